Context: an optimization exercise on an open-source flow, tuned for small area. The choices shown serve that exercise and are no tape-out recipe.
In this exercise RTL edits were held to simulation tests only and were not proved equivalent to the original.
The runs stand in the order in which they began. Some may have run side by side, so a run need not build on the results above it, and the first need not be the original design.
The series may have gaps, and a smaller design here may also do less where the tests do not look.
In runs 7 to 9 the design's own scripts or RTL, not TritonCTS, make the clock network.
The clock port is modelled as an ideal driver, which makes a skipped or thinned clock tree look cheaper than it is; a real chip needs a root buffer or a tree.
Power figures rest on the tool's default switching activity, not on a simulated workload.

[design/flow/design.v]
`timescale 1ns / 1ps
module image_gererator(
  input [11:0] h_active_value,
  input [11:0] v_active_value,
  input [3:0] sel,
  input [11:0] step_count,
  input [23:0] time_count,
  input [7:0] frame_count,
  output reg[7:0] red,
  output reg[7:0] green,
  output reg[7:0] blue
  );
parameter WHITE_R 		= 8'hff;
parameter WHITE_G 		= 8'hff;
parameter WHITE_B 		= 8'hff;
parameter YELLOW_R 		= 8'hff;
parameter YELLOW_G 		= 8'hff;
parameter YELLOW_B 		= 8'h00;                              	
parameter CYAN_R 		  = 8'h00;
parameter CYAN_G 		  = 8'hff;
parameter CYAN_B 		  = 8'hff;                             	
parameter GREEN_R 		= 8'h00;
parameter GREEN_G 		= 8'hff;
parameter GREEN_B 		= 8'h00;
parameter MAGENTA_R 	= 8'hff;
parameter MAGENTA_G 	= 8'h00;
parameter MAGENTA_B 	= 8'hff;
parameter RED_R 		  = 8'hff;
parameter RED_G 		  = 8'h00;
parameter RED_B 		  = 8'h00;
parameter BLUE_R 		  = 8'h00;
parameter BLUE_G 		  = 8'h00;
parameter BLUE_B 		  = 8'hff;
parameter BLACK_R 		= 8'h00;
parameter BLACK_G 		= 8'h00;
parameter BLACK_B 		= 8'h00;
parameter H_TOTAL = 12'd1920;
parameter V_TOTAL = 12'd1080;
reg [1:0]is_black;
always@(*) begin
  if((h_active_value == 12'd0) && (v_active_value == 12'd0)) begin
    red <= {sel,step_count[11:8]};
    green <= step_count[7:0];
    blue <= frame_count;
  end
  else if((h_active_value == 12'd1) && (v_active_value == 12'd0)) begin
    red <= time_count[23:16];
    green <= time_count[15:8];
    blue <= time_count[7:0];
  end
  else 
  case (sel)
    4'b0000:
      begin
        if(is_black[0] + is_black[1] == 2'b01)         
		  begin
            red <= BLACK_R;
            green <= BLACK_G;
            blue <= BLACK_B;
			 end
		 else
			 begin
            red <= WHITE_R;
            green <= WHITE_G;
            blue <= WHITE_B;
          end
		end
	4'b0001:
		begin
			red <= h_active_value[7:0];
			green <= v_active_value[7:0];
			blue <= {h_active_value[11:8], v_active_value[11:8]};	
		end
	4'b0010:
		begin
			if((h_active_value == 12'h02f) && (v_active_value == 12'h0f))
			begin
            red <= 8'hFF;
            green <= 8'hFE;
            blue <= 8'hFD;
			end
			else begin
				red <= 8'hAA;
            green <= 8'hBB;
            blue <= 8'hCC;
			end
		end
	4'b0011:
		begin
			if((h_active_value == 12'h02f) && (v_active_value == 12'h0f))
			begin
            red <= 8'hFF;
            green <= 8'hFF;
            blue <= 8'hFD;
			end
			else begin
				red <= 8'hAA;
            green <= 8'hBB;
            blue <= 8'hCC;
			end
		end
	4'b0100:
		begin
			red <= h_active_value[7:0]+step_count[7:0];
			green <= v_active_value[7:0]+step_count[7:0];
			blue <= {h_active_value[11:8], v_active_value[11:8]}+step_count[7:0];	
		end
    default:
	   if(h_active_value == 12'b0 & v_active_value == 12'b0)
		  begin
            red <= BLUE_R;
            green <= BLUE_G;
            blue <= BLUE_B;
		  end
		else if(h_active_value == H_TOTAL - 12'd1 & v_active_value == 12'b0)
		  begin
            red <= BLUE_R;
            green <= BLUE_G;
            blue <= BLUE_B;
		  end
      else if(h_active_value == 12'b0)
		  begin
            red <= WHITE_R;
            green <= WHITE_G;
            blue <= WHITE_B;
		  end
      else if(h_active_value == H_TOTAL-1)
		  begin
            red <= WHITE_R;
            green <= WHITE_G;
            blue <= WHITE_B;
		  end
      else if(v_active_value == 12'b0)
		  begin
            red <= GREEN_R;
            green <= GREEN_G;
            blue <= GREEN_B;
		  end
		 else if(v_active_value == V_TOTAL - 12'd1)
		  begin
            red <= BLUE_R;
            green <= BLUE_G;
            blue <= BLUE_B;
		  end
      else if(v_active_value == V_TOTAL)
		  begin
            red <= GREEN_R;
            green <= GREEN_G;
            blue <= GREEN_B;
		  end
		else
		  begin
            red <= RED_R;
            green <= RED_G;
            blue <= RED_B;
		  end
	endcase
end
always@(h_active_value)
begin
  if(h_active_value < (H_TOTAL/4) * 1)
    begin
      is_black[1] = 1'b1;
    end
  else if(h_active_value < (H_TOTAL/4) * 2)
    begin
      is_black[1] = 1'b0;
    end
  else if(h_active_value < (H_TOTAL/4) * 3)
    begin
      is_black[1] = 1'b1;
    end
  else
    begin
      is_black[1] = 1'b0;
    end
end
always@(v_active_value)
begin
  if(v_active_value < (V_TOTAL/4) * 1)
    begin
      is_black[0] = 1'b1;
    end
  else if(v_active_value < (V_TOTAL/4) * 2)
    begin
      is_black[0] = 1'b0;
    end
  else if(v_active_value < (V_TOTAL/4) * 3)
    begin
      is_black[0] = 1'b1;
    end
  else
    begin
      is_black[0] = 1'b0;
    end
end
endmodule
`timescale 1ns / 1ps
module hdmi_driver(
	input clk,
	input rst,
	input [23:0] time_count,
	output hs,
	output vs,
	output de,
	output[7:0] rgb_r,
	output[7:0] rgb_g,
	output[7:0] rgb_b
);
parameter H_ACTIVE = 12'd64;
parameter H_FP = 12'd4;
parameter H_SYNC = 12'd6;
parameter H_BP = 12'd6;
parameter V_ACTIVE = 12'd36;
parameter V_FP 	= 12'd2;
parameter V_SYNC  = 12'd2;
parameter V_BP	= 12'd3;
parameter H_TOTAL = H_ACTIVE + H_FP + H_SYNC + H_BP;
parameter V_TOTAL = V_ACTIVE + V_FP + V_SYNC + V_BP;
reg hs_reg;
reg vs_reg;
reg hs_reg_d0;
reg vs_reg_d0;
reg[11:0] h_cnt;
reg[11:0] v_cnt;
reg[11:0] active_x;
reg[11:0] active_y;
reg[7:0] rgb_r_reg;
reg[7:0] rgb_g_reg;
reg[7:0] rgb_b_reg;
reg h_active;
reg v_active;
wire video_active;
reg video_active_d0;
wire [7:0] r;
wire [7:0] g;
wire [7:0] b;
reg [7:0] frame_count;
reg [7:0] sel_count;
assign hs = hs_reg_d0;
assign vs = vs_reg_d0;
assign video_active = h_active & v_active;
assign de = video_active_d0;
assign rgb_r = rgb_r_reg;
assign rgb_g = rgb_g_reg;
assign rgb_b = rgb_b_reg;
wire vs_detected = vs_reg && (~vs_reg_d0);
always@(posedge clk or posedge rst) begin
	if(rst) begin
		hs_reg_d0 <= 1'b0;
		vs_reg_d0 <= 1'b0;
		video_active_d0 <= 1'b0;
	end
	else begin
			hs_reg_d0 <= hs_reg;
			vs_reg_d0 <= vs_reg;
			video_active_d0 <= video_active;
		end
end
always@(posedge clk or posedge rst) begin
	if(rst) begin
		frame_count <= 8'd0;
	end
	else
		if((v_cnt == V_FP) && (h_cnt == H_FP - 12'd1)) begin
			frame_count <= frame_count + 8'd1;
		end
end
always@(posedge clk or posedge rst) begin
	if(rst)
		h_cnt <= 12'd0;
	else if(h_cnt == H_TOTAL - 12'd1)
		h_cnt <= 12'd0;
	else
		h_cnt <= h_cnt + 12'd1;
end
always@(posedge clk or posedge rst) begin
	if(rst)
		hs_reg <= 1'b0;
	else if(h_cnt == H_FP - 12'd1)
		hs_reg <= 1'b1;
	else if(h_cnt == H_FP + H_SYNC - 12'd1)
		hs_reg <= 1'b0;
	else
		hs_reg <= hs_reg;
end
always@(posedge clk or posedge rst) begin
	if(rst)
		h_active <= 1'b0;
	else if(h_cnt == H_FP + H_SYNC + H_BP - 12'd1)
		h_active <= 1'b1;
	else if(h_cnt == H_TOTAL - 12'd1)
		h_active <= 1'b0;
	else
		h_active <= h_active;
end
always@(posedge clk or posedge rst) begin
	if(rst)
		active_x <= 12'd0;
	else if(h_cnt >= H_FP + H_SYNC + H_BP - 12'd1)
		active_x <= h_cnt - (H_FP[11:0] + H_SYNC[11:0] + H_BP[11:0] - 12'd1);
	else
		active_x <= active_x;
end
always@(posedge clk or posedge rst) begin
	if(rst)
		v_cnt <= 12'd0;
	else if(h_cnt == H_TOTAL  - 12'd1)
		if(v_cnt == V_TOTAL - 12'd1)
			v_cnt <= 12'd0;
		else
			v_cnt <= v_cnt + 12'd1;
	else
		v_cnt <= v_cnt;
end
always@(posedge clk or posedge rst) begin
	if(rst)
		vs_reg <= 1'd0;
	else if((v_cnt == V_FP) && (h_cnt == H_FP - 12'd1))
		vs_reg <= 1'b1;
	else if((v_cnt == V_FP + V_SYNC) && (h_cnt == H_FP - 12'd1))
		vs_reg <= 1'b0;	
	else
		vs_reg <= vs_reg;
end
always@(posedge clk or posedge rst) begin
	if(rst)
		v_active <= 1'd0;
	else if((v_cnt == V_FP + V_SYNC + V_BP - 12'd1) && (h_cnt == H_TOTAL  - 12'd1))
		v_active <= 1'b1;
	else if((v_cnt == V_TOTAL - 12'd1) && (h_cnt == H_TOTAL  - 12'd1))
		v_active <= 1'b0;	
	else
		v_active <= v_active;
end
always@(posedge clk or posedge rst) begin
	if(rst)
		active_y <= 12'd0;
	else if((v_cnt >= V_FP + V_SYNC + V_BP - 12'd1) && (h_cnt == H_TOTAL  - 12'd1))
		active_y <= v_cnt - (V_FP[11:0] + V_SYNC[11:0] + V_BP[11:0] - 12'd1);
	else
		active_y <= active_y;
end
always@(posedge clk or posedge rst) begin
	if(rst) begin
		rgb_r_reg <= 8'h00;
		rgb_g_reg <= 8'h00;
		rgb_b_reg <= 8'h00;
	end
	else if(video_active) begin
		rgb_r_reg <= r;
		rgb_g_reg <= g;
		rgb_b_reg <= b;
	end
	else begin
		rgb_r_reg <= 8'h00;
		rgb_g_reg <= 8'h00;
		rgb_b_reg <= 8'h00;
	end
end
reg [11:0] step_count;
always@(posedge clk or posedge rst) begin
	if(rst) begin
		step_count <= 12'h0;
		sel_count <= 8'b0;
	end
	else if((v_cnt == V_FP) && (h_cnt == H_FP - 12'd1)) begin
		step_count <= step_count + 12'b1;
		sel_count <= sel_count + 8'b1;
	end
	else begin
		step_count <= step_count;
		sel_count <= sel_count;
	end
end
reg [3:0]sel;
always@(posedge clk or posedge rst) begin
	if(rst) begin
		sel <= 4'h0;
	end
	else if((sel_count[3:0] == 4'b1111)&&(v_cnt == V_FP) && (h_cnt == H_FP - 12'd1)) begin
		sel <= sel + 4'b1;
	end
	else begin
		sel <= sel;
	end
end
image_gererator #(.H_TOTAL(H_ACTIVE), .V_TOTAL(V_ACTIVE)) image_gererator_m1(
	.h_active_value(active_x),
	.v_active_value(active_y),
	.sel(sel),
	.step_count(step_count),
	.time_count(time_count),
	.frame_count(frame_count),
	.red(r),
	.green(g),
	.blue(b)
	);
endmodule 
[design/flow/run.sh]
#!/bin/bash
# synth_recipe.tcl (not shown) runs the flow's synth.tcl, then flattens the netlist and writes it again
# the make line also repeats each setting of config.mk as NAME=value (left out here)
make -C /OpenROAD-flow-scripts/flow DESIGN_CONFIG=/design/flow/config.mk WORK_HOME=/design/flow/orfs CLKGATE_MAP_FILE= SYNTH_SCRIPT=/design/flow/synth_recipe.tcl finish
[design/flow/config.mk]
export PLATFORM = sky130hd
export DESIGN_NAME = hdmi_driver
export DESIGN_NICKNAME = hdmi_driver
export VERILOG_FILES = /design/flow/design.v
export SDC_FILE = /design/flow/constraint.sdc
export NUM_CORES = 4
export LEC_CHECK = 0
export CAP_MARGIN = 20
export CORE_MARGIN = 2
export CORE_UTILIZATION = 40
export SLEW_MARGIN = 20
[design/flow/constraint.sdc]
create_clock -name core_clock -period 6.7 [get_ports {clk}]
set_input_delay 1.3400 -clock core_clock [delete_from_list [all_inputs] [get_ports {clk}]]
set_output_delay 1.3400 -clock core_clock [all_outputs]
set_load 0.01 [all_outputs]
==> results of run 1 <==
[synthesized netlist by cell type, types with 10 or more instances]
library cell / instances
xnor2_1: 46
clkbuf_1: 26
o211ai_1: 10
a21o_1: 10
nand2_1: 68
ha_1: 34
nor4_1: 10
o21ai_0: 85
a21oi_1: 41
nor2_1: 40
nand4_1: 15
nand3_1: 21
nor3_1: 17
inv_1: 15
a211oi_1: 10
xor2_1: 19
dfrtp_1: 107
[final timing paths]
kind	slack, ns	from	end
min	0.41	vs_reg	vs_reg_d0
max in group asynchronous	4.06	rst	active_x[0]
min reg2reg	0.41	vs_reg	vs_reg_d0
min in group asynchronous	1.38	rst	rgb_r_reg[5]
max	3.72	sel[0]	rgb_b_reg[0]
max reg2reg	3.72	sel[0]	rgb_b_reg[0]
[final cells by class]
type / instances / share of cell area
inverters: 15 / 0.00747
flip-flops and latches: 107 / 0.340
multi-input cells: 575 / 0.502
well taps: 220 / 0.0350
clock buffers: 10 / 0.0303
repair buffers: 56 / 0.0699
clock inverters: 6 / 0.0151
[metal layers]
metal,vias up,part of all wire,track usage
li1,2762,-,-
met1,2738,0.45,0.284
met2,191,0.46,0.331
met3,41,0.058,0.0383
met4,0,0.034,0.0920
met5,-,0,0
[kinds of logic (layout without fill, tap and decap cells)]
family,after synthesis,count (layout)
buffers and inverters,54,87
adders and majority gates,37,37
muxes,13,13
DFF,107,107
and+or+nand+nor,249,249
AOI/OAI and AO/OA,210,210
xor gates and xnor gates,66,66
[critical path, delay by kind of cell (launching register included)]
family / cells / cell delay, ns
and+or+nand+nor: 1 / 0.57
buffers and inverters: 2 / 0.26
DFF: 1 / 0.44
AOI/OAI and AO/OA: 3 / 1.33
adders and majority gates: 1 / 0.25
[through the flow]
| step | setup slack [ns] | instances | instance area (um^2) | hold slack [ns] | util |
|---|---|---|---|---|---|
| 2_1_floorplan | 2.54 | 736 | 6870 | 0.369 | - |
| 3_3_place_gp | 3.65 | 973 | 7520 | 0.387 | 0.450 |
| 3_5_place_dp | 3.57 | 973 | 7520 | 0.391 | 0.450 |
| 4_1_cts | 3.69 | 989 | 7880 | 0.408 | 0.472 |
| 5_1_grt | 3.40 | 989 | 7880 | 0.420 | 0.472 |
| 6_report | 3.72 | 989 | 7880 | 0.406 | 0.472 |
==> results.sh, run 1 <==
export IMPL_synth_async_reset_ratio=1.00
export IMPL_synth_edf_count=0
export IMPL_synth_nets=799
export IMPL_multiInputGateArea_um2=3960
export IMPL_yosys_top_cells_area="dfrtp_1, ha_1, o21ai_0"
export IMPL_cp_cell_sequence="inv_1 > ha_1 > inv_1 > a221oi_1 > nand3_1 > o31ai_1 > a21oi_1"
export IMPL_ys_types=75
export IMPL_slew_viol_final=0
export IMPL_overflow=0
export IMPL_rsz0062_at_grt="no"
export IMPL_setup_viol=0
export IMPL_grt_pass1_vias=5602
export IMPL_synth_seq_cells=107
export IMPL_portBuffers=52
export IMPL_grt_first_pass_wirelength_um=30000
export IMPL_core_area_um2=16700
export IMPL_dieArea_um2=18200
export IMPL_synth_simple_area_share=0.209
export IMPL_clock_sinks=107
export IMPL_synth_flop_cell="dfrtp_1"
export IMPL_hp_class="register to register"
export IMPL_post_drt_via_cell_ratio=5.80
export IMPL_synth_fa_ha_area_frac=0.0706
export IMPL_crit_top_cell="inv_1"
export IMPL_cp_slowest_stage_delay_ns=0.79
export IMPL_post_cts_setup_buffer_count=0
export IMPL_status="no timing/DRC/antenna violations"
export IMPL_cts_hold_buf=0
export IMPL_crit_type="register to register"
export IMPL_io_pins=53
export IMPL_post_cts_resized=0
export IMPL_finalSetupTns_ns=0
export IMPL_crit_required_ns=6.93
export IMPL_yosysWarningCount=2
export IMPL_yosysTopAreaCellShare=0.390
export IMPL_nets=827
export IMPL_clock_latency_ns=0.36
export IMPL_slowest_stage="a221oi_1"
export IMPL_vias=5732
export IMPL_rows=47
export IMPL_synth_cells=736
export IMPL_relSlewSlack=0.389
export IMPL_synth_top_family_by_area="simple AND/OR/NAND/NOR gates"
export IMPL_routedWlPerCell_um=18.9
export IMPL_tightest_slew_ns=0.908
export IMPL_cts_root_buf="clkbuf_16"
export IMPL_drive_above_1_share=0.0715
export IMPL_whs_path_depth=0
export IMPL_arrival_ns=3.21
export IMPL_crit_path_max_fanout=10
export IMPL_fill_cells=1579
export IMPL_antennaDiodeCount=0
export IMPL_clk_transition_reported_paths_ns=0.07
export IMPL_fin_worst_skew_ns=0.00561
export IMPL_die_y_um=135
export IMPL_post_route_period_util=0.445
export IMPL_drcViolationCount=0
export IMPL_syn_area_per_cell_um2=9.34
export IMPL_netlist_area_um2=6870
export IMPL_grt_start_max_net_pins=70
export IMPL_synth_compound_area_share=0.190
export IMPL_gp_congestion=0.927
export IMPL_seq_area_frac_synth=0.390
export IMPL_finalHoldViolations=0
export IMPL_final_common_cell="dfrtp_1"
export IMPL_area_delta_synth_final_pct=14.6
export IMPL_final_seq_area_um2=2680
export IMPL_dpl_hpwl_um=13600
export IMPL_synthMuxAreaShare=0.0202
export IMPL_fmax_mhz=336
export IMPL_drt_iter0_drc=447
export IMPL_reg2reg_depth=7
export IMPL_synth_top_cell_by_area="dfrtp_1"
export IMPL_cts_made_buffers=9
export IMPL_ant_nets=0
export IMPL_max_cap_violations=0
export IMPL_cts_tree="yes"
export IMPL_endpoint_kind="register"
export IMPL_die_w_um=135
export IMPL_htree_levels=3
export IMPL_critPathLaunchType="register"
export IMPL_synth_xor_area_share=0.0852
export IMPL_firstDrtPassIters=5
export IMPL_wl_um=18600
export IMPL_mostFrequentLayoutCells="dfrtp_1, o21ai_0, nand2_1, clkdlybuf4s50_1, xnor2_1"
export IMPL_grt_usage=0.210
export IMPL_antenna_found_initial=0
export IMPL_period_minus_slack_ns=2.98
export IMPL_clock_path_buffers=2
export IMPL_start_util=0.411
Power of run 1 is not shown: the default activity estimate is doubtful for this run.
==> run 2, diff against run 1 <==
==> design/flow/design.v (replaced) <==
module image_gererator(
	input [5:0] x,
	input [5:0] y,
	input [11:0] step_count,
	input [23:0] time_count,
	output reg [7:0] red,
	output reg [7:0] green,
	output reg [7:0] blue
);
wire [3:0] sel = step_count[7:4];
wire [3:0] k = step_count[3:0];
wire x0 = (x == 6'd0);
wire x63 = (x == 6'd63);
wire y0 = (y == 6'd0);
wire marker = (x == 6'd47) & (y == 6'd15);
wire ib1 = ~x[4];
wire ib0 = (y < 6'd9) | ((y >= 6'd18) & (y < 6'd27));
wire white = ~(ib0 ^ ib1);
wire [6:0] xk = {1'b0, x} + {3'b0, k};
wire [5:0] yk = y + {2'b0, k};
always @(*) begin
	if (x0 & y0) begin
		red = {sel, step_count[11:8]};
		green = step_count[7:0];
		blue = step_count[7:0];
	end else if ((x == 6'd1) & y0) begin
		red = time_count[23:16];
		green = time_count[15:8];
		blue = time_count[7:0];
	end else case (sel)
	4'd0: begin
		red = {8{white}};
		green = {8{white}};
		blue = {8{white}};
	end
	4'd1: begin
		red = {2'b00, x};
		green = {2'b00, y};
		blue = 8'h00;
	end
	4'd2, 4'd3: begin
		red = marker ? 8'hFF : 8'hAA;
		green = marker ? {7'b1111111, sel[0]} : 8'hBB;
		blue = marker ? 8'hFD : 8'hCC;
	end
	4'd4: begin
		red = {xk[6], ~xk[6], xk[5:0]};
		green = {2'b01, yk};
		blue = {4'b0100, k};
	end
	default: begin
		if (x63 & y0) begin
			red = 8'h00; green = 8'h00; blue = 8'hFF;
		end else if (x0 | x63) begin
			red = 8'hFF; green = 8'hFF; blue = 8'hFF;
		end else if (y0) begin
			red = 8'h00; green = 8'hFF; blue = 8'h00;
		end else if (y == 6'd35) begin
			red = 8'h00; green = 8'h00; blue = 8'hFF;
		end else begin
			red = 8'hFF; green = 8'h00; blue = 8'h00;
		end
	end
	endcase
end
endmodule
module hdmi_driver(
	input clk,
	input rst,
	input [23:0] time_count,
	output hs,
	output vs,
	output de,
	output[7:0] rgb_r,
	output[7:0] rgb_g,
	output[7:0] rgb_b
);
reg [6:0] hc;
reg [5:0] vc;
reg [11:0] step_count;    
reg hs_reg, vs_reg, de_reg;
reg [7:0] rgb_r_reg, rgb_g_reg, rgb_b_reg;
assign hs = hs_reg;
assign vs = vs_reg;
assign de = de_reg;
assign rgb_r = rgb_r_reg;
assign rgb_g = rgb_g_reg;
assign rgb_b = rgb_b_reg;
wire h_blank = hc[6];
wire h_wrap  = hc[6] & hc[3] & hc[2] & hc[1] & hc[0];           
wire h_68    = hc[6] & ~hc[3] & hc[2] & ~hc[1] & ~hc[0];        
wire h_74    = hc[6] & hc[3] & ~hc[2] & hc[1] & ~hc[0];         
wire v_blank = vc[5] & (vc[3] | vc[2]);                           
wire v_last  = vc[5] & vc[3] & vc[1];                             
wire v_sync  = vc[5] & vc[2] & vc[0];                             
wire video_active = ~h_blank & ~v_blank;
always @(posedge clk or posedge rst) begin
	if (rst) begin
		hc <= 7'd64;
		vc <= 6'd35;
		step_count <= 12'd0;
		hs_reg <= 1'b0;
		vs_reg <= 1'b0;
		de_reg <= 1'b0;
	end else begin
		hc <= h_wrap ? 7'd0 : hc + 7'd1;
		if (h_wrap)
			vc <= v_last ? 6'd0 : vc + 6'd1;
		if (h_wrap & v_last)
			step_count <= step_count + 12'd1;
		hs_reg <= hs_reg ^ (h_68 | h_74);
		vs_reg <= vs_reg ^ (h_68 & v_sync);
		de_reg <= video_active;
	end
end
wire [7:0] r, g, b;
image_gererator image_gererator_m1(
	.x(hc[5:0]),
	.y(vc[5:0]),
	.step_count(step_count),
	.time_count(time_count),
	.red(r),
	.green(g),
	.blue(b)
);
always @(posedge clk or posedge rst) begin
	if (rst) begin
		rgb_r_reg <= 8'h00;
		rgb_g_reg <= 8'h00;
		rgb_b_reg <= 8'h00;
	end else if (video_active) begin
		rgb_r_reg <= r;
		rgb_g_reg <= g;
		rgb_b_reg <= b;
	end else begin
		rgb_r_reg <= 8'h00;
		rgb_g_reg <= 8'h00;
		rgb_b_reg <= 8'h00;
	end
end
endmodule
--- a/design/flow/config.mk
+++ b/design/flow/config.mk
@@ -5,6 +5,7 @@
 export SDC_FILE = /design/flow/constraint.sdc
 export NUM_CORES = 4
 export LEC_CHECK = 0
+export ABC_AREA = 1
 export CAP_MARGIN = 20
 export CORE_MARGIN = 2
 export CORE_UTILIZATION = 40
==> run 2 against run 1 <==
  * First-iteration DRC count is 27% lower
  * Non-clock buffer count down 3
  * Synthesized cell count down 42%
  * Clock-buffer cell count down 5
  * Area after synthesis fell by 51%
  * Sequential share of layout area shrank 1.5 points
  * Core utilization up 2.3 points
  * Final area shrank 49%
  * Via count decreased by 46%
  * Global-route usage grew 1.1 points
  * Flip-flop and latch count shrank 55
==> results.sh, run 2 <==
export IMPL_status="no timing/DRC/antenna violations"
export IMPL_clock_path_buffers=2
export IMPL_htree_levels=2
export IMPL_slowest_stage="dfstp_2"
export IMPL_cpLargestDelayFamily="simple AND/OR/NAND/NOR gates"
export IMPL_syn_area_per_cell_um2=7.88
export IMPL_clk_transition_reported_paths_ns=0.10
export IMPL_overflow=0
export IMPL_rsz0062_at_grt="no"
export IMPL_nets=513
export IMPL_start_util=0.411
export IMPL_cts_root_buf="clkbuf_8"
export IMPL_cp_cell_sequence="inv_1 > ha_1 > nand2_1 > nor2_2 > nand2_1 > inv_1 > nor2_2 > o21ai_0 > a31oi_1"
export IMPL_grt_first_pass_wirelength_um=15400
export IMPL_grt_pass1_vias=2911
export IMPL_endpoint_kind="register"
export IMPL_largest_reg_flops=12
export IMPL_critPathLaunchType="register"
export IMPL_wl_um=9430
export IMPL_grt_usage=0.221
export IMPL_clock_latency_ns=0.32
export IMPL_max_cap_violations=0
export IMPL_antennaDiodeCount=0
export IMPL_final_util=0.495
export IMPL_area_delta_synth_final_pct=20.5
export IMPL_crit_type="register to register"
export IMPL_die_y_um=95.4
export IMPL_yosys_top_cells_area="dfrtp_1, nand2_1, o21ai_0"
export IMPL_dieArea_um2=9100
export IMPL_regMostFlops="step_count"
export IMPL_fill_cells=787
export IMPL_synth_top_cell_by_area="dfrtp_1"
export IMPL_synth_edf_count=0
export IMPL_finalSetupTns_ns=0
export IMPL_setup_viol=0
export IMPL_post_cts_resized=0
export IMPL_arrival_ns=3.05
export IMPL_dpl_hpwl_um=7190
export IMPL_finalHoldViolations=0
export IMPL_hold_ws_ns=0.473
export IMPL_final_common_cell="nand2_1"
export IMPL_synth_nets=467
export IMPL_synth_commonest_cells="nand2_1, dfrtp_1, inv_1, o21ai_0, nand3_1"
export IMPL_multiInputGateArea_um2=1770
export IMPL_cts_tree="yes"
export IMPL_gp_congestion=0.922
export IMPL_firstDrtPassIters=6
export IMPL_fin_area_um2=4020
export IMPL_synth_async_reset_ratio=1.00
export IMPL_ant_nets=0
export IMPL_drive_above_1_share=0.0998
export IMPL_post_cts_setup_buffer_count=0
export IMPL_post_route_period_util=0.421
export IMPL_drt_iter0_drc=325
export IMPL_drcViolationCount=0
export IMPL_hp_class="register to register"
export IMPL_cp_num_buf_inv=2
export IMPL_seq_area_frac_synth=0.391
export IMPL_clock_sinks=52
export IMPL_vias=3120
export IMPL_core_area_um2=8130
export IMPL_yosysTopAreaCellShare=0.360
export IMPL_antenna_found_initial=0
export IMPL_synth_most_common_cell="nand2_1"
export IMPL_synth_seq_cells=52
export IMPL_portBuffers=52
export IMPL_placed_cell_area_um2=3930
export IMPL_slew_viol_final=0
export IMPL_netlist_area_um2=3340
export IMPL_post_drt_via_cell_ratio=5.42
export IMPL_cts_hold_buf=0
export IMPL_mostFrequentLayoutCells="nand2_1, clkdlybuf4s50_1, dfrtp_1, inv_1, o21ai_0"
export IMPL_synth_cells=424
export IMPL_die_w_um=95.4
export IMPL_cts_made_buffers=5
export IMPL_crit_path_max_fanout=24
export IMPL_cp_slowest_stage_delay_ns=0.59
export IMPL_yosysWarningCount=2
export IMPL_io_pins=53
export IMPL_final_seq_area_um2=1310
export IMPL_tightest_slew_ns=0.988
export IMPL_routedWlPerCell_um=16.4
export IMPL_rows=33
export IMPL_fmax_mhz=354
export IMPL_grt_start_max_net_pins=37
export IMPL_crit_required_ns=6.93
export IMPL_ys_types=40
export IMPL_fin_worst_skew_ns=0.0118
export IMPL_synth_flop_cell="dfrtp_1"
export IMPL_period_minus_slack_ns=2.82
export IMPL_relSlewSlack=0.341
## run 2: logic make-up (layout without fill, tap and decap cells)
| logic type | Yosys count | count (layout) | synth area share |
|---|---|---|---|
| and+or+nand+nor | 184 | 184 | 0.271 |
| buffers and inverters | 63 | 110 | 0.0794 |
| adders and majority gates | 17 | 17 | 0.0682 |
| AOI/OAI and AO/OA | 94 | 94 | 0.153 |
| xor gates and xnor gates | 14 | 14 | 0.0367 |
| DFF | 52 | 52 | 0.391 |
## run 2: final cells by class
class / count / share of cell area
multi-input cells: 309 / 0.439
flip-flops and latches: 52 / 0.325
repair buffers: 53 / 0.134
inverters: 49 / 0.0457
well taps: 105 / 0.0326
clock buffers: 5 / 0.0171
clock inverters: 3 / 0.00622
## run 2: final timing paths
check	to	startpoint	slack, ns	cells after the start
worst max-delay path	rgb_r_reg[1]	vc[1]	3.88	9
worst min-delay path	hs_reg	hs_reg	0.47	1
worst max register to register	rgb_r_reg[1]	vc[1]	3.88	9
worst min register to register	hs_reg	hs_reg	0.47	1
max in group asynchronous	rgb_r_reg[2]	rst	4.82	3
min in group asynchronous	hc[3]	rst	1.36	2
## run 2: per-stage QoR
step,instances,setup slack [ns]
floorplan,424,4.11
global placement,567,3.97
detailed placement,568,3.91
CTS,576,3.90
global route,576,3.62
finish,576,3.88
## run 2: per-layer routing
layer,routed length [um],up-vias,part of all wire,global-route usage
met4,172,0,0.018,0.0476
li1,-,1516,-,-
met1,4170,1455,0.44,0.299
met3,614,22,0.065,0.0348
met5,0,-,0,0
met2,4470,127,0.47,0.374
Power of run 2 is not shown: the default activity estimate is doubtful for this run.
==> run 3, diff against run 2 <==
==> design/flow/design.v (replaced) <==
module image_gererator(
	input en,
	input [5:0] x,
	input [5:0] y,
	input [11:0] step_count,
	input [23:0] time_count,
	output [7:0] red,
	output [7:0] green,
	output [7:0] blue
);
wire [3:0] sel = step_count[7:4];
wire [3:0] k = step_count[3:0];
wire x0 = ~|x;
wire x63 = &x;
wire y0 = ~|y;
wire y35 = y[5] & y[1] & y[0];                         
wire marker = (x == 6'd47) & (y == 6'd15);
wire ib1 = ~x[4];
wire y_lt9 = ~y[5] & ~y[4] & ~(y[3] & (y[2] | y[1] | y[0]));
wire y_lt18 = ~y[5] & ~(y[4] & (y[3] | y[2] | y[1]));
wire y_lt27 = ~y[5] & ~(y[4] & y[3] & (y[2] | (y[1] & y[0])));
wire ib0 = y_lt9 | (~y_lt18 & y_lt27);
wire white = ~(ib0 ^ ib1);
wire s4 = (sel == 4'd4);
wire [3:0] kk = k & {4{s4}};
wire [6:0] xk = {1'b0, x} + {3'b0, kk};
wire [5:0] yk = y + {2'b0, kk};
wire q = y0 & (x[5:1] == 5'd0);         
wire e_p00 = en & q & ~x[0];
wire e_p10 = en & q & x[0];
wire e_n = en & ~q;
wire e_s0 = e_n & (sel == 4'd0);
wire e_s14 = e_n & ((sel == 4'd1) | s4);
wire e_s4 = e_n & s4;
wire e_s23 = e_n & (sel[3:1] == 3'd1);
wire e_sd = e_n & (sel > 4'd4);
wire edge_x = x0 | x63;
wire d_r = edge_x ? ~(x63 & y0) : ~(y0 | y35);
wire d_g = edge_x ? ~(x63 & y0) : y0;
wire d_b = edge_x | y35;
wire w = e_s0 & white;
wire e_m = e_s23 & marker;
wire kr_o = w | (e_sd & d_r) | e_s23;    
wire kr_e = w | (e_sd & d_r) | e_m;      
wire kg_a = w | (e_sd & d_g) | e_s23;
wire kg_b = w | (e_sd & d_g) | e_m;
wire kb_a = w | (e_sd & d_b) | e_s23;
wire kb_m = w | (e_sd & d_b) | e_m;
wire kb_1 = w | (e_sd & d_b);
wire [7:0] p00_r = {sel, step_count[11:8]};
wire [7:0] kr = {kr_o, kr_e | (e_s4 & ~xk[6]), kr_o, kr_e, kr_o, kr_e, kr_o, kr_e};
wire [7:0] kg = {kg_a, kg_b | e_s4, kg_a, kg_a, kg_a, kg_b, kg_a,
	w | (e_sd & d_g) | (e_s23 & (~marker | sel[0]))};
wire [7:0] kb = {kb_a, kb_a, kb_m, kb_m, kb_a, kb_a, kb_1, kb_m};
assign red = ({8{e_p00}} & p00_r) | ({8{e_p10}} & time_count[23:16])
	| ({8{e_s14}} & {xk[6], 1'b0, xk[5:0]}) | kr;
assign green = ({8{e_p00}} & step_count[7:0]) | ({8{e_p10}} & time_count[15:8])
	| ({8{e_s14}} & {2'b00, yk}) | kg;
assign blue = ({8{e_p00 | e_s4}} & step_count[7:0]) | ({8{e_p10}} & time_count[7:0]) | kb;
endmodule
module hdmi_driver(
	input clk,
	input rst,
	input [23:0] time_count,
	output hs,
	output vs,
	output de,
	output[7:0] rgb_r,
	output[7:0] rgb_g,
	output[7:0] rgb_b
);
reg [6:0] hc;
reg [5:0] vc;
reg [11:0] step_count;    
reg hs_reg, vs_reg, de_reg;
reg [7:0] rgb_r_reg, rgb_g_reg, rgb_b_reg;
assign hs = hs_reg;
assign vs = vs_reg;
assign de = de_reg;
assign rgb_r = rgb_r_reg;
assign rgb_g = rgb_g_reg;
assign rgb_b = rgb_b_reg;
wire h_blank = hc[6];
wire h_wrap  = hc[6] & hc[3] & hc[2] & hc[1] & hc[0];           
wire h_68    = hc[6] & ~hc[3] & hc[2] & ~hc[1] & ~hc[0];        
wire h_74    = hc[6] & hc[3] & ~hc[2] & hc[1] & ~hc[0];         
wire v_blank = vc[5] & (vc[3] | vc[2]);                           
wire v_last  = vc[5] & vc[3] & vc[1];                             
wire v_sync  = vc[5] & vc[2] & vc[0];                             
wire video_active = ~h_blank & ~v_blank;
always @(posedge clk or posedge rst) begin
	if (rst) begin
		hc <= 7'd64;
		vc <= 6'd35;
		step_count <= 12'd0;
		hs_reg <= 1'b0;
		vs_reg <= 1'b0;
		de_reg <= 1'b0;
	end else begin
		hc <= h_wrap ? 7'd0 : hc + 7'd1;
		if (h_wrap)
			vc <= v_last ? 6'd0 : vc + 6'd1;
		if (h_wrap & v_last)
			step_count <= step_count + 12'd1;
		hs_reg <= hs_reg ^ (h_68 | h_74);
		vs_reg <= vs_reg ^ (h_68 & v_sync);
		de_reg <= video_active;
	end
end
wire [7:0] r, g, b;
image_gererator image_gererator_m1(
	.en(video_active),
	.x(hc[5:0]),
	.y(vc[5:0]),
	.step_count(step_count),
	.time_count(time_count),
	.red(r),
	.green(g),
	.blue(b)
);
always @(posedge clk or posedge rst) begin
	if (rst) begin
		rgb_r_reg <= 8'h00;
		rgb_g_reg <= 8'h00;
		rgb_b_reg <= 8'h00;
	end else begin
		rgb_r_reg <= r;
		rgb_g_reg <= g;
		rgb_b_reg <= b;
	end
end
endmodule
==> design/flow/flow/run.sh (new file) <==
#!/bin/bash
# Own layout flow: the standard ORFS flow (standard.sh) with three changes:
#  - synthesis maps with flow/abc.script (an area-oriented ABC script) instead
#    of ORFS's abc_area/abc_speed script; everything else in synth_recipe.tcl
#    (synth -nofsm -noshare, flatten, renames) is unchanged;
#  - the port buffers are the smallest buffer, sky130_fd_sc_hd__buf_1;
#  - clock tree synthesis without dummy loads, using small clock buffers.
# Each tool's full output is in orfs/logs/ and flow.log in the work folder.
set -euo pipefail
W=$(pwd)
cat > "$W/own_synth.tcl" <<X
proc abc {args} {
  set i [lsearch -exact \$args -script]
  if {\$i >= 0} { lset args [expr {\$i + 1}] $W/flow/abc.script }
  yosys abc {*}\$args
}
source $W/synth_recipe.tcl
X
bash standard.sh SYNTH_SCRIPT="$W/own_synth.tcl" \
  "BUFFER_PORTS_ARGS=-buffer_cell sky130_fd_sc_hd__buf_1" \
  "CTS_ARGS=-sink_clustering_enable -repair_clock_nets -dont_use_dummy_load -buf_list sky130_fd_sc_hd__clkbuf_4 -root_buf sky130_fd_sc_hd__clkbuf_4" \
  POST_CTS_TCL="$W/flow/cts_post.tcl" \
  finish > "$W/flow.log" 2>&1
==> design/flow/flow/abc.script (new file) <==
strash
&get -n
&st
&dch -f
&nf -R 1000 -p -a
&put
topo
==> design/flow/flow/cts_post.tcl (new file) <==
set block [ord::get_db_block]
set root [$block findInst clkbuf_0_clk]
set root_net [$block findNet clknet_0_clk]
set clk_net [[$block findBTerm clk] getNet]
set leaves {}
foreach it [$root_net getITerms] {
  if {[$it getInst] ne $root} { lappend leaves $it }
}
if {[llength $leaves] <= 4} {
  foreach it $leaves {
    $it disconnect
    $it connect $clk_net
  }
  odb::dbInst_destroy $root
  odb::dbNet_destroy $root_net
}
foreach inst [$block getInsts] {
  if {[string match "clkbuf_*_clk" [$inst getName]]} {
    replace_cell [$inst getName] sky130_fd_sc_hd__clkbuf_8
  }
}
detailed_placement
estimate_parasitics -placement
==> design/flow/standard.sh (new file) <==
#!/bin/bash
# synth_recipe.tcl (not shown) runs the flow's synth.tcl, then flattens the netlist and writes it again
# the make line also repeats each setting of config.mk as NAME=value (left out here)
make -C /OpenROAD-flow-scripts/flow DESIGN_CONFIG=/design/flow/config.mk WORK_HOME=/design/flow/orfs CLKGATE_MAP_FILE= SYNTH_SCRIPT=/design/flow/synth_recipe.tcl "${@:-finish}"
removed: design/flow/run.sh
==> run 3 against run 2 <==
  * Flip-flop and latch count unchanged
  * Global-route usage decreased by 3.1 points
  * Critical endpoint is now rgb_r_reg[4]
  * Non-clock buffer count is 1 higher
  * Clock-buffer cell count fell by 1
==> results.sh, run 3 <==
export IMPL_crit_type="register to register"
export IMPL_slew_viol_final=0
export IMPL_setup_viol=0
export IMPL_synth_seq_cells=52
export IMPL_dieArea_um2=7490
export IMPL_syn_area_per_cell_um2=9.60
export IMPL_fmax_mhz=338
export IMPL_post_route_period_util=0.441
export IMPL_vias=2308
export IMPL_dpl_hpwl_um=5110
export IMPL_core_area_um2=6680
export IMPL_yosysTopAreaCellShare=0.441
export IMPL_synth_nets=322
export IMPL_period_minus_slack_ns=2.96
export IMPL_regMostFlops="step_count"
export IMPL_placed_cell_area_um2=3050
export IMPL_grt_pass1_vias=2238
export IMPL_finalSetupTns_ns=0
export IMPL_synth_commonest_cells="dfrtp_1, nand2_1, nor2_1, xnor2_1"
export IMPL_antenna_found_initial=0
export IMPL_crit_top_cell="nand2_1"
export IMPL_yosysWarningCount=1
export IMPL_cp_slowest_stage_delay_ns=0.62
export IMPL_synth_async_reset_ratio=1.00
export IMPL_ant_nets=0
export IMPL_synth_cells=284
export IMPL_drcViolationCount=0
export IMPL_antennaDiodeCount=0
export IMPL_drive_above_1_share=0.0351
export IMPL_synth_edf_count=0
export IMPL_hold_ws_ns=0.475
export IMPL_firstDrtPassIters=4
export IMPL_synth_xor_area_share=0.0771
export IMPL_overflow=0
export IMPL_tightest_slew_ns=0.870
export IMPL_gp_congestion=0.890
export IMPL_mostFrequentLayoutCells="buf_1, dfrtp_1, nand2_1, nor2_1, xnor2_1"
export IMPL_synth_flop_cell="dfrtp_1"
export IMPL_final_cells=422
export IMPL_cp_num_buf_inv=0
export IMPL_rsz0062_at_grt="no"
export IMPL_ys_types=35
export IMPL_die_w_um=86.5
export IMPL_rows=30
export IMPL_reg2reg_depth=11
export IMPL_post_drt_via_cell_ratio=5.47
export IMPL_relSlewSlack=0.420
export IMPL_largest_reg_flops=12
export IMPL_critPathLaunchType="register"
export IMPL_portBuffers=52
export IMPL_synth_top_family_by_area="simple AND/OR/NAND/NOR gates"
export IMPL_crit_path_max_fanout=8
export IMPL_hp_class="register to register"
export IMPL_cp_cell_sequence="nor4b_2 > nand2_1 > nor2_1 > nor2_1 > ha_1 > o21ai_0 > nand2_1 > a21o_1 > xor2_1 > a221oi_1 > nand2_1"
export IMPL_synth_top_cell_by_area="dfrtp_1"
export IMPL_nets=382
export IMPL_fin_worst_skew_ns=0.0252
export IMPL_grt_start_max_net_pins=30
export IMPL_routedWlPerCell_um=16.1
export IMPL_max_cap_violations=0
export IMPL_arrival_ns=2.99
export IMPL_clk_transition_reported_paths_ns=0.10
export IMPL_fin_area_um2=3110
export IMPL_synth_simple_area_share=0.217
export IMPL_place_inst=418
export IMPL_netlist_area_um2=2730
export IMPL_crit_required_ns=6.73
export IMPL_clock_sinks=52
export IMPL_grt_usage=0.191
export IMPL_grt_first_pass_wirelength_um=11200
export IMPL_synthMuxAreaShare=0.00413
export IMPL_start_util=0.408
export IMPL_seq_area_frac_synth=0.479
export IMPL_die_y_um=86.5
export IMPL_slowest_stage="nor4b_2"
export IMPL_whs_path_depth=1
export IMPL_clock_latency_ns=0.16
export IMPL_endpoint_kind="register"
export IMPL_status="no timing/DRC/antenna violations"
export IMPL_final_common_cell="buf_1"
export IMPL_synth_fa_ha_area_frac=0.0551
export IMPL_yosys_top_cells_area="dfrtp_1, xnor2_1, ha_1"
export IMPL_path_depth=11
export IMPL_finalHoldViolations=0
export IMPL_fill_cells=682
export IMPL_synth_compound_area_share=0.155
export IMPL_area_delta_synth_final_pct=14.1
export IMPL_wl_um=6800
export IMPL_io_pins=53
export IMPL_cpLargestDelayFamily="simple AND/OR/NAND/NOR gates"
export IMPL_drt_iter0_drc=163
export IMPL_synth_most_common_cell="dfrtp_1"
==> run 3: cell count changes after synthesis, moves of 6 or more <==
cell,change
a22oi_1,+6
nand2_1,-43
o21ai_0,-27
xnor2_1,+12
inv_2,-6
a31oi_1,-8
and3_1,+9
nand3_1,-15
inv_1,-42
a21oi_1,-13
clkinv_1,+8
or2_2,-10
==> run 3: cell families (layout without fill, tap and decap cells) <==
family,after synthesis,after routing
adders and majority gates,12,12
muxes,1,1
xor gates and xnor gates,24,24
and+or+nand+nor,124,124
DFF,52,52
AOI/OAI and AO/OA,62,62
buffers and inverters,9,67
==> run 3: cell type report <==
| cell class | instances | area (um^2) | share of cell area |
|---|---|---|---|
| Inverter | 9 | 33.8 | 0.0109 |
| Tap cell | 80 | 100 | 0.0322 |
| Timing Repair Buffer | 54 | 223 | 0.0716 |
| Sequential cell | 52 | 1310 | 0.420 |
| Clock buffer | 4 | 55.1 | 0.0177 |
| Multi-Input combinational cell | 223 | 1390 | 0.447 |
==> run 3: layer usage <==
layer,share of wire,GRT usage,vias up
met5,0,0,-
met3,0.045,0.0314,4
met1,0.47,0.271,1093
met4,0.0068,0.0341,0
li1,-,-,1151
met2,0.48,0.310,60
==> run 3: worst paths after layout <==
path	from	slack, ns	to
max	step_count[7]	3.74	rgb_r_reg[4]
min in group asynchronous	rst	1.21	rgb_g_reg[5]
max in group asynchronous	rst	4.94	step_count[10]
min reg2reg	hs_reg	0.47	hs_reg
max reg2reg	step_count[7]	3.74	rgb_r_reg[4]
min	hs_reg	0.47	hs_reg
==> run 3: through the flow <==
stage                     utilization  worst slack, ns
after global placement          0.453             3.52
after detailed placement        0.456             3.43
after floorplan                     -             3.82
final                           0.465             3.74
after global routing            0.465             3.50
Power of run 3 is not shown: the default activity estimate is doubtful for this run.
==> run 4, diff against run 3 <==
--- a/design/flow/design.v
+++ b/design/flow/design.v
@@ -23,8 +23,24 @@
 wire white = ~(ib0 ^ ib1);
 wire s4 = (sel == 4'd4);
 wire [3:0] kk = k & {4{s4}};
-wire [6:0] xk = {1'b0, x} + {3'b0, kk};
-wire [5:0] yk = y + {2'b0, kk};
+wire [5:0] kx = {2'b00, kk};
+reg [6:0] xk;
+reg [5:0] yk;
+reg c;
+integer i;
+always @(*) begin
+	c = 1'b0;
+	for (i = 0; i < 6; i = i + 1) begin
+		xk[i] = x[i] ^ kx[i] ^ c;
+		c = (x[i] & kx[i]) | (c & (x[i] ^ kx[i]));
+	end
+	xk[6] = c;
+	c = 1'b0;
+	for (i = 0; i < 6; i = i + 1) begin
+		yk[i] = y[i] ^ kx[i] ^ c;
+		c = (y[i] & kx[i]) | (c & (y[i] ^ kx[i]));
+	end
+end
 wire q = y0 & (x[5:1] == 5'd0);         
 wire e_p00 = en & q & ~x[0];
 wire e_p10 = en & q & x[0];
@@ -69,48 +85,71 @@
 	output[7:0] rgb_g,
 	output[7:0] rgb_b
 );
-reg [6:0] hc;
+reg [3:0] hl;
+reg [2:0] hh;
 reg [5:0] vc;
 reg [11:0] step_count;    
-reg hs_reg, vs_reg, de_reg;
+reg de_reg;
 reg [7:0] rgb_r_reg, rgb_g_reg, rgb_b_reg;
-assign hs = hs_reg;
-assign vs = vs_reg;
+wire hl_last = &hl;
+wire h_blank = hh[2];
+wire h_wrap  = h_blank & hl_last;                                
+wire v_blank = vc[5] & (vc[3] | vc[2]);                           
+wire v_last  = vc[5] & vc[3] & vc[1];                             
+wire f_wrap  = h_wrap & v_last;
+wire video_active = ~h_blank & ~v_blank;
+wire h_sync = h_blank & (hl[3] ? ~(hl[2] | (hl[1] & hl[0])) : (hl[2] & (hl[1] | hl[0])));
+wire h_late = h_blank & (hl[3] | (hl[2] & (hl[1] | hl[0])));     
+assign hs = h_sync;
+assign vs = vc[5] & vc[2] & (vc[1] ^ (vc[0] & h_late));
 assign de = de_reg;
 assign rgb_r = rgb_r_reg;
 assign rgb_g = rgb_g_reg;
 assign rgb_b = rgb_b_reg;
-wire h_blank = hc[6];
-wire h_wrap  = hc[6] & hc[3] & hc[2] & hc[1] & hc[0];           
-wire h_68    = hc[6] & ~hc[3] & hc[2] & ~hc[1] & ~hc[0];        
-wire h_74    = hc[6] & hc[3] & ~hc[2] & hc[1] & ~hc[0];         
-wire v_blank = vc[5] & (vc[3] | vc[2]);                           
-wire v_last  = vc[5] & vc[3] & vc[1];                             
-wire v_sync  = vc[5] & vc[2] & vc[0];                             
-wire video_active = ~h_blank & ~v_blank;
+reg [5:0] vc_inc;
+reg [11:0] st_inc;
+reg [3:0] hl_inc;
+reg c;
+integer i;
+always @(*) begin
+	c = h_wrap;
+	for (i = 0; i < 6; i = i + 1) begin
+		vc_inc[i] = vc[i] ^ c;
+		c = c & vc[i];
+	end
+	c = f_wrap;
+	for (i = 0; i < 12; i = i + 1) begin
+		st_inc[i] = step_count[i] ^ c;
+		c = c & step_count[i];
+	end
+	c = 1'b1;
+	for (i = 0; i < 4; i = i + 1) begin
+		hl_inc[i] = hl[i] ^ c;
+		c = c & hl[i];
+	end
+end
+wire [5:0] vc_next = vc_inc & ~({6{f_wrap}} & 6'b101011);
 always @(posedge clk or posedge rst) begin
 	if (rst) begin
-		hc <= 7'd64;
+		hl <= 4'd0;
+		hh <= 3'd4;
 		vc <= 6'd35;
 		step_count <= 12'd0;
-		hs_reg <= 1'b0;
-		vs_reg <= 1'b0;
 		de_reg <= 1'b0;
 	end else begin
-		hc <= h_wrap ? 7'd0 : hc + 7'd1;
-		if (h_wrap)
-			vc <= v_last ? 6'd0 : vc + 6'd1;
-		if (h_wrap & v_last)
-			step_count <= step_count + 12'd1;
-		hs_reg <= hs_reg ^ (h_68 | h_74);
-		vs_reg <= vs_reg ^ (h_68 & v_sync);
+		hl <= hl_inc;
+		hh[0] <= hh[0] ^ (hl_last & ~hh[2]);
+		hh[1] <= hh[1] ^ (hl_last & hh[0]);
+		hh[2] <= hh[2] ^ (hl_last & (hh[2] | (hh[1] & hh[0])));
+		vc <= vc_next;
+		step_count <= st_inc;
 		de_reg <= video_active;
 	end
 end
 wire [7:0] r, g, b;
 image_gererator image_gererator_m1(
 	.en(video_active),
-	.x(hc[5:0]),
+	.x({hh[1:0], hl}),
 	.y(vc[5:0]),
 	.step_count(step_count),
 	.time_count(time_count),
==> run 4 against run 3 <==
  * Still clean on timing, DRC and antenna
  * Die area decreased by 8.2%
  * Fmax decreased by 18%
  * First-iteration DRC count increased by 4.3%
  * Flip-flop and latch count decreased by 2
  * Routed wire length decreased by 17%
  * Register-to-register slack got worse by 0.66 ns
  * Critical path depth increased by 5
  * Synthesized cell count decreased by 23%
  * Global-route usage decreased by 1.6 points
  * Hold slack improved by 0.037 ns
  * Critical path type unchanged
==> results.sh, run 4 <==
export IMPL_yosysTopAreaCellShare=0.462
export IMPL_crit_type="register to register"
export IMPL_fill_cells=563
export IMPL_die_y_um=82.9
export IMPL_final_common_cell="buf_1"
export IMPL_power_share_clock=0.293
export IMPL_seqPwrFrac=0.682
export IMPL_synth_async_reset_ratio=1.00
export IMPL_finalSetupTns_ns=0
export IMPL_dieArea_um2=6880
export IMPL_post_route_period_util=0.540
export IMPL_synth_seq_cells=50
export IMPL_synthMuxAreaShare=0
export IMPL_synth_top_family_by_area="adder cells"
export IMPL_yosysWarningCount=2
export IMPL_crit_required_ns=6.74
export IMPL_switching_share=0.187
export IMPL_synth_top_cell_by_area="dfrtp_1"
export IMPL_hp_start="step_count[8]"
export IMPL_regMostFlops="step_count"
export IMPL_status="no timing/DRC/antenna violations"
export IMPL_endpoint_kind="register"
export IMPL_clock_sinks=50
export IMPL_die_w_um=82.9
export IMPL_max_cap_violations=0
export IMPL_hold_end="step_count[8]"
export IMPL_post_drt_via_cell_ratio=5.49
export IMPL_synth_edf_count=0
export IMPL_total_power_mw=0.443
export IMPL_whs_path_depth=1
export IMPL_start_util=0.418
export IMPL_nets=335
export IMPL_synth_compound_area_share=0.131
export IMPL_synth_most_common_cell="dfrtp_1"
export IMPL_gp_congestion=0.801
export IMPL_synth_cells=218
export IMPL_io_pins=53
export IMPL_synth_nets=275
export IMPL_hp_class="register to register"
export IMPL_mostFrequentLayoutCells="buf_1, dfrtp_1, nand2_1, ha_1, nor2_1"
export IMPL_ir_drop_v=0.0000780
export IMPL_largest_reg_flops=12
export IMPL_power_density_nw_per_um2=155
export IMPL_crit_path_max_fanout=6
export IMPL_antennaDiodeCount=0
export IMPL_p_leak_nw=1.49
export IMPL_grt_start_max_net_pins=51
export IMPL_reg2reg_slack_ns=3.08
export IMPL_grt_usage=0.174
export IMPL_clk_transition_reported_paths_ns=0.09
export IMPL_antenna_found_initial=0
export IMPL_power_frac_comb=0.026
export IMPL_dpl_hpwl_um=4270
export IMPL_synth_xor_area_share=0.0246
export IMPL_arrival_ns=3.66
export IMPL_area_delta_synth_final_pct=14.5
export IMPL_internal_power_mw=0.360
export IMPL_firstDrtPassIters=5
export IMPL_routedWlPerCell_um=16.1
export IMPL_fmax_mhz=276
export IMPL_slew_viol_final=0
export IMPL_reg2reg_depth=16
export IMPL_netlist_area_um2=2490
export IMPL_vias=1926
export IMPL_tightest_slew_ns=0.837
export IMPL_r2r_end="step_count[11]"
export IMPL_portBuffers=52
export IMPL_ys_types=31
export IMPL_drt_iter0_drc=170
export IMPL_rsz0062_at_grt="no"
export IMPL_place_inst=347
export IMPL_synth_commonest_cells="dfrtp_1, ha_1, nand2_1, nor2_1, clkinv_1"
export IMPL_setup_viol=0
export IMPL_fin_worst_skew_ns=0.0191
export IMPL_period_minus_slack_ns=3.62
export IMPL_drive_above_1_share=0.0399
export IMPL_clock_latency_ns=0.15
export IMPL_synth_fa_ha_area_frac=0.174
export IMPL_wl_um=5640
export IMPL_reg2reg_from="hl[0]"
export IMPL_grt_pass1_vias=1950
export IMPL_p_sw_mw=0.0827
export IMPL_synth_flop_cell="dfrtp_1"
export IMPL_critPathLaunchType="register"
export IMPL_rows=28
export IMPL_overflow=0
export IMPL_drcViolationCount=0
export IMPL_ant_nets=0
export IMPL_final_cells=351
export IMPL_core_area_um2=5960
export IMPL_grt_first_pass_wirelength_um=9750
export IMPL_syn_area_per_cell_um2=11.4
export IMPL_seq_area_frac_synth=0.504
export IMPL_yosys_top_cells_area="dfrtp_1, ha_1, a222oi_1"
export IMPL_synth_simple_area_share=0.146
export IMPL_relSlewSlack=0.441
export IMPL_finalHoldViolations=0
run 4: changes by cell type in the layout (fill, tap and decap cells not counted), sizes merged, moves of 5 or more:
cell / before / now
clkinv: 8 / 14
ha: 12 / 25
a222oi: 3 / 12
nand3: 16 / 10
xnor2: 18 / 2
nand2: 39 / 25
a31oi: 5 / 0
o21ai: 11 / 5
nand4: 8 / 0
nor3: 7 / 2
a21oi: 16 / 7
nor2: 27 / 16
fa: 0 / 6
run 4: per-stage QoR:
step | utilization | setup slack (ns) | instance area, um^2 | hold slack (ns)
after detailed placement | 0.470 | 3.09 | 2800 | 0.488
after global routing | 0.479 | 2.91 | 2850 | 0.543
final | 0.479 | 3.08 | 2850 | 0.512
after floorplan | - | 3.34 | 2490 | 0.443
after global placement | 0.470 | 3.16 | 2800 | 0.487
run 4: kinds of logic after synthesis:
group	count (synthesis)
simple gates	75
flops	50
compound gates	41
fa+ha+maj	31
buf+inv	14
xor+xnor	7
run 4: power by group through the flow:
stage                     clock network (mW)  logic [mW]  registers, mW
after floorplan                            0     0.00459          0.308
after global placement                     0      0.0121          0.308
after detailed placement                   0      0.0119          0.308
after global routing                   0.146      0.0133          0.302
final                                  0.129      0.0115          0.302
run 4: worst max path at each step:
stage,from,end,slack (ns),cells past startpoint
global route,hl[0],step_count[11],2.91,16
global placement,hl[0],step_count[11],3.16,16
finish,hl[0],step_count[11],3.08,16
detailed placement,hl[0],step_count[11],3.09,16
floorplan,hl[0],step_count[11],3.34,16
run 4: critical path: stages (launching register included):
cell	delay, ns
dfrtp_1	0.43
ha_1	0.27
and3_1	0.25
nand2_1	0.11
nor2_1	0.11
ha_1	0.22
ha_1	0.20
ha_1	0.19
ha_1	0.19
ha_1	0.20
ha_1	0.21
ha_1	0.21
ha_1	0.20
ha_1	0.19
ha_1	0.19
ha_1	0.20
xor2_1	0.14
run 4: cell type report:
cell class                 count  area (um^2)  share of cell area
tap                           75         93.8              0.0329
inverter                      14         53.8              0.0189
sequential                    50         1260               0.440
multi-input combinational    154         1180               0.415
timing repair buffer          54          210              0.0737
clock buffer                   4         55.1              0.0193
run 4: metal layers:
metal	GRT usage	part of all wire	wire, um
met5	0	0	0
met4	0.0268	0.0051	29
met3	0.0368	0.063	353
met2	0.284	0.47	2640
met1	0.245	0.46	2620
==> run 5, diff against run 4 <==
--- a/design/flow/design.v
+++ b/design/flow/design.v
@@ -49,7 +49,7 @@
 wire e_s14 = e_n & ((sel == 4'd1) | s4);
 wire e_s4 = e_n & s4;
 wire e_s23 = e_n & (sel[3:1] == 3'd1);
-wire e_sd = e_n & (sel > 4'd4);
+wire e_sd = e_n & (sel[3] | (sel[2] & (sel[1] | sel[0])));
 wire edge_x = x0 | x63;
 wire d_r = edge_x ? ~(x63 & y0) : ~(y0 | y35);
 wire d_g = edge_x ? ~(x63 & y0) : y0;
--- a/design/flow/flow/cts_post.tcl
+++ b/design/flow/flow/cts_post.tcl
@@ -16,7 +16,12 @@
 }
 foreach inst [$block getInsts] {
   if {[string match "clkbuf_*_clk" [$inst getName]]} {
-    replace_cell [$inst getName] sky130_fd_sc_hd__clkbuf_8
+    set n [expr {[llength [[[$inst findITerm X] getNet] getITerms]] - 1}]
+    if {$n <= 11} {
+      replace_cell [$inst getName] sky130_fd_sc_hd__clkbuf_4
+    } else {
+      replace_cell [$inst getName] sky130_fd_sc_hd__clkbuf_8
+    }
   }
 }
 detailed_placement
==> run 5 against run 4 <==
  * Highest routed layer unchanged
  * Sequential share of layout area rose by 0.41 points
  * Still clean
  * Clock power fell by 9%
  * Critical endpoint unchanged
  * Hold slack got worse by 0.028 ns
  * Core utilization fell by 0.44 points
==> results.sh, run 5 <==
export IMPL_status="no timing/DRC/antenna violations"
export IMPL_power_share_clock=0.272
export IMPL_ant_nets=0
export IMPL_hp_class="register to register"
export IMPL_portBuffers=52
export IMPL_finalSetupTns_ns=0
export IMPL_post_route_period_util=0.547
export IMPL_synth_top_cell_by_area="dfrtp_1"
export IMPL_crit_required_ns=6.74
export IMPL_synth_async_reset_ratio=1.00
export IMPL_clk_transition_reported_paths_ns=0.11
export IMPL_firstDrtPassIters=5
export IMPL_setup_viol=0
export IMPL_nets=334
export IMPL_regMostFlops="step_count"
export IMPL_ir_drop_v=0.0000744
export IMPL_whs_path_depth=1
export IMPL_synth_seq_cells=50
export IMPL_clock_sinks=50
export IMPL_fmax_mhz=273
export IMPL_synth_flop_cell="dfrtp_1"
export IMPL_internal_power_mw=0.347
export IMPL_power_density_nw_per_um2=152
export IMPL_syn_area_per_cell_um2=11.4
export IMPL_hp_start="step_count[11]"
export IMPL_synth_most_common_cell="dfrtp_1"
export IMPL_critPathCapture="step_count[11]"
export IMPL_synth_commonest_cells="dfrtp_1, ha_1, nand2_1, nor2_1, clkinv_1"
export IMPL_r2r_end="step_count[11]"
export IMPL_reg2reg_from="hl[0]"
export IMPL_grt_pass1_vias=1911
export IMPL_fill_cells=581
export IMPL_die_w_um=82.8
export IMPL_grt_start_max_net_pins=51
export IMPL_grt_usage=0.177
export IMPL_ys_types=30
export IMPL_clock_latency_ns=0.17
export IMPL_p_sw_mw=0.0834
export IMPL_synth_nets=275
export IMPL_mostFrequentLayoutCells="buf_1, dfrtp_1, nand2_1, ha_1, nor2_1"
export IMPL_rows=28
export IMPL_drt_iter0_drc=119
export IMPL_crit_type="register to register"
export IMPL_crit_path_max_fanout=5
export IMPL_dieArea_um2=6860
export IMPL_netlist_area_um2=2480
export IMPL_rsz0062_at_grt="no"
export IMPL_io_pins=53
export IMPL_startpoint="hl[0]"
export IMPL_slew_viol_final=0
export IMPL_finalHoldViolations=0
export IMPL_die_y_um=82.8
export IMPL_reg2reg_depth=16
export IMPL_largest_reg_flops=12
export IMPL_yosysWarningCount=2
export IMPL_final_util=0.475
export IMPL_overflow=0
export IMPL_drcViolationCount=0
export IMPL_critPathLaunchType="register"
export IMPL_drive_above_1_share=0.0400
export IMPL_reg2reg_slack_ns=3.03
export IMPL_synth_edf_count=0
export IMPL_area_delta_synth_final_pct=13.8
export IMPL_antenna_found_initial=0
export IMPL_post_drt_via_cell_ratio=5.43
export IMPL_vias=1900
export IMPL_p_leak_nw=1.46
export IMPL_max_cap_violations=0
export IMPL_core_area_um2=5960
export IMPL_grt_first_pass_wirelength_um=9190
export IMPL_final_common_cell="buf_1"
export IMPL_yosysTopAreaCellShare=0.463
export IMPL_power_frac_comb=0.027
export IMPL_tightest_slew_ns=0.879
export IMPL_antennaDiodeCount=0
export IMPL_start_util=0.417
export IMPL_arrival_ns=3.70
export IMPL_fin_worst_skew_ns=0.0282
export IMPL_endpoint_kind="register"
export IMPL_routedWlPerCell_um=16.0
export IMPL_wl_um=5610
export IMPL_period_minus_slack_ns=3.67
export IMPL_relSlewSlack=0.408
export IMPL_yosys_top_cells_area="dfrtp_1, ha_1, fa_1"
export IMPL_synth_cells=218
export IMPL_switching_share=0.194
export IMPL_dpl_hpwl_um=4300
export IMPL_seq_area_frac_synth=0.506
export IMPL_gp_congestion=0.771
export IMPL_seqPwrFrac=0.701
run 5: power groups by stage:
stage | Clock, mW | Sequential [mW] | Combinational [mW]
2_1_floorplan | 0 | 0.308 | 0.00459
3_3_place_gp | 0 | 0.308 | 0.0119
3_5_place_dp | 0 | 0.308 | 0.0120
5_1_grt | 0.133 | 0.302 | 0.0133
6_report | 0.117 | 0.302 | 0.0115
run 5: per-stage QoR:
stage	std cells	hold WS, ns	area [um^2]	setup slack [ns]	power (mW)
final	350	0.484	2830	3.03	0.430
after global routing	350	0.501	2830	2.86	0.448
after detailed placement	346	0.460	2780	3.07	0.319
after global placement	346	0.461	2780	3.19	0.319
after floorplan	218	0.442	2480	3.35	0.312
run 5: worst min-delay path by stage:
| stage | endpoint |
|---|---|
| final | step_count[11] |
| after global routing | step_count[11] |
| after detailed placement | step_count[11] |
| after global placement | step_count[11] |
| after floorplan | step_count[11] |
run 5: critical path, cell delays in order, from the launching register on:
cell	delay [ns]
dfrtp_1	0.45
ha_1	0.26
and3_1	0.24
nand2_1	0.10
nor2_1	0.10
ha_1	0.21
ha_1	0.20
ha_1	0.20
ha_1	0.20
ha_1	0.20
ha_1	0.20
ha_1	0.21
ha_1	0.21
ha_1	0.20
ha_1	0.21
ha_1	0.21
xor2_1	0.14
run 5: kinds of logic (layout without fill, tap and decap cells):
group	count (synthesis)	count (layout)	synth area share
buffers and inverters	14	71	0.0212
adder cells (fa/ha/maj)	31	31	0.174
XOR/XNOR	7	7	0.0247
AND/OR/NAND/NOR	76	76	0.147
flip-flops	50	50	0.506
AO/OA/AOI/OAI	40	40	0.127
run 5: metal layers:
metal | global-route usage | up-vias | routed length [um]
li1 | - | 911 | -
met5 | 0 | - | 0
met4 | 0.0262 | 0 | 13
met1 | 0.232 | 922 | 2580
met2 | 0.312 | 65 | 2670
met3 | 0.0335 | 2 | 345
run 5: layout make-up:
| class | instances | area [um^2] | area share |
|---|---|---|---|
| well taps | 75 | 93.8 | 0.0332 |
| multi-input cells | 154 | 1180 | 0.417 |
| inverters | 14 | 53.8 | 0.0190 |
| clock buffers | 4 | 42.5 | 0.0151 |
| repair buffers | 53 | 203 | 0.0717 |
| flip-flops and latches | 50 | 1260 | 0.444 |
==> run 6, diff against run 5 <==
--- a/design/flow/design.v
+++ b/design/flow/design.v
@@ -89,30 +89,26 @@
 reg [2:0] hh;
 reg [5:0] vc;
 reg [11:0] step_count;    
-reg de_reg;
-reg [7:0] rgb_r_reg, rgb_g_reg, rgb_b_reg;
+reg [23:0] time_q;
 wire hl_last = &hl;
 wire h_blank = hh[2];
-wire h_wrap  = h_blank & hl_last;                                
-wire v_blank = vc[5] & (vc[3] | vc[2]);                           
+wire line_end = hl_last & hh[1] & hh[0];                          
+wire v_blank = vc[5] & (vc[4] | vc[3] | vc[2]);                   
 wire v_last  = vc[5] & vc[3] & vc[1];                             
-wire f_wrap  = h_wrap & v_last;
+wire f_wrap  = line_end & v_last;
 wire video_active = ~h_blank & ~v_blank;
-wire h_sync = h_blank & (hl[3] ? ~(hl[2] | (hl[1] & hl[0])) : (hl[2] & (hl[1] | hl[0])));
-wire h_late = h_blank & (hl[3] | (hl[2] & (hl[1] | hl[0])));     
-assign hs = h_sync;
-assign vs = vc[5] & vc[2] & (vc[1] ^ (vc[0] & h_late));
-assign de = de_reg;
-assign rgb_r = rgb_r_reg;
-assign rgb_g = rgb_g_reg;
-assign rgb_b = rgb_b_reg;
+wire h_0_3 = h_blank & ~hl[3] & ~hl[2];                           
+assign hs = h_blank & (hl[3] ? ~(hl[2] | hl[1]) : hl[2]);
+assign vs = vc[5] & ~vc[4] & ((vc[2] & vc[1] & (vc[0] | ~h_0_3))         
+                              | (vc[3] & ~vc[2] & ~vc[1] & ~vc[0] & h_0_3));  
+assign de = video_active;
 reg [5:0] vc_inc;
 reg [11:0] st_inc;
 reg [3:0] hl_inc;
 reg c;
 integer i;
 always @(*) begin
-	c = h_wrap;
+	c = line_end;
 	for (i = 0; i < 6; i = i + 1) begin
 		vc_inc[i] = vc[i] ^ c;
 		c = c & vc[i];
@@ -128,14 +124,13 @@
 		c = c & hl[i];
 	end
 end
-wire [5:0] vc_next = vc_inc & ~({6{f_wrap}} & 6'b101011);
+wire [5:0] vc_next = vc_inc & ~({6{f_wrap}} & 6'b101011) & {1'b1, ~vc[5], 4'b1111};
 always @(posedge clk or posedge rst) begin
 	if (rst) begin
-		hl <= 4'd0;
-		hh <= 3'd4;
-		vc <= 6'd35;
+		hl <= 4'd15;
+		hh <= 3'd3;
+		vc <= 6'd51;
 		step_count <= 12'd0;
-		de_reg <= 1'b0;
 	end else begin
 		hl <= hl_inc;
 		hh[0] <= hh[0] ^ (hl_last & ~hh[2]);
@@ -143,29 +138,18 @@
 		hh[2] <= hh[2] ^ (hl_last & (hh[2] | (hh[1] & hh[0])));
 		vc <= vc_next;
 		step_count <= st_inc;
-		de_reg <= video_active;
 	end
 end
-wire [7:0] r, g, b;
+always @(posedge clk)
+	time_q <= time_count;
 image_gererator image_gererator_m1(
 	.en(video_active),
 	.x({hh[1:0], hl}),
 	.y(vc[5:0]),
 	.step_count(step_count),
-	.time_count(time_count),
-	.red(r),
-	.green(g),
-	.blue(b)
+	.time_count(time_q),
+	.red(rgb_r),
+	.green(rgb_g),
+	.blue(rgb_b)
 );
-always @(posedge clk or posedge rst) begin
-	if (rst) begin
-		rgb_r_reg <= 8'h00;
-		rgb_g_reg <= 8'h00;
-		rgb_b_reg <= 8'h00;
-	end else begin
-		rgb_r_reg <= r;
-		rgb_g_reg <= g;
-		rgb_b_reg <= b;
-	end
-end
 endmodule
==> design/flow/flow/run.sh (replaced) <==
#!/bin/bash
# Own layout flow: the standard ORFS flow (standard.sh) with three changes:
#  - synthesis maps with flow/abc.script (an area-oriented ABC script) instead
#    of ORFS's abc_area/abc_speed script, and leaves the adders to ABC
#    (ADDER_MAP_FILE empty: no half/full adder cells); everything else in
#    synth_recipe.tcl (synth -nofsm -noshare, flatten, renames) is unchanged;
#  - the port buffers are the smallest buffer, sky130_fd_sc_hd__buf_1;
#  - clock tree synthesis without dummy loads, using small clock buffers.
# Each tool's full output is in orfs/logs/ and flow.log in the work folder.
set -euo pipefail
W=$(pwd)
cat > "$W/own_synth.tcl" <<X
proc abc {args} {
  set i [lsearch -exact \$args -script]
  if {\$i >= 0} { lset args [expr {\$i + 1}] $W/flow/abc.script }
  yosys abc {*}\$args
}
source $W/synth_recipe.tcl
X
bash standard.sh SYNTH_SCRIPT="$W/own_synth.tcl" ADDER_MAP_FILE= \
  "BUFFER_PORTS_ARGS=-buffer_cell sky130_fd_sc_hd__buf_1" \
  "CTS_ARGS=-sink_clustering_enable -repair_clock_nets -dont_use_dummy_load -buf_list sky130_fd_sc_hd__clkbuf_4 -root_buf sky130_fd_sc_hd__clkbuf_4" \
  POST_CTS_TCL="$W/flow/cts_post.tcl" \
  finish > "$W/flow.log" 2>&1
==> run 6 against run 5 <==
  * Critical path depth is the same
  * Fmax shrank 21%
  * Die area shrank 5.3%
  * Register-to-register slack gained 0.20 ns
  * Via count grew 13%
  * Core utilization grew 1.0 points
  * Global-route usage grew 1.6 points
  * Still clean
==> results.sh, run 6 <==
export IMPL_grt_first_pass_wirelength_um=9690
export IMPL_synth_cells=252
export IMPL_syn_area_per_cell_um2=9.30
export IMPL_placed_cell_area_um2=2650
export IMPL_finalSetupTns_ns=0
export IMPL_arrival_ns=3.31
export IMPL_drt_iter0_drc=138
export IMPL_post_drt_via_cell_ratio=5.59
export IMPL_wl_um=6070
export IMPL_yosysWarningCount=2
export IMPL_synth_most_common_cell="nand2_1"
export IMPL_antenna_found_initial=0
export IMPL_clk_transition_reported_paths_ns=0.08
export IMPL_reg2reg_depth=11
export IMPL_largest_reg_flops=24
export IMPL_clock_latency_ns=0.16
export IMPL_finalHoldViolations=0
export IMPL_nets=339
export IMPL_fill_cells=544
export IMPL_grt_use_met3=0.0337
export IMPL_antennaDiodeCount=0
export IMPL_synth_flop_cell="dfxtp_1"
export IMPL_final_common_cell="buf_1"
export IMPL_rows=27
export IMPL_synth_edf_count=0
export IMPL_synth_nets=278
export IMPL_netlist_area_um2=2340
export IMPL_top_usage_layer="met2"
export IMPL_grt_pass1_vias=1951
export IMPL_synth_top_family_by_area="simple AND/OR/NAND/NOR gates"
export IMPL_synth_seq_cells=49
export IMPL_slew_viol_final=0
export IMPL_area_delta_synth_final_pct=15.3
export IMPL_firstDrtPassIters=5
export IMPL_dpl_hpwl_um=4430
export IMPL_mostFrequentLayoutCells="buf_1, nand2_1, dfxtp_1, nand3_1, nor2_1"
export IMPL_portBuffers=52
export IMPL_whs_path_depth=1
export IMPL_final_seq_area_um2=1120
export IMPL_status="no timing/DRC/antenna violations"
export IMPL_max_cap_violations=0
export IMPL_multiInputGateArea_um2=1220
export IMPL_synth_xor_area_share=0.0934
export IMPL_core_area_um2=5570
export IMPL_die_y_um=80.6
export IMPL_final_util=0.485
export IMPL_grt_util_met2=0.304
export IMPL_overflow=0
export IMPL_ant_nets=0
export IMPL_clock_sinks=49
export IMPL_start_util=0.421
export IMPL_relSlewSlack=0.378
export IMPL_crit_required_ns=5.36
export IMPL_cp_cell_sequence="nor2_1 > nand2_1 > nor2_1 > buf_4 > nand2_1 > xor2_1 > nor2_1 > a31oi_1 > or2_0 > a21oi_1 > o21ai_0 > nand2b_1 > clkinv_1 > a222oi_1 > nand2_1 > buf_1"
export IMPL_critPathLaunchType="register"
export IMPL_slowest_stage="dfrtp_1"
export IMPL_tightest_slew_ns=0.927
export IMPL_yosys_top_cells_area="dfxtp_1, dfrtp_1, dfstp_2"
export IMPL_seq_area_frac_synth=0.477
export IMPL_fmax_mhz=215
export IMPL_yosysTopAreaCellShare=0.205
export IMPL_synth_commonest_cells="nand2_1, dfxtp_1, nand3_1, nor2_1"
export IMPL_fin_worst_skew_ns=0.0308
export IMPL_period_minus_slack_ns=4.65
export IMPL_dieArea_um2=6490
export IMPL_grt_usage=0.193
export IMPL_synth_simple_area_share=0.243
export IMPL_ys_types=34
export IMPL_synth_async_reset_ratio=0.510
export IMPL_drive_above_1_share=0.0579
export IMPL_hp_class="register to register"
export IMPL_routedWlPerCell_um=15.8
export IMPL_grt_start_max_net_pins=26
export IMPL_use_met1=0.282
export IMPL_synthMuxAreaShare=0
export IMPL_synth_compound_area_share=0.182
export IMPL_crit_path_max_fanout=15
export IMPL_reg_largest_list="time_q: 24 flops, step_count: 12 flops, vc: 6 flops"
export IMPL_vias=2142
export IMPL_io_pins=53
export IMPL_endpoint_kind="output pin"
export IMPL_setup_viol=0
export IMPL_cp_slowest_stage_delay_ns=0.50
export IMPL_synth_fa_ha_area_frac=0
export IMPL_regMostFlops="time_q"
export IMPL_drcViolationCount=0
export IMPL_gp_congestion=0.836
export IMPL_die_w_um=80.6
export IMPL_crit_type="register to output pin"
export IMPL_hold_ws_ns=0.486
export IMPL_post_route_period_util=0.695
export IMPL_fin_area_um2=2700
export IMPL_synth_top_cell_by_area="dfxtp_1"
export IMPL_rsz0062_at_grt="no"
## run 6: cell count changes after synthesis, moves of 6 or more
cell	delta
dfxtp_1	+24
clkinv_1	-11
o21ai_0	+6
ha_1	-25
nor2b_1	+7
dfstp_2	+6
xnor2_1	+8
xor2_1	+10
nand3_1	+12
nor3_1	+6
fa_1	-6
dfrtp_1	-31
## run 6: critical path: cells and delay by family, from the launching register on
| family | cells | cell delay (ns) |
|---|---|---|
| buffers and inverters | 3 | 0.43 |
| and+or+nand+nor | 8 | 1.12 |
| AOI/OAI and AO/OA | 4 | 0.87 |
| DFF | 1 | 0.50 |
| xor gates and xnor gates | 1 | 0.25 |
## run 6: worst paths after layout
path	start	end	slack, ns
min in group asynchronous	rst	hh[2]	1.23
hold reg to reg	step_count[11]	step_count[11]	0.49
hold / removal	step_count[11]	step_count[11]	0.49
setup / recovery	step_count[5]	rgb_r[7]	2.05
setup reg to reg	hl[0]	step_count[10]	3.23
max in group asynchronous	rst	step_count[2]	5.01
## run 6: cell type report
cell class                 count  share of cell area
inverter                       3             0.00416
tap                           72              0.0333
sequential                    49               0.414
multi-input combinational    200               0.450
timing repair buffer          55              0.0805
clock buffer                   4              0.0180
## run 6: logic make-up after synthesis
kind of cell | after synthesis
flops | 49
compound gates | 60
buf+inv | 3
xor+xnor | 25
simple gates | 115
## run 6: per-stage QoR
step,std cells,setup slack (ns)
6_report,383,2.05
3_3_place_gp,379,2.17
2_1_floorplan,252,2.44
3_5_place_dp,379,2.11
5_1_grt,383,1.69
## run 6: per-layer routing
layer  vias up  routed length, um
met3         4                360
li1       1055                  -
met1      1019               3020
met5         -                  0
met4         0                 31
met2        64               2650
Power of run 6 is not shown: the default activity estimate is doubtful for this run.
==> run 7, diff against run 6 <==
--- a/design/flow/design.v
+++ b/design/flow/design.v
@@ -85,9 +85,15 @@
 	output[7:0] rgb_g,
 	output[7:0] rgb_b
 );
-reg [3:0] hl;
-reg [2:0] hh;
-reg [5:0] vc;
+localparam [3:0] HL_INV = 4'b1111;
+localparam [2:0] HH_INV = 3'b011;
+localparam [5:0] VC_INV = 6'b110011;
+reg [3:0] hl_q;
+reg [2:0] hh_q;
+reg [5:0] vc_q;
+wire [3:0] hl = hl_q ^ HL_INV;
+wire [2:0] hh = hh_q ^ HH_INV;
+wire [5:0] vc = vc_q ^ VC_INV;
 reg [11:0] step_count;    
 reg [23:0] time_q;
 wire hl_last = &hl;
@@ -127,16 +133,14 @@
 wire [5:0] vc_next = vc_inc & ~({6{f_wrap}} & 6'b101011) & {1'b1, ~vc[5], 4'b1111};
 always @(posedge clk or posedge rst) begin
 	if (rst) begin
-		hl <= 4'd15;
-		hh <= 3'd3;
-		vc <= 6'd51;
+		hl_q <= 4'd0;    
+		hh_q <= 3'd0;    
+		vc_q <= 6'd0;    
 		step_count <= 12'd0;
 	end else begin
-		hl <= hl_inc;
-		hh[0] <= hh[0] ^ (hl_last & ~hh[2]);
-		hh[1] <= hh[1] ^ (hl_last & hh[0]);
-		hh[2] <= hh[2] ^ (hl_last & (hh[2] | (hh[1] & hh[0])));
-		vc <= vc_next;
+		hl_q <= hl_inc ^ HL_INV;
+		hh_q <= hh_q ^ {hl_last & (hh[2] | (hh[1] & hh[0])), hl_last & hh[0], hl_last & ~hh[2]};
+		vc_q <= vc_next ^ VC_INV;
 		step_count <= st_inc;
 	end
 end
--- a/design/flow/flow/run.sh
+++ b/design/flow/flow/run.sh
@@ -20,5 +20,5 @@
 bash standard.sh SYNTH_SCRIPT="$W/own_synth.tcl" ADDER_MAP_FILE= \
   "BUFFER_PORTS_ARGS=-buffer_cell sky130_fd_sc_hd__buf_1" \
   "CTS_ARGS=-sink_clustering_enable -repair_clock_nets -dont_use_dummy_load -buf_list sky130_fd_sc_hd__clkbuf_4 -root_buf sky130_fd_sc_hd__clkbuf_4" \
-  POST_CTS_TCL="$W/flow/cts_post.tcl" \
+  LEAF_SLEW_MAX=0.128 POST_CTS_TCL="$W/flow/cts_post.tcl" \
   finish > "$W/flow.log" 2>&1
==> design/flow/flow/cts_post.tcl (replaced) <==
set block [ord::get_db_block]
set clk_net [[$block findBTerm clk] getNet]
# the flip-flop clock pins, wherever CTS connected them
set sinks {}
foreach inst [$block getInsts] {
  set it [$inst findITerm CLK]
  if {$it ne "NULL" && [[$inst getMaster] isSequential]} {
    set bb [$inst getBBox]
    lappend sinks [list $it [expr {([$bb xMin] + [$bb xMax]) / 2}] [expr {([$bb yMin] + [$bb yMax]) / 2}]]
  }
}
# remove CTS's buffers and nets
set old_nets {}
foreach inst [$block getInsts] {
  if {[string match "clkbuf_*_clk" [$inst getName]]} {
    set n [[$inst findITerm X] getNet]
    if {$n ne "NULL"} { lappend old_nets $n }
    odb::dbInst_destroy $inst
  }
}
foreach s $sinks { [lindex $s 0] disconnect }
foreach n $old_nets { odb::dbNet_destroy $n }
# four groups
set byx [lsort -integer -index 1 $sinks]
set h [expr {[llength $byx] / 2}]
set groups {}
foreach half [list [lrange $byx 0 [expr {$h - 1}]] [lrange $byx $h end]] {
  set byy [lsort -integer -index 2 $half]
  set q [expr {[llength $byy] / 2}]
  lappend groups [lrange $byy 0 [expr {$q - 1}]] [lrange $byy $q end]
}
set master4 [[ord::get_db] findMaster sky130_fd_sc_hd__clkbuf_4]
set leaves {}
set k 0
foreach g $groups {
  set sx 0; set sy 0
  foreach s $g { incr sx [lindex $s 1]; incr sy [lindex $s 2] }
  set cx [expr {$sx / [llength $g]}]
  set cy [expr {$sy / [llength $g]}]
  set buf [odb::dbInst_create $block $master4 clkbuf_leaf_${k}_clk]
  set net [odb::dbNet_create $block clknet_leaf_${k}_clk]
  $net setSigType CLOCK
  [$buf findITerm A] connect $clk_net
  [$buf findITerm X] connect $net
  foreach s $g { [lindex $s 0] connect $net }
  $buf setLocation $cx $cy
  $buf setPlacementStatus PLACED
  lappend leaves [list $buf $g]
  incr k
}
detailed_placement
estimate_parasitics -placement
foreach l $leaves {
  set worst 0
  foreach s [lindex $l 1] {
    set it [lindex $s 0]
    set sl [get_property [get_pins [[$it getInst] getName]/CLK] slew_max]
    if {$sl > $worst} { set worst $sl }
  }
  puts "LEAFSLEW [[lindex $l 0] getName] [llength [lindex $l 1]] $worst"
  if {$worst > $::env(LEAF_SLEW_MAX)} {
    replace_cell [[lindex $l 0] getName] sky130_fd_sc_hd__clkbuf_8
  }
}
detailed_placement
estimate_parasitics -placement
--- a/design/flow/config.mk
+++ b/design/flow/config.mk
@@ -6,7 +6,7 @@
 export NUM_CORES = 4
 export LEC_CHECK = 0
 export ABC_AREA = 1
-export CAP_MARGIN = 20
+export CAP_MARGIN = 0
 export CORE_MARGIN = 2
 export CORE_UTILIZATION = 40
-export SLEW_MARGIN = 20
+export SLEW_MARGIN = 0
==> run 7 against run 6 <==
  * First-iteration DRC count decreased by 3.6%
  * Final area shrank 0.79%
  * Flip-flop and latch count unchanged
  * Area after synthesis is 0.48% lower
  * Sequential share of layout area fell by 0.14 points
  * Register-to-register slack is essentially flat
  * Core utilization shrank 0.38 points
  * Critical endpoint is now rgb_g[5]
==> results.sh, run 7 <==
export IMPL_synth_edf_count=0
export IMPL_multiInputGateArea_um2=1220
export IMPL_gp_congestion=0.831
export IMPL_synth_top_cell_by_area="dfrtp_1"
export IMPL_dieArea_um2=6460
export IMPL_endpoint_kind="output pin"
export IMPL_finalSetupTns_ns=0
export IMPL_antennaDiodeCount=0
export IMPL_clk_transition_reported_paths_ns=0.11
export IMPL_cp_cell_sequence="nor2_1 > nand2_1 > nor2_1 > nand2_1 > xnor2_1 > nand2_1 > o21ai_0 > nor2b_1 > a31oi_1 > or2_0 > a21oi_1 > xnor2_1 > a222oi_1 > nand2_1 > buf_1"
export IMPL_synth_commonest_cells="nand2_1, dfrtp_1, dfxtp_1, nand3_1, nor2_1"
export IMPL_fill_cells=578
export IMPL_synth_async_reset_ratio=0.510
export IMPL_max_cap_violations=0
export IMPL_seq_area_frac_synth=0.474
export IMPL_fin_worst_skew_ns=0.0289
export IMPL_mostFrequentLayoutCells="buf_1, nand2_1, dfrtp_1, dfxtp_1, nand3_1"
export IMPL_wl_um=5980
export IMPL_tightest_slew_ns=0.934
export IMPL_synth_flop_cell="dfrtp_1"
export IMPL_critPathLaunchType="register"
export IMPL_crit_path_max_fanout=11
export IMPL_setup_slack_ns=1.71
export IMPL_final_common_cell="buf_1"
export IMPL_final_seq_area_um2=1110
export IMPL_cp_num_buf_inv=1
export IMPL_io_pins=53
export IMPL_hold_ws_ns=0.479
export IMPL_routedWlPerCell_um=15.7
export IMPL_cpLargestDelayFamily="simple AND/OR/NAND/NOR gates"
export IMPL_synth_compound_area_share=0.192
export IMPL_setup_viol=0
export IMPL_synth_xor_area_share=0.0863
export IMPL_cp_slowest_stage_delay_ns=0.54
export IMPL_post_route_period_util=0.744
export IMPL_grt_first_pass_wirelength_um=9860
export IMPL_rows=27
export IMPL_overflow=0
export IMPL_start_util=0.419
export IMPL_clock_latency_ns=0.17
export IMPL_crit_required_ns=5.36
export IMPL_die_w_um=80.4
export IMPL_grt_pass1_vias=2010
export IMPL_synth_nets=278
export IMPL_final_util=0.481
export IMPL_synth_most_common_cell="nand2_1"
export IMPL_finalHoldViolations=0
export IMPL_die_y_um=80.4
export IMPL_regMostFlops="time_q"
export IMPL_antenna_found_initial=0
export IMPL_ant_nets=0
export IMPL_rsz0062_at_grt="no"
export IMPL_slowest_stage="nor2_1"
export IMPL_post_drt_via_cell_ratio=5.53
export IMPL_synth_top_family_by_area="simple AND/OR/NAND/NOR gates"
export IMPL_relSlewSlack=0.373
export IMPL_largest_reg_flops=24
export IMPL_drt_iter0_drc=133
export IMPL_core_area_um2=5570
export IMPL_synth_fa_ha_area_frac=0
export IMPL_grt_start_max_net_pins=26
export IMPL_hp_class="register to register"
export IMPL_synthMuxAreaShare=0
export IMPL_period_minus_slack_ns=4.99
export IMPL_synth_seq_cells=49
export IMPL_dp_slack_ns=1.99
export IMPL_ys_types=36
export IMPL_yosysWarningCount=2
export IMPL_portBuffers=52
export IMPL_clock_sinks=49
export IMPL_nets=338
export IMPL_status="no timing/DRC/antenna violations"
export IMPL_reg_largest_list="time_q: 24 flops, step_count: 12 flops, vc_q: 6 flops"
export IMPL_firstDrtPassIters=5
export IMPL_synth_simple_area_share=0.239
export IMPL_slew_viol_final=0
export IMPL_arrival_ns=3.65
export IMPL_yosys_top_cells_area="dfrtp_1, dfxtp_1, nand2_1"
export IMPL_crit_type="register to output pin"
export IMPL_crit_top_cell="nand2_1"
export IMPL_area_delta_synth_final_pct=15.0
export IMPL_netlist_area_um2=2330
export IMPL_synth_cells=252
export IMPL_dpl_hpwl_um=4350
export IMPL_vias=2111
export IMPL_yosysTopAreaCellShare=0.268
export IMPL_fmax_mhz=201
export IMPL_grt_usage=0.198
export IMPL_drcViolationCount=0
export IMPL_drive_above_1_share=0.0258
export IMPL_syn_area_per_cell_um2=9.26
run 7: cell types whose count changed after synthesis, moves of 3 or more:
cell      previous run  this run
nor2b_1             13         8
nand2_1             28        31
dfrtp_1             15        25
nand4_1              5         2
dfstp_2             10         0
nand3b_1             1         4
run 7: cells by family after synthesis:
logic type / count (synthesis)
and+or+nand+nor: 113
AOI/OAI and AO/OA: 62
DFF: 49
buffers and inverters: 5
xor gates and xnor gates: 23
run 7: path summary, 6_finish.rpt:
check,depth (start not counted),startpoint,to,slack [ns]
worst max-delay path,15,step_count[5],rgb_g[5],1.71
worst min-delay path,1,step_count[11],step_count[11],0.48
worst max register to register,11,hl_q[1],step_count[11],3.23
worst min register to register,1,step_count[11],step_count[11],0.48
max in group asynchronous,2,rst,step_count[6],5.02
min in group asynchronous,2,rst,hl_q[1],1.22
run 7: stage by stage:
step,instances,cell area (um^2)
after floorplan,252,2330
after global placement,378,2650
after detailed placement,378,2650
after global routing,382,2680
final,382,2680
run 7: metal layers:
metal  GRT usage  vias to the layer above  wire length (um)
met5           0                        -                 0
met4      0.0492                        0                60
met3      0.0607                        4               489
met2       0.293                       84              2600
met1       0.282                      967              2830
li1            -                     1056                 -
run 7: layout make-up:
| type | instances | area share |
|---|---|---|
| multi-input cells | 198 | 0.455 |
| flip-flops and latches | 49 | 0.412 |
| repair buffers | 54 | 0.0784 |
| well taps | 72 | 0.0336 |
| plain buffers | 4 | 0.0135 |
| inverters | 5 | 0.00700 |
Power of run 7 is not shown: the default activity estimate is doubtful for this run.
==> run 8, diff against run 7 <==
==> design/flow/flow/abc.script (replaced) <==
strash
&get -n
&deepsyn -T 60
&dch -f
&nf -R 1000 -p -a -F 10 -A 10
&put
topo
==> run 8 against run 7 <==
  * Routed wire length rose by 0.80%
  * Fmax rose by 8.0%
  * Area after synthesis fell by 1.9%
  * Clock skew rose by 0.0037 ns
  * Critical path depth fell by 3
  * Flip-flop and latch count did not move
  * Hold slack improved by 0.0054 ns
  * Sequential share of layout area rose by 0.64 points
  * Setup slack improved by 0.37 ns
  * Final cell count rose by 2.1%
  * Synthesized cell count rose by 2.4%
  * Critical path type unchanged
  * Critical endpoint is now rgb_r[3]
  * Largest cell class unchanged
==> results.sh, run 8 <==
export IMPL_synth_flop_cell="dfrtp_1"
export IMPL_grt_pass1_vias=1964
export IMPL_overflow=0
export IMPL_drcViolationCount=0
export IMPL_setup_viol=0
export IMPL_period_minus_slack_ns=4.62
export IMPL_io_pins=53
export IMPL_rsz0062_at_grt="no"
export IMPL_netlist_area_um2=2290
export IMPL_grt_first_pass_wirelength_um=9890
export IMPL_die_y_um=79.7
export IMPL_drive_above_1_share=0.0252
export IMPL_clock_sinks=49
export IMPL_grt_start_max_net_pins=26
export IMPL_status="no timing/DRC/antenna violations"
export IMPL_yosysWarningCount=2
export IMPL_crit_path_max_fanout=11
export IMPL_crit_type="register to output pin"
export IMPL_synth_cells=258
export IMPL_synth_most_common_cell="nand2_1"
export IMPL_endpoint_kind="output pin"
export IMPL_finalSetupTns_ns=0
export IMPL_finalHoldViolations=0
export IMPL_clk_transition_reported_paths_ns=0.12
export IMPL_die_w_um=79.7
export IMPL_critPathLaunchType="register"
export IMPL_yosysTopAreaCellShare=0.273
export IMPL_reg_largest_list="time_q: 24 flops, step_count: 12 flops, vc_q: 6 flops"
export IMPL_grt_usage=0.203
export IMPL_vias=2096
export IMPL_synth_seq_cells=49
export IMPL_fill_cells=563
export IMPL_clock_latency_ns=0.18
export IMPL_final_common_cell="buf_1"
export IMPL_nets=346
export IMPL_synth_top_cell_by_area="dfrtp_1"
export IMPL_max_cap_violations=0
export IMPL_ant_nets=0
export IMPL_synth_commonest_cells="nand2_1, dfrtp_1, dfxtp_1, nor2_1, nand3_1"
export IMPL_gp_congestion=0.904
export IMPL_drt_iter0_drc=203
export IMPL_mostFrequentLayoutCells="buf_1, nand2_1, dfrtp_1, dfxtp_1, nor2_1"
export IMPL_tightest_slew_ns=1.10
export IMPL_wl_um=6030
export IMPL_fmax_mhz=217
export IMPL_relSlewSlack=0.262
export IMPL_arrival_ns=3.28
export IMPL_dieArea_um2=6350
export IMPL_core_area_um2=5510
export IMPL_syn_area_per_cell_um2=8.87
export IMPL_synth_nets=284
export IMPL_area_delta_synth_final_pct=15.4
export IMPL_routedWlPerCell_um=15.5
export IMPL_slew_viol_final=0
export IMPL_regMostFlops="time_q"
export IMPL_post_drt_via_cell_ratio=5.37
export IMPL_antenna_found_initial=0
export IMPL_crit_required_ns=5.36
export IMPL_start_util=0.416
export IMPL_synth_edf_count=0
export IMPL_rows=27
export IMPL_ys_types=35
export IMPL_yosys_top_cells_area="dfrtp_1, dfxtp_1, nand2_1"
export IMPL_post_route_period_util=0.689
export IMPL_largest_reg_flops=24
export IMPL_portBuffers=52
export IMPL_fin_worst_skew_ns=0.0326
export IMPL_antennaDiodeCount=0
export IMPL_synth_async_reset_ratio=0.510
export IMPL_seq_area_frac_synth=0.483
export IMPL_hp_class="register to register"
export IMPL_dpl_hpwl_um=4360
export IMPL_firstDrtPassIters=4
run 8: changes by cell type in the layout (fill, tap and decap cells not counted), moves of 3 or more:
cell / previous run / this run
a21oi_1: 10 / 14
a31oi_1: 6 / 2
nand2_1: 31 / 48
and3_1: 4 / 0
nand4_1: 2 / 7
o21ai_0: 11 / 14
o211ai_1: 1 / 4
a222oi_1: 8 / 3
nor4b_1: 0 / 3
nand3_1: 21 / 17
run 8: final timing paths:
check,end,cells past startpoint,start,slack [ns]
worst max-delay path,rgb_r[3],12,vc_q[2],2.08
worst min-delay path,step_count[11],1,step_count[11],0.48
worst max register to register,step_count[11],12,hl_q[1],2.94
worst min register to register,step_count[11],1,step_count[11],0.48
max in group asynchronous,step_count[6],2,rst,5.02
min in group asynchronous,vc_q[0],2,rst,1.21
run 8: routing by layer:
metal,global-route usage,vias to the layer above,wire length [um]
met5,0,-,0
met4,0.0672,0,63
met3,0.0351,5,357
met2,0.315,69,2740
met1,0.287,973,2870
li1,-,1049,-
run 8: cell type report:
| cell class | count | area [um^2] | share of cell area |
|---|---|---|---|
| flip-flops and latches | 49 | 1110 | 0.419 |
| multi-input cells | 205 | 1170 | 0.442 |
| repair buffers | 56 | 225 | 0.0853 |
| inverters | 4 | 15.0 | 0.00568 |
| plain buffers | 4 | 36.3 | 0.0137 |
| well taps | 72 | 90.1 | 0.0341 |
run 8: critical path, stage by stage (launching register included):
cell      delay [ns]
dfrtp_1         0.55
nor3b_1         0.31
nor2_1          0.07
nor2_1          0.21
nand2b_1        0.12
nor3_1          0.34
nand2_1         0.09
o21ai_0         0.61
buf_4           0.27
a21boi_0        0.17
o21ai_0         0.11
nand3_1         0.10
buf_1           0.15
run 8: cell families (layout without fill, tap and decap cells):
logic type,Yosys count,after routing,synth area share
AOI/OAI and AO/OA,58,58,0.168
and+or+nand+nor,127,127,0.266
xor gates and xnor gates,20,20,0.0765
DFF,49,49,0.483
buffers and inverters,4,64,0.00656
run 8: stage by stage:
stage	util	hold slack [ns]	area [um^2]	setup slack, ns	cells
floorplan	-	0.446	2290	2.34	258
global placement	0.473	0.465	2610	2.29	386
detailed placement	0.473	0.464	2610	2.33	386
global route	0.480	0.510	2640	1.82	390
finish	0.480	0.484	2640	2.08	390
Power of run 8 is not shown: the default activity estimate is doubtful for this run.
==> run 9, diff against run 8 <==
--- a/design/flow/flow/run.sh
+++ b/design/flow/flow/run.sh
@@ -20,5 +20,5 @@
 bash standard.sh SYNTH_SCRIPT="$W/own_synth.tcl" ADDER_MAP_FILE= \
   "BUFFER_PORTS_ARGS=-buffer_cell sky130_fd_sc_hd__buf_1" \
   "CTS_ARGS=-sink_clustering_enable -repair_clock_nets -dont_use_dummy_load -buf_list sky130_fd_sc_hd__clkbuf_4 -root_buf sky130_fd_sc_hd__clkbuf_4" \
-  LEAF_SLEW_MAX=0.128 POST_CTS_TCL="$W/flow/cts_post.tcl" \
+  LEAF_SLEW_MAX=0.120 POST_CTS_TCL="$W/flow/cts_post.tcl" \
   finish > "$W/flow.log" 2>&1
==> run 9 against run 8 <==
  * Fmax increased by 0.66%
  * Via count rose by 0.52%
  * Core utilization grew 0.23 points
  * Clock skew is 0.0036 ns higher
  * Sequential share of layout area shrank 0.20 points
  * Largest cell class unchanged
  * Critical endpoint unchanged
  * Critical path depth did not move
  * Register-to-register slack barely moved
==> results.sh, run 9 <==
export IMPL_status="no timing/DRC/antenna violations"
export IMPL_drt_iter0_drc=166
export IMPL_finalHoldViolations=0
export IMPL_yosysWarningCount=2
export IMPL_grt_first_pass_wirelength_um=9910
export IMPL_synth_commonest_cells="nand2_1, dfrtp_1, dfxtp_1, nor2_1, nand3_1"
export IMPL_arrival_ns=3.25
export IMPL_crit_required_ns=5.36
export IMPL_ant_nets=0
export IMPL_dpl_hpwl_um=4360
export IMPL_synth_nets=284
export IMPL_area_delta_synth_final_pct=15.9
export IMPL_reg2reg_slack_ns=2.93
export IMPL_syn_area_per_cell_um2=8.87
export IMPL_synth_async_reset_ratio=0.510
export IMPL_fin_worst_skew_ns=0.0362
export IMPL_antenna_found_initial=0
export IMPL_largest_reg_flops=24
export IMPL_post_drt_via_cell_ratio=5.40
export IMPL_grt_start_max_net_pins=26
export IMPL_fill_cells=560
export IMPL_fmax_mhz=218
export IMPL_final_cells=390
export IMPL_whs_path_depth=1
export IMPL_path_depth=12
export IMPL_clock_sinks=49
export IMPL_ys_types=35
export IMPL_rsz0062_at_grt="no"
export IMPL_place_inst=386
export IMPL_hp_start="step_count[11]"
export IMPL_mostFrequentLayoutCells="buf_1, nand2_1, dfrtp_1, dfxtp_1, nor2_1"
export IMPL_reg_largest_list="time_q: 24 flops, step_count: 12 flops, vc_q: 6 flops"
export IMPL_die_w_um=79.7
export IMPL_cpLargestDelayFamily="simple AND/OR/NAND/NOR gates"
export IMPL_critPathLaunchType="register"
export IMPL_regMostFlops="time_q"
export IMPL_grt_pass1_vias=1972
export IMPL_period_minus_slack_ns=4.59
export IMPL_core_area_um2=5510
export IMPL_slew_viol_final=0
export IMPL_synth_edf_count=0
export IMPL_endpoint_kind="output pin"
export IMPL_seq_area_frac_synth=0.483
export IMPL_gp_congestion=0.904
export IMPL_crit_type="register to output pin"
export IMPL_post_route_period_util=0.685
export IMPL_synth_most_common_cell="nand2_1"
export IMPL_drive_above_1_share=0.0252
export IMPL_yosysTopAreaCellShare=0.273
export IMPL_cp_num_buf_inv=2
export IMPL_fin_area_um2=2650
export IMPL_overflow=0
export IMPL_clock_latency_ns=0.17
export IMPL_dieArea_um2=6350
export IMPL_crit_path_max_fanout=10
export IMPL_startpoint="vc_q[4]"
export IMPL_slowest_stage="o21ai_0"
export IMPL_start_util=0.416
export IMPL_setup_viol=0
export IMPL_reg2reg_from="hl_q[1]"
export IMPL_synth_cells=258
export IMPL_vias=2107
export IMPL_routedWlPerCell_um=15.5
export IMPL_synth_flop_cell="dfrtp_1"
export IMPL_die_y_um=79.7
export IMPL_antennaDiodeCount=0
export IMPL_drcViolationCount=0
export IMPL_relSlewSlack=0.213
export IMPL_cp_cell_sequence="nor3b_1 > nor2_1 > nor2_1 > nand2b_1 > nor3_1 > nand2_1 > o21ai_0 > buf_4 > a21boi_0 > o21ai_0 > nand3_1 > buf_1"
export IMPL_cp_slowest_stage_delay_ns=0.60
export IMPL_placed_cell_area_um2=2610
export IMPL_final_common_cell="buf_1"
export IMPL_synth_top_cell_by_area="dfrtp_1"
export IMPL_grt_usage=0.203
export IMPL_hp_class="register to register"
export IMPL_finalSetupTns_ns=0
export IMPL_portBuffers=52
export IMPL_io_pins=53
export IMPL_firstDrtPassIters=4
export IMPL_nets=346
export IMPL_netlist_area_um2=2290
export IMPL_max_cap_violations=0
export IMPL_synth_seq_cells=49
export IMPL_wl_um=6050
export IMPL_yosys_top_cells_area="dfrtp_1, dfxtp_1, nand2_1"
export IMPL_reg2reg_depth=12
export IMPL_rows=27
export IMPL_tightest_slew_ns=1.17
export IMPL_clk_transition_reported_paths_ns=0.11
-- run 9: worst register-to-register path, stage by stage (launching register included) --
cell and delay (ns):
dfrtp_1 0.47, or4_1 0.65, or3_1 0.47, nor4b_1 0.29
buf_4 0.21, nand4_1 0.20, nor2b_1 0.28, nand3_1 0.18
nor2b_1 0.27, nand3_1 0.18, nor2b_1 0.23, nand2_1 0.09
xnor2_1 0.13
-- run 9: area by class of cell --
cell class | count | area [um^2] | share of cell area
Multi-Input combinational cell | 205 | 1170 | 0.440
Sequential cell | 49 | 1110 | 0.417
Timing Repair Buffer | 56 | 225 | 0.0849
Tap cell | 72 | 90.1 | 0.0339
Buffer | 4 | 48.8 | 0.0184
Inverter | 4 | 15.0 | 0.00566
-- run 9: path summary, 6_finish.rpt --
path | endpoint
max | rgb_r[3]
min | step_count[11]
max reg2reg | step_count[11]
min reg2reg | step_count[11]
max in group asynchronous | step_count[7]
min in group asynchronous | vc_q[3]
-- run 9: metal layers --
layer	part of all wire	global-route usage
met1	0.48	0.288
met2	0.45	0.315
met3	0.055	0.0351
met4	0.016	0.0672
met5	0	0
-- run 9: through the flow --
step           setup WS [ns]  hold WS [ns]  utilization
3_3_place_gp            2.29         0.465        0.473
3_5_place_dp            2.33         0.464        0.473
2_1_floorplan           2.34         0.446            -
6_report                2.11         0.477        0.482
5_1_grt                 1.83         0.504        0.482
-- run 9: cells by family after synthesis --
family / synth area share
AOI/OAI and AO/OA: 0.168
xor gates and xnor gates: 0.0765
buffers and inverters: 0.00656
DFF: 0.483
and+or+nand+nor: 0.266
Power of run 9 is not shown: the default activity estimate is doubtful for this run.

afterwards: timing with drivers on the ports:
The flow's constraints put no driver on any port. The routed layouts listed below were extracted and timed again, unchanged, in two steps. Step 1 sets driving cells, clkbuf_16 on the clock port and buf_2 on the other inputs (assumed; they add their load-dependent delay and slew). Step 2, shift: input delay + t, output delay - t, t = (earliest + latest rising clock arrival at the registers) / 2. This alone moves slack from input paths to output paths. a / b / c = ideal / step 1 / step 2; a / b = the first two.
run | t (ns) | slack for setup (ns) | slew at the worst register clock pin (ns) | worst data-port slew with drivers (ns) | cell pins on the clock port's net
run 1 | 0.396 | 3.720 / 3.720 / 3.682 | 0.07 / 0.07 | 0.04 | 1
run 2 | 0.342 | 3.878 / 3.878 / 3.878 | 0.11 / 0.11 | 0.04 | 1
run 3 | 0.203 | 3.743 / 3.743 / 3.743 | 0.10 / 0.10 | 0.04 | 4
run 4 | 0.193 | 3.083 / 3.083 / 3.083 | 0.09 / 0.09 | 0.04 | 4
run 5 | 0.203 | 3.034 / 3.034 / 3.034 | 0.11 / 0.11 | 0.04 | 4
run 6 | 0.199 | 2.046 / 1.996 / 2.195 | 0.11 / 0.11 | 0.04 | 4
run 7 | 0.211 | 1.715 / 1.662 / 1.873 | 0.12 / 0.12 | 0.03 | 4
run 8 | 0.215 | 2.083 / 2.030 / 2.245 | 0.12 / 0.12 | 0.04 | 4
run 9 | 0.211 | 2.114 / 2.056 / 2.267 | 0.11 / 0.11 | 0.04 | 4
After both steps setup and hold are still met in every run listed. For run 1, which loses most, drivers alone change the setup slack by 0.000 ns; drivers and shift together by -0.038 ns. Setup slack includes reset recovery checks.
